Context: an optimization exercise on an open-source flow, tuned for small area. The choices shown serve that exercise and are no tape-out recipe. In this exercise RTL edits were held to simulation tests only and were not proved equivalent to the original. Runs are listed by start time; runs that overlapped did not see each other's results, and the first one shown may already differ from the original design. The series may have gaps, and a smaller design here may also do less where the tests do not look. Power is estimated from default activity; no workload was simulated.

**flow/config.mk**
```make
export PLATFORM = sky130hd
export DESIGN_NAME = sortAndMerge
export DESIGN_NICKNAME = sortAndMerge
export VERILOG_FILES = /design/flow/design.v
export SDC_FILE = /design/flow/constraint.sdc
export NUM_CORES = 4
export LEC_CHECK = 0
export CAP_MARGIN = 20
export CORE_MARGIN = 2
export CORE_UTILIZATION = 40
export PLACE_DENSITY = 0.6
export SLEW_MARGIN = 20
```
**flow/constraint.sdc**
```tcl
create_clock -name core_clock -period 10.0 [get_ports {clk}]
set_input_delay 2.0000 -clock core_clock [delete_from_list [all_inputs] [get_ports {clk}]]
set_output_delay 2.0000 -clock core_clock [all_outputs]
set_load 0.01 [all_outputs]
```
**flow/design.v**
```verilog
module ftadder(
	clk0,
	ena,
	ax,
	ay,
	result
);
input clk0;
input ena;
input [31:0] ax, ay;
output reg [31:0] result;
wire [7:0] ea = ax[30:23];
wire [7:0] eb = ay[30:23];
wire [22:0] fa = ax[22:0];
wire [22:0] fb = ay[22:0];
wire nan_a = (ea == 8'hFF) && (fa != 0);
wire nan_b = (eb == 8'hFF) && (fb != 0);
wire inf_a = (ea == 8'hFF) && (fa == 0);
wire inf_b = (eb == 8'hFF) && (fb == 0);
wire a_big = (ax[30:0] >= ay[30:0]);
wire        s_big   = a_big ? ax[31] : ay[31];
wire        s_small = a_big ? ay[31] : ax[31];
wire [7:0]  e_bigr  = a_big ? ea : eb;
wire [7:0]  e_smlr  = a_big ? eb : ea;
wire [22:0] f_big   = a_big ? fa : fb;
wire [22:0] f_sml   = a_big ? fb : fa;
wire [7:0]  e_big  = (e_bigr == 0) ? 8'd1 : e_bigr;
wire [7:0]  e_sml  = (e_smlr == 0) ? 8'd1 : e_smlr;
wire [26:0] m_big  = {(e_bigr != 0), f_big, 3'b000};
wire [26:0] m_sml  = {(e_smlr != 0), f_sml, 3'b000};
wire [7:0]  diff   = e_big - e_sml;
reg [26:0] m_sml_sh;
reg        sticky;
integer k;
always @(*) begin
	if (diff >= 8'd27) begin
		m_sml_sh = 27'd0;
		sticky = (m_sml != 0);
	end
	else begin
		m_sml_sh = m_sml >> diff;
		sticky = 1'b0;
		for (k = 0; k < 27; k = k + 1)
			if (k < diff && m_sml[k])
				sticky = 1'b1;
	end
end
wire        special1 = nan_a | nan_b | inf_a | inf_b;
wire [31:0] spec_val1 = (nan_a | nan_b | (inf_a & inf_b & (ax[31] != ay[31]))) ? 32'h7FC00000 :
                        inf_a ? ax : ay;
reg        r1_special;
reg [31:0] r1_spec_val;
reg        r1_sign;
reg        r1_sub;
reg [7:0]  r1_exp;
reg [26:0] r1_mbig;
reg [26:0] r1_msml;
always @(posedge clk0) begin
	if (ena) begin
		r1_special  <= special1;
		r1_spec_val <= spec_val1;
		r1_sign     <= s_big;
		r1_sub      <= s_big ^ s_small;
		r1_exp      <= e_big;
		r1_mbig     <= m_big;
		r1_msml     <= {m_sml_sh[26:1], m_sml_sh[0] | sticky};
	end
end
wire [27:0] sum2 = r1_sub ? ({1'b0, r1_mbig} - {1'b0, r1_msml}) : ({1'b0, r1_mbig} + {1'b0, r1_msml});
reg [4:0] lz2;
integer j;
always @(*) begin
	lz2 = 5'd27;
	for (j = 0; j < 27; j = j + 1)
		if (sum2[j])
			lz2 = 26 - j;
end
reg        r2_special;
reg [31:0] r2_spec_val;
reg        r2_sign;
reg        r2_sub;
reg [7:0]  r2_exp;
reg [27:0] r2_sum;
reg [4:0]  r2_lz;
always @(posedge clk0) begin
	if (ena) begin
		r2_special  <= r1_special;
		r2_spec_val <= r1_spec_val;
		r2_sign     <= r1_sign;
		r2_sub      <= r1_sub;
		r2_exp      <= r1_exp;
		r2_sum      <= sum2;
		r2_lz       <= lz2;
	end
end
reg [26:0] norm;
reg [9:0]  eout;
always @(*) begin
	if (r2_sum[27]) begin
		norm = {r2_sum[27:2], r2_sum[1] | r2_sum[0]};
		eout = {2'b00, r2_exp} + 10'd1;
	end
	else if ({5'd0, r2_lz} < {2'b00, r2_exp}) begin
		norm = r2_sum[26:0] << r2_lz;
		eout = {2'b00, r2_exp} - {5'd0, r2_lz};
	end
	else begin
		norm = r2_sum[26:0] << (r2_exp - 8'd1);
		eout = 10'd0;
	end
end
wire        rnd_up  = norm[2] & (norm[1] | norm[0] | norm[3]);
wire [30:0] pk  = {eout[7:0], norm[25:3]} + {30'd0, rnd_up};
wire        ovf     = (eout >= 10'd255) || (pk[30:23] == 8'hFF);
wire        zero    = (r2_sum == 28'd0);
wire [31:0] res3 = r2_special ? r2_spec_val :
                   zero       ? {r2_sign & ~r2_sub, 31'd0} :
                   ovf        ? {r2_sign, 8'hFF, 23'd0} :
                                {r2_sign, pk};
always @(posedge clk0) begin
	if (ena)
		result <= res3;
end
endmodule
module CAS(
	clk,
	ena,
	valid1,
	valid2,
	index1,
	index2,
	value1,
	value2,
	outindex1,
	outindex2,
	outvalue1,
	outvalue2,
	outvalid1,
	outvalid2
);
parameter PIPEDEPTH = 5;
parameter ADDRW = 16;
parameter WL = 32;
input clk;
input ena;
input valid1, valid2;
input [ADDRW - 1: 0] index1, index2;
input [WL - 1: 0] value1, value2;
wire [WL - 1: 0]  ftoutput;
output reg outvalid1, outvalid2;
output wire [ADDRW - 1: 0] outindex1, outindex2;
output reg [WL - 1: 0] outvalue1, outvalue2;
reg [WL - 1: 0] tmpvalue1[PIPEDEPTH - 1:0], tmpvalue2[PIPEDEPTH - 1:0];
reg [ADDRW - 1: 0] tmpindex1[PIPEDEPTH - 1:0], tmpindex2[PIPEDEPTH - 1:0];
reg tmpvalid1[PIPEDEPTH - 1:0], tmpvalid2[PIPEDEPTH - 1:0];
ftadder u0 (
        .clk0   (clk),    
        .ena    (ena),     
        .result (ftoutput),  
        .ax     (tmpvalue1[1]),      
        .ay     (tmpvalue2[1])       
);
always @ (posedge clk)
begin
	if (ena) begin
		case ({valid1, valid2})
		2'b11: begin
					if (index1 == index2)
						begin
							tmpindex1[0] <= index1;
							tmpindex2[0] <= index2;
							tmpvalue1[0] <= value1;
							tmpvalue2[0] <= value2;
						end
					else if (index1 < index2)
						begin
							tmpindex1[0] <= index1;
							tmpindex2[0] <= index2;
							tmpvalue1[0] <= value1;
							tmpvalue2[0] <= value2;
						end
					else
						begin
							tmpindex1[0] <= index2;
							tmpindex2[0] <= index1;
							tmpvalue1[0] <= value2;
							tmpvalue2[0] <= value1;
						end
					tmpvalid1[0] <= 1'b1;
				    tmpvalid2[0] <= 1'b1;
			   end
	    2'b10: begin
	     			tmpindex1[0] <= index1;
					tmpindex2[0] <= index2;
	     			tmpvalid1[0] <= 1'b1;
				    tmpvalid2[0] <= 1'b0;
				    tmpvalue1[0] <= value1;
					tmpvalue2[0] <= value2;
	     	   end
	    2'b01: begin
	    			tmpindex1[0] <= index2;
					tmpindex2[0] <= index2;
					tmpvalid1[0] <= 1'b1;
				    tmpvalid2[0] <= 1'b0;
				    tmpvalue1[0] <= value2;
					tmpvalue2[0] <= value2;
	    	   end
	    2'b00: begin
	    			tmpindex1[0] <= index1;
					tmpindex2[0] <= index2;
					tmpvalid1[0] <= 1'b0;
				    tmpvalid2[0] <= 1'b0;
				    tmpvalue1[0] <= value1;
					tmpvalue2[0] <= value2;
	           end
		endcase
	end
	else begin
		tmpindex1[0] <= tmpindex1[0];
		tmpindex2[0] <= tmpindex2[0];
		tmpvalid1[0] <= tmpvalid1[0];
		tmpvalid2[0] <= tmpvalid2[0];
		tmpvalue1[0] <= tmpvalue1[0];
		tmpvalue2[0] <= tmpvalue2[0];
	end
end
genvar i;
generate
for (i = 1; i < PIPEDEPTH; i = i + 1) begin: indexpropogate
	always @(posedge clk) 
		begin
		if (ena)
			begin
					tmpindex1[i] <= tmpindex1[i - 1];
					tmpindex2[i] <= tmpindex2[i - 1];
					tmpvalue1[i] <= tmpvalue1[i - 1];
					tmpvalue2[i] <= tmpvalue2[i - 1];
					tmpvalid1[i] <= tmpvalid1[i - 1];
					tmpvalid2[i] <= tmpvalid2[i - 1];
			end
		else begin
					tmpindex1[i] <= tmpindex1[i];
					tmpindex2[i] <= tmpindex2[i];
					tmpvalue1[i] <= tmpvalue1[i];
					tmpvalue2[i] <= tmpvalue2[i];
					tmpvalid1[i] <= tmpvalid1[i];
					tmpvalid2[i] <= tmpvalid2[i];
		end
	end
end
endgenerate
assign outindex1 = tmpindex1[PIPEDEPTH - 1];
assign outindex2 = tmpindex2[PIPEDEPTH - 1];
always @ (*) begin
	case ({tmpvalid1[PIPEDEPTH - 1], tmpvalid2[PIPEDEPTH - 1]})
	2'b11:begin
		if (tmpindex1[PIPEDEPTH - 1] == tmpindex2[PIPEDEPTH - 1]) begin
			outvalid1 = 1'b1;
			outvalid2 = 1'b0;
			outvalue1 = ftoutput;
			outvalue2 = ftoutput;
		end
		else begin
			outvalid1 = 1'b1;
			outvalid2 = 1'b1;
			outvalue1 = tmpvalue1[PIPEDEPTH - 1];
			outvalue2 = tmpvalue2[PIPEDEPTH - 1];			
		end
	end
	2'b10:begin
		outvalid1 = 1'b1;
		outvalid2 = 1'b0;
		outvalue1 = tmpvalue1[PIPEDEPTH - 1];
		outvalue2 = tmpvalue2[PIPEDEPTH - 1];
	end
	default: begin
		outvalid1 = 1'b0;
		outvalid2 = 1'b0;
		outvalue1 = 32'd0;
		outvalue2 = 32'd0;
    end	
	endcase
end
endmodule 
module sortAndMerge(
	clk,
	ena,
	valid1,
	valid2,
	valid3,
	valid4,
	index1,
	index2,
	index3,
	index4,
	value1,
	value2,
	value3,
	value4,
	outindex1,
	outindex2,
	outindex3,
	outindex4,
	outvalue1,
	outvalue2,
	outvalue3,
	outvalue4,
	outvalid1,
	outvalid2,
	outvalid3,
	outvalid4
);
parameter PIPEDEPTH = 5;
parameter ADDRW = 16;
parameter WL = 32;
input clk;
input ena;
input valid1, valid2, valid3, valid4;
input [ADDRW - 1 : 0] index1, index2, index3, index4;
input [WL - 1 : 0] value1, value2, value3, value4;
output wire outvalid1, outvalid2, outvalid3, outvalid4;
output wire [ADDRW - 1 : 0] outindex1, outindex2, outindex3, outindex4;
output wire [WL - 1 : 0] outvalue1, outvalue2, outvalue3, outvalue4;
wire F2Svalid1, F2Svalid2, F2Svalid3, F2Svalid4;
wire [ADDRW - 1 : 0] F2Sindex1, F2Sindex2, F2Sindex3, F2Sindex4;
wire [WL - 1 : 0] F2Svalue1, F2Svalue2, F2Svalue3, F2Svalue4;
wire S2Tvalid1, S2Tvalid2, S2Tvalid3, S2Tvalid4;
wire [ADDRW - 1 : 0] S2Tindex1, S2Tindex2, S2Tindex3, S2Tindex4;
wire [WL - 1 : 0] S2Tvalue1, S2Tvalue2, S2Tvalue3, S2Tvalue4;
CAS insfirstlayer1(
	.clk(clk),
	.ena(ena),
	.valid1(valid1),
	.valid2(valid2),
	.index1(index1),
	.index2(index2),
	.value1(value1),
	.value2(value2),
	.outindex1(F2Sindex1),
	.outindex2(F2Sindex2),
	.outvalue1(F2Svalue1),
	.outvalue2(F2Svalue2),
	.outvalid1(F2Svalid1),
	.outvalid2(F2Svalid2)
);
CAS insfirstlayerw(
	.clk(clk),
	.ena(ena),
	.valid1(valid3),
	.valid2(valid4),
	.index1(index3),
	.index2(index4),
	.value1(value3),
	.value2(value4),
	.outindex1(F2Sindex3),
	.outindex2(F2Sindex4),
	.outvalue1(F2Svalue3),
	.outvalue2(F2Svalue4),
	.outvalid1(F2Svalid3),
	.outvalid2(F2Svalid4)
);
CAS inssecondlayer1(
	.clk(clk),
	.ena(ena),
	.valid1(F2Svalid1),
	.valid2(F2Svalid3),
	.index1(F2Sindex1),
	.index2(F2Sindex3),
	.value1(F2Svalue1),
	.value2(F2Svalue3),
	.outindex1(S2Tindex1),
	.outindex2(S2Tindex3),
	.outvalue1(S2Tvalue1),
	.outvalue2(S2Tvalue3),
	.outvalid1(S2Tvalid1),
	.outvalid2(S2Tvalid3)
);
CAS inssecondlayerw(
	.clk(clk),
	.ena(ena),
	.valid1(F2Svalid2),
	.valid2(F2Svalid4),
	.index1(F2Sindex2),
	.index2(F2Sindex4),
	.value1(F2Svalue2),
	.value2(F2Svalue4),
	.outindex1(S2Tindex2),
	.outindex2(S2Tindex4),
	.outvalue1(S2Tvalue2),
	.outvalue2(S2Tvalue4),
	.outvalid1(S2Tvalid2),
	.outvalid2(S2Tvalid4)
);
CAS insthirdlayer1(
	.clk(clk),
	.ena(ena),
	.valid1(S2Tvalid1),
	.valid2(S2Tvalid2),
	.index1(S2Tindex1),
	.index2(S2Tindex2),
	.value1(S2Tvalue1),
	.value2(S2Tvalue2),
	.outindex1(outindex1),
	.outindex2(outindex2),
	.outvalue1(outvalue1),
	.outvalue2(outvalue2),
	.outvalid1(outvalid1),
	.outvalid2(outvalid2)
);
CAS insthirdlayerw(
	.clk(clk),
	.ena(ena),
	.valid1(S2Tvalid3),
	.valid2(S2Tvalid4),
	.index1(S2Tindex3),
	.index2(S2Tindex4),
	.value1(S2Tvalue3),
	.value2(S2Tvalue4),
	.outindex1(outindex3),
	.outindex2(outindex4),
	.outvalue1(outvalue3),
	.outvalue2(outvalue4),
	.outvalid1(outvalid3),
	.outvalid2(outvalid4)
);
endmodule
```
**flow/run.sh**
```bash
#!/bin/bash
# synth_recipe.tcl (not shown) runs the flow's synth.tcl, then flattens the netlist and writes it again
# the make line also repeats each setting of config.mk as NAME=value (left out here)
make -C /OpenROAD-flow-scripts/flow DESIGN_CONFIG=/design/flow/config.mk WORK_HOME=/design/flow/orfs CLKGATE_MAP_FILE= SYNTH_SCRIPT=/design/flow/synth_recipe.tcl finish
```
==> results of run 1 <==
## stage by stage
| stage | area, µm² | util, % |
|---|---|---|
| after floorplan | 201500 | - |
| after global placement | 213100 | 42.49 |
| after detailed placement | 213100 | 42.49 |
| after CTS | 227100 | 45.27 |
| after global routing | 227100 | 45.28 |
| final | 227200 | 45.29 |
## logic make-up (layout without fill, tap and decap cells)
group                    Yosys count  in the layout  synth area share (%)
adder cells (fa/ha/maj)          685            685                 4.320
AO/OA/AOI/OAI                   4084           4084                 13.56
multiplexers                     911            911                 5.130
buffers and inverters           1535           2168                 2.953
other                              0             13                     0
XOR/XNOR                         490            490                 2.130
flip-flops                      4152           4152                 61.88
AND/OR/NAND/NOR                 4247           4247                 10.02
## layout make-up
class	count	area (µm²)
Tap cell	6681	8359
Fill cell	45300	274500
Sequential cell	4152	124700
Clock buffer	490	10730
Inverter	767	2879
Clock inverter	279	3218
Multi-Input combinational cell	10420	71240
Timing Repair Buffer	632	6036
Antenna cell	13	32.53
## synth_stat cells, types with 110 or more instances
cell type,number
xor2_1,241
a22oi_1,187
a22o_1,298
ha_1,666
edfxtp_1,4152
a31oi_1,139
nand4_1,183
and2_1,134
a211oi_1,160
nand2b_1,123
o31ai_1,121
nor3_1,402
nor2b_1,110
clkbuf_1,605
o22ai_1,147
nor4_1,203
o21ai_0,958
mux2i_1,499
mux2_2,348
nand3_1,286
inv_1,756
nand2_1,1449
a21o_1,172
a21oi_1,793
nor2_1,964
xnor2_1,249
## worst reg2reg max path: cells and delay by family, from the launching register on
family	cells	cell delay (ns)
AO/OA/AOI/OAI	20	5.20
adder cells (fa/ha/maj)	3	0.98
buffers and inverters	3	0.44
flip-flops	1	0.48
multiplexers	1	0.12
AND/OR/NAND/NOR	7	1.69
## metal layers
layer	vias to the layer above	share of wire [%]	track usage (%)
met1	65910	44	32.28
li1	62390	-	-
met4	12	3.6	7.198
met2	5200	47	36.62
met3	957	6.1	2.716
met5	-	0.015	0
## state kept, by name (all words and copies together) (netlist names), 160 cells and up
register                   flops
insfirstlayerw.tmpvalue2     160
inssecondlayerw.tmpvalue1    160
inssecondlayerw.tmpvalue2    160
insthirdlayerw.tmpvalue1     160
insthirdlayer1.tmpvalue2     160
insfirstlayer1.tmpvalue2     160
inssecondlayer1.tmpvalue2    160
insthirdlayer1.tmpvalue1     160
inssecondlayer1.tmpvalue1    160
insfirstlayer1.tmpvalue1     160
insthirdlayerw.tmpvalue2     160
insfirstlayerw.tmpvalue1     160
## final timing paths
kind	endpoint
worst max-delay path	insthirdlayerw.u0.r1_msml[0]
worst min-delay path	insfirstlayerw.u0.r2_spec_val[9]
worst max register to register	insthirdlayerw.u0.r1_msml[0]
worst min register to register	insfirstlayerw.u0.r2_spec_val[9]
## power by group through the flow
| stage | logic (mW) | clock network [mW] | registers, mW |
|---|---|---|---|
| 2_1_floorplan | 7.76 | 0 | 21.8 |
| 3_3_place_gp | 11.7 | 0 | 22.6 |
| 3_5_place_dp | 11.5 | 0 | 22.6 |
| 4_1_cts | 11.6 | 16.1 | 22.3 |
| 5_1_grt | 12.7 | 16.8 | 22.4 |
| 6_report | 11.8 | 15.8 | 22.3 |
==> metrics.md, run 1 <==
| Metric | Value |
|---|---|
| Max-Cap Viols | 0 |
| Crit end category | flop |
| Count of state elements after synthesis | 4152 |
| Vias | ~130k |
| DRT Wirelength | 599900 µm |
| Total power draw | 49.81 mW |
| F_max | 109.3 MHz |
| Avg WL per Cell | 25.60 µm |
| Initial Util | 40.16% |
| Lkg Pwr | 81.42 nW |
| Commonest non-fill, non-tap cell in the layout | edfxtp_1 |
| Sequential area share after synthesis | 61.88% |
| P_sw | 15.88 mW |
| Synth Instances | around 16000 |
| EDFF count, synth | 4152 |
| Post-CTS Hold Fix Bufs | 0 |
| Post-CTS sizing | 0 |
| Vias in the first global route | 126400 |
| Commonest cells after routing, fill and taps aside | edfxtp_1 (4152), nand2_1 (1444), nor2_1 (958), o21ai_0 (958), a21oi_1 (787) |
| CP Class | reg2reg |
| TritonCTS clock tree | yes |
| Synth cell types | 118 |
| Critical Path Max Stage Delay | 0.65 ns |
| Levels on crit path | 34 |
| PnR worst setup slack | 0.8467 ns |
| Peak VDD IR | around 0.17 mV |
| Antenna Nets Post-Route | 0 |
| Non-filler cells, final | around 23000 |
| Fin. Hold Viols | 0 |
| Biggest area consumer among synthesized cells | edfxtp_1 |
| Height of the die | between 700 and 800 µm |
| Clock Pin Slew Worst Setup and Hold Paths | 0.06 ns |
| Top-area cell type share of the netlist area | 61.88% |
| Nets | ~17000 |
| Final setup fails | 0 |
| Setup TNS | 0 ns |
| Ys async rst share | 0% |
| Worst reg-to-reg path cell count | 34 |
| First-pass GRT wire length | 873500 µm |
| Routability congestion estimate | 0.9254 |
| Number of buffers added on ports | 393 |
| Final worst path period share | 91.53% |
| Sw frac | around a third |
| Total gr overflow | 0 |
| HP Class | reg2reg |
| Synth-to-Final Area Change | 12.75% |
| Critical path arrival | 9.91 ns |
| Worst hold start | insfirstlayerw.u0.r1_spec_val[9] |
| Core footprint | 501600 µm² |
| Seq pwr share | between 40 and 50% |
| 1st-pass router iterations | 7 |
| Syn nets | roughly 17000 |
| H-tree levels | 5 |
| Vias/cell | 5.739 |
| Cell repeated most along the worst path | o21ai_0 |
| Cell Pwr Density | 219.2 nW/µm² |
| Slowest-stage cell, CP | o21ai_0 |
| WP buf/inv | 3 |
| Placed instance count | roughly 23000 |
| Hold_ws | 0.3358 ns |
| Num CTS Buffers | 417 |
| Worst Path Required | between 10 and 15 ns |
| Status | no timing/DRC/antenna violations |
| Unrepaired setup endpoints after global routing | no |
| Avg Inst Size Synth | around 13 µm² |
| Worst Path Max Fanout | 27 |
| Ratio of cells with drive above 1 in the final layout | 8.926% |
| Clock latency (worst-skew pair) | 1.03 ns |
| CP Launch Type | flop |
| Cell family with most CP delay | compound AO/OA/AOI/OAI gates |
| Critical Path Start | insthirdlayerw.tmpvalue2[1][12] |
| Pin count of the biggest net entering global routing | ~200 |
| Top FF cell, synth | edfxtp_1 |
| # IOs | between 300 and 400 |
| Tmin final | about 9.2 ns |
| Max-slew headroom | 17.88% |
| YS warnings | 14 |
| Cell Int Power | approximately 34 mW |
| Top area cells in the synthesized netlist | edfxtp_1 (62%), ha_1 (4.1%), nand2_1 (2.7%) |
| Worst-case clock buffer depth | 4 |
| Reg2reg setup slack | roughly 0.85 ns |
| Clock root buffer master | clkbuf_16 |
| Die Width | 713.7 µm |
| Worst slew pin tran | ~1.2 ns |
| Initial DRC count | 16520 |
| Clock power frac | 31.6% |
| Clock skew | about 0.10 ns |
| Reg2reg start | insthirdlayerw.tmpvalue2[1][12] |
| Total die area | between 500000 and 600000 µm² |
| Site Rows | 260 |
| Initial antenna violation count | 41 |
| WHS Path Cells | 0 |
| DRC viols | 0 |
| Setup Buffers After CTS | 0 |
| Pins Over Slew Limit | 0 |
| Num Clock Sinks | 4152 |
| Total Routing Usage GR | 22.77% |
| HPWL Detailed | 445100 µm |
| Pre-CTS WS | 1.081 ns |
| Logic gate share of total power | a little under a quarter |
| Mapped Area | between 200000 and 250000 µm² |
==> run 2, diff against run 1 <==
==> flow/design.v (replaced) <==
module ftadder(
	a,
	b,
	add,
	bsel,
	result
);
input [31:0] a, b;
input add;
input bsel;
output [31:0] result;
wire nan_a = (a[30:23] == 8'hFF) && (a[22:0] != 0);
wire nan_b = (b[30:23] == 8'hFF) && (b[22:0] != 0);
wire inf_a = (a[30:23] == 8'hFF) && (a[22:0] == 0);
wire inf_b = (b[30:23] == 8'hFF) && (b[22:0] == 0);
wire sub = a[31] ^ b[31];
wire a_big = add ? (a[30:0] >= b[30:0]) : ~bsel;
wire [30:0] big = a_big ? a[30:0] : b[30:0];
wire [30:0] sml = a_big ? b[30:0] : a[30:0];
wire        sb  = a_big ? a[31] : b[31];
wire        hb = |big[30:23];
wire        hs = |sml[30:23];
wire [7:0]  eb = {big[30:24], big[23] | ~hb};
wire [7:0]  es = {sml[30:24], sml[23] | ~hs};
wire [7:0]  d  = eb - es;
wire [4:0]  dd = (d[7:5] != 3'd0) ? 5'd31 : d[4:0];
reg [25:0] x;
reg        st;
integer k;
always @(*) begin
	x = {hs, sml[22:0], 2'b00};
	st = 1'b0;
	if (dd[0]) begin st = st | x[0];       x = {1'd0,  x[25:1]};  end
	if (dd[1]) begin st = st | (|x[1:0]);  x = {2'd0,  x[25:2]};  end
	if (dd[2]) begin st = st | (|x[3:0]);  x = {4'd0,  x[25:4]};  end
	if (dd[3]) begin st = st | (|x[7:0]);  x = {8'd0,  x[25:8]};  end
	if (dd[4]) begin st = st | (|x[15:0]); x = {16'd0, x[25:16]}; end
end
wire [27:0] mb = {1'b0, hb, big[22:0], 3'b000};
wire [27:0] ms = {1'b0, x, st};
wire [27:0] sum = sub ? (mb - ms) : (mb + ms);
reg [4:0] lz;
integer j;
always @(*) begin
	lz = 5'd28;
	for (j = 0; j < 28; j = j + 1)
		if (sum[j])
			lz = 27 - j;
end
wire [4:0] sh = ({3'b000, lz} > eb) ? eb[4:0] : lz;
wire [27:0] norm = sum << sh;
wire [8:0]  ex = {1'b0, eb} + 9'd1 - {4'd0, sh};
wire [7:0]  ef = norm[27] ? ex[7:0] : 8'd0;
wire        rnd = norm[3] & (norm[4] | norm[2] | norm[1] | norm[0]);
wire [30:0] pk  = {ef, norm[26:4]} + {30'd0, rnd};
wire        ovf = norm[27] & (ex[7:0] == 8'hFF);
wire        zero = (sum == 28'd0);
wire special = ~add | nan_a | nan_b | inf_a | inf_b;
wire qnan = add & (nan_a | nan_b | (inf_a & inf_b & sub));
assign result = qnan    ? 32'h7FC00000 :
                special ? {sb, big} :
                zero    ? {sb & ~sub, 31'd0} :
                ovf     ? {sb, 8'hFF, 23'd0} :
                          {sb, pk};
endmodule
module CAS(
	valid1,
	valid2,
	index1,
	index2,
	outvalid1,
	outvalid2,
	outindex1,
	outindex2,
	swap,
	merge
);
parameter ADDRW = 16;
input valid1, valid2;
input [ADDRW - 1 : 0] index1, index2;
output outvalid1, outvalid2;
output [ADDRW - 1 : 0] outindex1, outindex2;
output swap, merge;
wire eq = (index1 == index2);
assign swap = valid2 & (~valid1 | (index2 < index1));
assign merge = valid1 & valid2 & eq;
assign outvalid1 = valid1 | valid2;
assign outvalid2 = valid1 & valid2 & ~eq;
assign outindex1 = swap ? index2 : index1;
assign outindex2 = swap ? index1 : index2;
endmodule
module sortAndMerge(
	clk,
	ena,
	valid1,
	valid2,
	valid3,
	valid4,
	index1,
	index2,
	index3,
	index4,
	value1,
	value2,
	value3,
	value4,
	outindex1,
	outindex2,
	outindex3,
	outindex4,
	outvalue1,
	outvalue2,
	outvalue3,
	outvalue4,
	outvalid1,
	outvalid2,
	outvalid3,
	outvalid4
);
parameter ADDRW = 16;
parameter WL = 32;
parameter DELAY = 12;	 
input clk;
input ena;
input valid1, valid2, valid3, valid4;
input [ADDRW - 1 : 0] index1, index2, index3, index4;
input [WL - 1 : 0] value1, value2, value3, value4;
output wire outvalid1, outvalid2, outvalid3, outvalid4;
output wire [ADDRW - 1 : 0] outindex1, outindex2, outindex3, outindex4;
output wire [WL - 1 : 0] outvalue1, outvalue2, outvalue3, outvalue4;
wire fv1, fv2, fv3, fv4;
wire [ADDRW - 1 : 0] fi1, fi2, fi3, fi4;
wire s12, m12, s34, m34;
CAS c12(.valid1(valid1), .valid2(valid2), .index1(index1), .index2(index2),
	.outvalid1(fv1), .outvalid2(fv2), .outindex1(fi1), .outindex2(fi2), .swap(s12), .merge(m12));
CAS c34(.valid1(valid3), .valid2(valid4), .index1(index3), .index2(index4),
	.outvalid1(fv3), .outvalid2(fv4), .outindex1(fi3), .outindex2(fi4), .swap(s34), .merge(m34));
wire sv1, sv2, sv3, sv4;
wire [ADDRW - 1 : 0] si1, si2, si3, si4;
wire s13, m13, s24, m24;
CAS c13(.valid1(fv1), .valid2(fv3), .index1(fi1), .index2(fi3),
	.outvalid1(sv1), .outvalid2(sv3), .outindex1(si1), .outindex2(si3), .swap(s13), .merge(m13));
CAS c24(.valid1(fv2), .valid2(fv4), .index1(fi2), .index2(fi4),
	.outvalid1(sv2), .outvalid2(sv4), .outindex1(si2), .outindex2(si4), .swap(s24), .merge(m24));
reg [WL - 1 : 0] r1v1, r1v2, r1v3, r1v4;
reg [ADDRW - 1 : 0] r1i1, r1i2, r1i3, r1i4;
reg [3:0] r1vld;
reg r1s12, r1m12, r1s34, r1m34, r1dm, r1s13, r1m13, r1s24, r1o3;
always @(posedge clk) begin
	if (ena) begin
		r1v1 <= value1;
		r1v2 <= value2;
		r1v3 <= value3;
		r1v4 <= value4;
		r1i1 <= si1;
		r1i2 <= si2;
		r1i3 <= sv3 ? si3 : si4;
		r1i4 <= si4;
		r1vld <= {sv3 & sv4, sv3 | sv4, sv2, sv1};
		r1s12 <= s12;
		r1m12 <= m12;
		r1s34 <= s34;
		r1m34 <= m34;
		r1dm <= m24;
		r1s13 <= s13;
		r1m13 <= m13;
		r1s24 <= s24 & ~m24;
		r1o3 <= sv3;
	end
end
wire [WL - 1 : 0] max34 = r1s34 ? r1v3 : r1v4;
wire [WL - 1 : 0] xa = (r1dm & ~r1s12) ? r1v2 : r1v1;
wire [WL - 1 : 0] xb = r1dm ? max34 : r1v2;
wire [WL - 1 : 0] xr, yr;
ftadder ux(.a(xa), .b(xb), .add(r1m12 | r1dm), .bsel(r1s12), .result(xr));
ftadder uy(.a(r1v3), .b(r1v4), .add(r1m34), .bsel(r1s34), .result(yr));
reg [WL - 1 : 0] r2w1, r2w2, r2w3, r2w4;
reg [ADDRW - 1 : 0] r2i1, r2i2, r2i3, r2i4;
reg [3:0] r2vld;
reg r2dm, r2s13, r2m13, r2s24, r2o3;
always @(posedge clk) begin
	if (ena) begin
		r2w1 <= xr;			 
		r2w2 <= (r1dm ^ r1s12) ? r1v1 : r1v2;	 
		r2w3 <= yr;			 
		r2w4 <= max34;			 
		r2i1 <= r1i1;
		r2i2 <= r1i2;
		r2i3 <= r1i3;
		r2i4 <= r1i4;
		r2vld <= r1vld;
		r2dm <= r1dm;
		r2s13 <= r1s13;
		r2m13 <= r1m13;
		r2s24 <= r1s24;
		r2o3 <= r1o3;
	end
end
wire [WL - 1 : 0] f1 = r2dm ? r2w2 : r2w1;
wire [WL - 1 : 0] f2 = r2dm ? r2w1 : r2w2;
wire [WL - 1 : 0] zr;
ftadder uz(.a(f1), .b(r2w3), .add(r2m13), .bsel(r2s13), .result(zr));
wire [WL - 1 : 0] s3 = r2s13 ? f1 : r2w3;
wire [WL - 1 : 0] s2 = r2s24 ? r2w4 : f2;
wire [WL - 1 : 0] s4 = r2s24 ? f2 : r2w4;
localparam W = 4 * (WL + ADDRW) + 4;
wire [W - 1 : 0] pin = {r2vld, r2i4, r2i3, r2i2, r2i1, s4, (r2o3 ? s3 : s4), s2, zr};
reg [W * (DELAY + 1) - 1 : 0] pipe;
always @(posedge clk)
	if (ena)
		pipe <= {pipe[W * DELAY - 1 : 0], pin};
assign {outvalid4, outvalid3, outvalid2, outvalid1,
	outindex4, outindex3, outindex2, outindex1,
	outvalue4, outvalue3, outvalue2, outvalue1} = pipe[W * (DELAY + 1) - 1 : W * DELAY];
endmodule
--- a/flow/config.mk
+++ b/flow/config.mk
@@ -5,6 +5,7 @@
 export SDC_FILE = /design/flow/constraint.sdc
 export NUM_CORES = 4
 export LEC_CHECK = 0
+export ABC_AREA = 1
 export CAP_MARGIN = 20
 export CORE_MARGIN = 2
 export CORE_UTILIZATION = 40
==> run 2 against run 1 <==
Highest routed layer unchanged. Global-route usage shrank 1.6 points. Largest cell class unchanged. Count of clock-buffer cells in the layout decreased by 138. Hold slack improved by 0.047 ns. Via count down 36%. Now fails the layout checks on negative setup slack. Core utilization rose by 7.0 points.
==> metrics.md, run 2 <==
| Metric | Value |
|---|---|
| Mapped Area | 128300 µm² |
| Failing Checks | negative setup slack |
| Worst Path Required | 10.59 ns |
| Sequential area share after synthesis | between 60% and 70% |
| Biggest area consumer among synthesized cells | edfxtp_1 |
| Vias | 86470 |
| Syn nets | 11140 |
| Unrepaired setup endpoints after global routing | yes |
| Avg Inst Size Synth | between 10 and 15 µm² |
| Crit end category | flop |
| Most frequent cell after synthesis | edfxtp_1 |
| Clock Pin Slew Worst Setup and Hold Paths | 0.06 ns |
| Ys async rst share | 0% |
| Initial antenna violation count | 13 |
| Number of buffers added on ports | ~390 |
| Seq pwr share | roughly a third |
| Clock power frac | a little under a quarter |
| TritonCTS clock tree | yes |
| Worst hold start | r2i4[15] |
| Capturing point of the worst reg2reg path | pipe[5] |
| H-tree levels | 5 |
| Sw frac | 35.68% |
| Num CTS Buffers | 300 |
| Worst slew pin tran | 1.223 ns |
| EDFF count, synth | 2954 |
| Worst Path Max Fanout | 7 |
| Peak VDD IR | 0.1621 mV |
| Critical path arrival | 13.26 ns |
| Clock skew | 0.1000 ns |
| Cell Pwr Density | 286.7 nW/µm² |
| Site Rows | ~210 |
| HP Class | reg2reg |
| Nets | 13600 |
| Status | failed layout checks |
| Cell Int Power | 30.72 mW |
| Top FF cell, synth | edfxtp_1 |
| F_max | about 80 MHz |
| PnR worst setup slack | -2.675 ns |
| Vias in the first global route | about 84000 |
| WHS Path Cells | 0 |
| Worst-case clock buffer depth | 4 |
| YS warnings | 2 |
| Top area cells in the synthesized netlist | edfxtp_1 (69%), nand2_1 (6.4%), nand3_1 (4.7%) |
| Height of the die | 570.5 µm |
| Logic gate share of total power | 44.8% |
| Reg2reg start | r2dm |
| P_sw | 17.04 mW |
| Commonest non-fill, non-tap cell in the layout | edfxtp_1 |
| Total die area | 325400 µm² |
| Synth cell types | 85 |
| Ratio of cells with drive above 1 in the final layout | about 28% |
| Fin. Hold Viols | 0 |
| Clock latency (worst-skew pair) | 0.89 ns |
| Initial DRC count | 7790 |
| Total Routing Usage GR | around a fifth |
| Synth-to-Final Area Change | 29.79% |
| Clock root buffer master | clkbuf_16 |
| Setup TNS | -223.14 ns |
| Core footprint | 318600 µm² |
| Synth cell count leaders | edfxtp_1 (2954), nand2_1 (2190), nand3_1 (1209), inv_1 (854), o21ai_0 (653) |
| Tmin final | 12.67 ns |
| 1st-pass router iterations | 6 |
| First-pass GRT wire length | ~520000 µm |
| Register with the most flip-flops | pipe |
| Num Clock Sinks | 2954 |
| Avg WL per Cell | between 20 and 25 µm |
| DRC viols | 0 |
| Commonest cells after routing, fill and taps aside | edfxtp_1 (2954), buf_4 (2153), nand2_1 (2059), nand3_1 (992), inv_1 (800) |
| Critical Path Max Stage Delay | between 0.4 and 0.5 ns |
| Finished Core Util | 52.29% |
| Routability congestion estimate | 0.9468 |
| DRT Wirelength | about 360000 µm |
| Max-Cap Viols | 0 |
| # IOs | 394 |
| Cell repeated most along the worst path | buf_4 |
| Fill cells | 27420 |
| CP Launch Type | flop |
| CP Class | reg2reg |
| Initial Util | ~40% |
| Total gr overflow | 0 |
| Reg2reg setup slack | -2.67 ns |
| Pin count of the biggest net entering global routing | 188 |
| Vias/cell | 4.953 |
| Max-slew headroom | around 18% |
| Max reg flops | 2548 |
| Post-CTS Hold Fix Bufs | 0 |
| Final setup fails | 93 |
| Antenna Nets Post-Route | 0 |
| Synth Instances | 10570 |
| HPWL Detailed | roughly 270000 µm |
| Hold EP | pipe[191] |
| Die Width | ~570 µm |
| Lkg Pwr | around 67 nW |
| Pins Over Slew Limit | 0 |
| Top-area cell type share of the netlist area | 69.11% |
| Final worst path period share | 126.7% |
| Worst reg-to-reg path cell count | 93 |
| Slowest-stage cell, CP | edfxtp_1 |
| Count of state elements after synthesis | 2954 |
[run 2: metrics by stage]
stage | power [mW] | instances | setup WS [ns] | hold WS, ns | area, µm²
2_1_floorplan | 24.95 | 10570 | -1.962 | 0.4003 | 129600
3_3_place_gp | 34.77 | 16700 | -3.643 | 0.4002 | 151100
3_5_place_dp | 34.81 | 16700 | -3.909 | 0.4045 | 151100
4_1_cts | 46.43 | 17340 | -2.666 | 0.3680 | 162500
5_1_grt | 50.67 | 17460 | -3.314 | 0.3590 | 166600
6_report | 47.75 | 17460 | -2.675 | 0.3831 | 166600
[run 2: worst max path at each step]
stage                         from        to  slack, ns
after floorplan               r1dm   r2w1[3]      -1.96
after global placement        r2dm  pipe[11]      -3.64
after detailed placement      r2dm  pipe[11]      -3.91
after CTS                     r2dm  pipe[30]      -2.67
after global routing      r1v4[26]   r2w3[8]      -3.31
final                         r2dm   pipe[5]      -2.67
[run 2: area by class of cell]
type,count,area [µm²],share of cell area [%]
Clock inverter,192,2034,1.221
Timing Repair inverter,1,16.27,0.009764
Inverter,910,3515,2.110
Timing Repair Buffer,2685,22470,13.49
Antenna cell,3,7.507,0.004507
Sequential cell,2954,88710,53.25
Clock buffer,352,7745,4.649
Multi-Input combinational cell,6182,36850,22.12
Tap cell,4180,5230,3.140
[run 2: layer usage]
layer  vias to the layer above  share of wire, %  GRT usage, %
met5                         -            0.0062             0
met3                       511               5.1         2.532
met1                     41390                45         29.62
met2                      2325                47         34.62
met4                         4               3.2         6.587
li1                      42240                 -             -
[run 2: what timing repair did]
action,in CTS,in global routing
pin swaps,66,243
endpoints found under the setup margin,96,96
gates resized for setup,188,662
setup buffers,88,114
gates cloned,7,19
[run 2: cells by family (layout without fill, tap and decap cells)]
group,Yosys count,in the layout,share of synthesized area (%)
other,0,3,0
AO/OA/AOI/OAI,1260,1260,5.372
flip-flops,2954,2954,69.11
buffers and inverters,1442,4140,5.489
XOR/XNOR,79,79,0.5625
multiplexers,15,15,0.1170
adder cells (fa/ha/maj),372,372,3.662
AND/OR/NAND/NOR,4450,4456,15.68
[run 2: power by group through the flow]
stage / combinational [mW] / sequential [mW] / clock (mW)
6_report: 21.4 / 15.4 / 11.0
4_1_cts: 19.7 / 15.4 / 11.3
2_1_floorplan: 9.57 / 15.4 / 0
5_1_grt: 23.4 / 15.5 / 11.8
3_3_place_gp: 19.1 / 15.6 / 0
3_5_place_dp: 19.1 / 15.7 / 0
[run 2: worst max-delay path: cells and delay by family, from the launching register on]
| kind | cells | cell delay, ns |
|---|---|---|
| buffers and inverters | 53 | 6.30 |
| and+or+nand+nor | 24 | 2.98 |
| adders and majority gates | 7 | 1.64 |
| AOI/OAI and AO/OA | 8 | 0.85 |
| DFF | 1 | 0.42 |
| xor gates and xnor gates | 1 | 0.14 |
==> run 3, diff against run 2 <==
==> flow/design.v (replaced) <==
module ftadder(
	clk,
	ena,
	a,
	b,
	add,
	bsel,
	r,
	q,
	added
);
input clk;
input ena;
input [31:0] a, b;
input add;
input bsel;
output [31:0] r;
output [31:0] q;
output added;
genvar i;
wire [31:0] ge;
assign ge[0] = 1'b1;
generate for (i = 0; i < 31; i = i + 1) begin: gcmp
	assign ge[i + 1] = (a[i] ^ b[i]) ? a[i] : ge[i];
end endgenerate
wire a_big = add ? ge[31] : ~bsel;
wire [30:0] big = a_big ? a[30:0] : b[30:0];
wire [30:0] sml = a_big ? b[30:0] : a[30:0];
wire        sb  = a_big ? a[31] : b[31];
wire        ss  = a_big ? b[31] : a[31];
wire        hs = |sml[30:23];
wire [7:0]  eb = {big[30:24], big[23] | ~(|big[30:23])};
wire [7:0]  es = {sml[30:24], sml[23] | ~hs};
wire [8:0] dc;
wire [7:0] d;
assign dc[0] = 1'b1;
generate for (i = 0; i < 8; i = i + 1) begin: gd
	assign d[i] = eb[i] ^ ~es[i] ^ dc[i];
	assign dc[i + 1] = (eb[i] & ~es[i]) | (dc[i] & (eb[i] ^ ~es[i]));
end endgenerate
wire [4:0] dd = ~add ? 5'd0 : (d[7:5] != 3'd0) ? 5'd31 : d[4:0];
reg [25:0] x;
reg        st;
always @(*) begin
	x = {hs, sml[22:0], 2'b00};
	st = 1'b0;
	if (dd[0]) begin st = st | x[0];       x = {1'd0,  x[25:1]};  end
	if (dd[1]) begin st = st | (|x[1:0]);  x = {2'd0,  x[25:2]};  end
	if (dd[2]) begin st = st | (|x[3:0]);  x = {4'd0,  x[25:4]};  end
	if (dd[3]) begin st = st | (|x[7:0]);  x = {8'd0,  x[25:8]};  end
	if (dd[4]) begin st = st | (|x[15:0]); x = {16'd0, x[25:16]}; end
end
wire qnan1 = add & (&big[30:23]) & ((|big[22:0]) | ((&sml[30:23]) & (sb ^ ss)));
reg [30:0] r1_big;
reg        r1_sb, r1_ss, r1_add, r1_qnan;
reg [25:0] r1_x;
reg        r1_st;
reg [7:0]  r1_qexp;
always @(posedge clk) begin
	if (ena) begin
		r1_big  <= big;
		r1_sb   <= sb;
		r1_ss   <= ss;
		r1_add  <= add;
		r1_qnan <= qnan1;
		r1_x    <= x;
		r1_st   <= st;
		r1_qexp <= sml[30:23];
	end
end
wire        hb2  = |r1_big[30:23];
wire        kill = ~r1_add | (&r1_big[30:23]);
wire        sub  = r1_add & (r1_sb ^ r1_ss);
wire [27:0] mb   = {1'b0, hb2, r1_big[22:0], 3'b000};
wire [27:0] ms   = kill ? 28'd0 : {1'b0, r1_x, r1_st};
wire [27:0] mo   = ms ^ {28{sub}};
wire [27:0] ap = mb ^ mo, ag = mb & mo;
wire [14:0] sc;
wire [27:0] sum;
wire [8:0] lc;
assign lc[0] = sub;
generate for (i = 0; i < 8; i = i + 1) begin: gs
	assign sum[i] = ap[i] ^ lc[i];
	assign lc[i + 1] = (mb[i] & mo[i]) | (lc[i] & ap[i]);
end endgenerate
assign sc[4] = lc[8];
generate for (i = 4; i < 14; i = i + 1) begin: gs2
	wire c1 = ag[2 * i] | (ap[2 * i] & sc[i]);
	assign sum[2 * i] = ap[2 * i] ^ sc[i];
	assign sum[2 * i + 1] = ap[2 * i + 1] ^ c1;
	assign sc[i + 1] = ag[2 * i + 1] | (ap[2 * i + 1] & ag[2 * i]) | (ap[2 * i + 1] & ap[2 * i] & sc[i]);
end endgenerate
reg [27:0] r2_sum;
reg [7:0]  r2_eb;
reg        r2_sb, r2_sub, r2_add, r2_qnan;
reg [31:0] r2_q;
always @(posedge clk) begin
	if (ena) begin
		r2_sum  <= sum;
		r2_eb   <= {r1_big[30:24], r1_big[23] | ~hb2};
		r2_sb   <= r1_sb;
		r2_sub  <= sub;
		r2_add  <= r1_add;
		r2_qnan <= r1_qnan;
		r2_q    <= {r1_ss, r1_qexp, r1_x[24:2]};
	end
end
reg [27:0] stop;
integer j;
always @(*) begin
	stop = 28'd0;
	for (j = 0; j < 28; j = j + 1)
		if (r2_eb == 27 - j)
			stop[j] = 1'b1;
end
wire [27:0] lzin = r2_sum | stop;
reg [4:0] lz;
always @(*) begin
	lz = 5'd0;
	for (j = 0; j < 28; j = j + 1)
		if (lzin[j])
			lz = 27 - j;
end
wire [27:0] norm = r2_sum << lz;
wire [7:0] en;
wire [8:0] ec;
wire [7:0] nlz = ~{3'b000, lz};
assign ec[0] = 1'b1;
generate for (i = 0; i < 8; i = i + 1) begin: ge3
	assign en[i] = r2_eb[i] ^ nlz[i] ^ ec[i];
	assign ec[i + 1] = (r2_eb[i] & nlz[i]) | (ec[i] & (r2_eb[i] ^ nlz[i]));
end endgenerate
wire [30:0] inc = {7'd0, norm[27], 22'd0, norm[3] & (norm[4] | norm[2] | norm[1] | norm[0])};
wire [30:0] base = {en, norm[26:4]};
wire rnd = inc[0];
wire [6:0] blk;
wire [23:0] pc;
assign blk[0] = rnd;
generate for (i = 0; i < 6; i = i + 1) begin: gb
	assign blk[i + 1] = blk[i] & (&base[4 * i + 3 : 4 * i]);
end endgenerate
generate for (i = 0; i < 24; i = i + 1) begin: gp
	if (i % 4 == 0)
		assign pc[i] = blk[i / 4];
	else
		assign pc[i] = blk[i / 4] & (&base[i - 1 : (i / 4) * 4]);
end endgenerate
wire [30:0] pk;
assign pk[22:0] = base[22:0] ^ pc[22:0];
assign pk[30:23] = base[30:23] + {7'd0, norm[27]} + {7'd0, pc[23]};
wire ovf  = r2_add & norm[27] & (en == 8'hFE);
wire zero = (r2_sum == 28'd0);
assign r = r2_qnan ? 32'h7FC00000 :
           zero    ? {r2_sb & ~r2_sub, 31'd0} :
           ovf     ? {r2_sb, 8'hFF, 23'd0} :
                     {r2_sb, pk};
assign q = r2_q;
assign added = r2_add;
endmodule
module CAS(
	valid1,
	valid2,
	index1,
	index2,
	outvalid1,
	outvalid2,
	outindex1,
	outindex2,
	swap,
	merge
);
parameter ADDRW = 16;
input valid1, valid2;
input [ADDRW - 1 : 0] index1, index2;
output outvalid1, outvalid2;
output [ADDRW - 1 : 0] outindex1, outindex2;
output swap, merge;
wire eq = (index1 == index2);
assign swap = valid2 & (~valid1 | (index2 < index1));
assign merge = valid1 & valid2 & eq;
assign outvalid1 = valid1 | valid2;
assign outvalid2 = valid1 & valid2 & ~eq;
assign outindex1 = swap ? index2 : index1;
assign outindex2 = swap ? index1 : index2;
endmodule
module sortAndMerge(
	clk,
	ena,
	valid1,
	valid2,
	valid3,
	valid4,
	index1,
	index2,
	index3,
	index4,
	value1,
	value2,
	value3,
	value4,
	outindex1,
	outindex2,
	outindex3,
	outindex4,
	outvalue1,
	outvalue2,
	outvalue3,
	outvalue4,
	outvalid1,
	outvalid2,
	outvalid3,
	outvalid4
);
parameter ADDRW = 16;
parameter WL = 32;
input clk;
input ena;
input valid1, valid2, valid3, valid4;
input [ADDRW - 1 : 0] index1, index2, index3, index4;
input [WL - 1 : 0] value1, value2, value3, value4;
output wire outvalid1, outvalid2, outvalid3, outvalid4;
output wire [ADDRW - 1 : 0] outindex1, outindex2, outindex3, outindex4;
output wire [WL - 1 : 0] outvalue1, outvalue2, outvalue3, outvalue4;
wire fv1, fv2, fv3, fv4;
wire [ADDRW - 1 : 0] fi1, fi2, fi3, fi4;
wire s12, m12, s34, m34;
CAS c12(.valid1(valid1), .valid2(valid2), .index1(index1), .index2(index2),
	.outvalid1(fv1), .outvalid2(fv2), .outindex1(fi1), .outindex2(fi2), .swap(s12), .merge(m12));
CAS c34(.valid1(valid3), .valid2(valid4), .index1(index3), .index2(index4),
	.outvalid1(fv3), .outvalid2(fv4), .outindex1(fi3), .outindex2(fi4), .swap(s34), .merge(m34));
wire sv1, sv2, sv3, sv4;
wire [ADDRW - 1 : 0] si1, si2, si3, si4;
wire s13, m13, s24, m24;
CAS c13(.valid1(fv1), .valid2(fv3), .index1(fi1), .index2(fi3),
	.outvalid1(sv1), .outvalid2(sv3), .outindex1(si1), .outindex2(si3), .swap(s13), .merge(m13));
CAS c24(.valid1(fv2), .valid2(fv4), .index1(fi2), .index2(fi4),
	.outvalid1(sv2), .outvalid2(sv4), .outindex1(si2), .outindex2(si4), .swap(s24), .merge(m24));
reg [WL - 1 : 0] r1v1, r1v2, r1v3, r1v4;
reg [4 * ADDRW + 3 : 0] r1ix;
reg r1s12, r1m12, r1s34, r1m34, r1dm, r1s13, r1m13, r1s24;
always @(posedge clk) begin
	if (ena) begin
		r1v1 <= value1;
		r1v2 <= value2;
		r1v3 <= value3;
		r1v4 <= value4;
		r1ix <= {sv3 & sv4, sv3 | sv4, sv2, sv1, si4, (sv3 ? si3 : si4), si2, si1};
		r1s12 <= s12;
		r1m12 <= m12;
		r1s34 <= s34;
		r1m34 <= m34;
		r1dm <= m24;
		r1s13 <= s13;
		r1m13 <= m13;
		r1s24 <= s24;
	end
end
wire [WL - 1 : 0] xa = (r1dm & r1s12) ? r1v2 : r1v1;
wire [WL - 1 : 0] xb = r1dm ? (r1s34 ? r1v4 : r1v3) : r1v2;
wire [WL - 1 : 0] ya = r1dm ? (r1s12 ? r1v1 : r1v2) : r1v3;
wire [WL - 1 : 0] yb = (r1dm & r1s34) ? r1v3 : r1v4;
wire [WL - 1 : 0] xp, xq, yp, yq, zp, zq;
wire xadd, yadd, zadd;
ftadder ux(.clk(clk), .ena(ena), .a(xa), .b(xb),
	.add(r1dm ? r1m13 : r1m12), .bsel(r1dm ? r1s13 : r1s12), .r(xp), .q(xq), .added(xadd));
ftadder uy(.clk(clk), .ena(ena), .a(ya), .b(yb),
	.add(r1dm | r1m34), .bsel(r1s34), .r(yp), .q(yq), .added(yadd));
reg [4 * ADDRW + 3 : 0] r2ix, r3ix, r4ix;
reg r2dm, r2s13, r2m13, r2s24;
reg r3dm, r3s13, r3m13, r3s24;
reg r4dm, r4s13, r4m13, r4s24;
reg [WL - 1 : 0] r4xp, r4xq, r4yp, r4yq;
always @(posedge clk) begin
	if (ena) begin
		r2ix <= r1ix;
		r2dm <= r1dm;
		r2s13 <= r1s13;
		r2m13 <= r1m13;
		r2s24 <= r1s24;
		r3ix <= r2ix;
		r3dm <= r2dm;
		r3s13 <= r2s13;
		r3m13 <= r2m13;
		r3s24 <= r2s24;
		r4ix <= r3ix;
		r4dm <= r3dm;
		r4s13 <= r3s13;
		r4m13 <= r3m13;
		r4s24 <= r3s24;
		r4xp <= xp;	 
		r4xq <= xq;	 
		r4yp <= yp;	 
		r4yq <= yq;	 
	end
end
ftadder uz(.clk(clk), .ena(ena), .a(r4xp), .b(r4dm ? r4xq : r4yp),
	.add(~r4dm & r4m13), .bsel(~r4dm & r4s13), .r(zp), .q(zq), .added(zadd));
reg [4 * ADDRW + 3 : 0] r5ix, r6ix;
reg [WL - 1 : 0] r5s2, r5s4, r6s2, r6s4;
always @(posedge clk) begin
	if (ena) begin
		r5ix <= r4ix;
		r5s2 <= r4dm ? r4yp : (r4s24 ? r4yq : r4xq);
		r5s4 <= r4s24 ? r4xq : r4yq;
		r6ix <= r5ix;
		r6s2 <= r5s2;
		r6s4 <= r5s4;
	end
end
localparam W = 4 * (WL + ADDRW) + 4;
localparam DELAY = 8;
wire [W - 1 : 0] pin = {r6ix, r6s4, (zadd ? r6s4 : zq), r6s2, zp};
reg [W * (DELAY + 1) - 1 : 0] pipe;
always @(posedge clk)
	if (ena)
		pipe <= {pipe[W * DELAY - 1 : 0], pin};
assign {outvalid4, outvalid3, outvalid2, outvalid1,
	outindex4, outindex3, outindex2, outindex1,
	outvalue4, outvalue3, outvalue2, outvalue1} = pipe[W * (DELAY + 1) - 1 : W * DELAY];
endmodule
--- a/flow/config.mk
+++ b/flow/config.mk
@@ -8,6 +8,9 @@
 export ABC_AREA = 1
 export CAP_MARGIN = 20
 export CORE_MARGIN = 2
-export CORE_UTILIZATION = 40
+export CORE_UTILIZATION = 45
+export CTS_BUF_LIST = sky130_fd_sc_hd__clkbuf_16
+export CTS_CLUSTER_DIAMETER = 80
+export CTS_CLUSTER_SIZE = 24
 export PLACE_DENSITY = 0.6
 export SLEW_MARGIN = 20
==> run 3 against run 2 <==
Largest power group is now registers. Non-clock buffer count is 2179 lower. Clock skew is 0.035 ns lower. Core utilization is 2.7 points lower. Wire length is 22% lower. Die area is 16% lower. The run now finishes clean. Worst setup slack better by 3.6 ns. Synthesized cell count is 14% lower. Global-route usage is 1.4 points lower. Fmax is 40% higher. Register-to-register slack better by 3.6 ns. Hold slack worse by 0.013 ns. Critical path type unchanged. Flip-flop and latch count is 48 higher.
==> metrics.md, run 3 <==
| Metric | Value |
|---|---|
| Count of state elements after synthesis | between 3000 and 4000 |
| Core footprint | 267900 µm² |
| WP buf/inv | 9 |
| Site Rows | 190 |
| CP Class | reg2reg |
| Cell repeated most along the worst path | nand2_1 |
| First-pass GRT wire length | approximately 410000 µm |
| Register with the most flip-flops | pipe |
| Status | no timing/DRC/antenna violations |
| Number of buffers added on ports | 393 |
| Max reg flops | 1764 |
| Initial antenna violation count | 10 |
| DRT Wirelength | between 200000 and 300000 µm |
| F_max | 110.4 MHz |
| Num CTS Buffers | 168 |
| YS warnings | 2 |
| Setup crit end | ux.r1_st |
| Clock root buffer master | clkbuf_16 |
| Lkg Pwr | 49.74 nW |
| Clock latency (worst-skew pair) | 0.87 ns |
| 1st-pass router iterations | 7 |
| Vias/cell | about 5.1 |
| Fill cells | 22920 |
| Initial DRC count | 5789 |
| Reg2reg start | r1dm |
| H-tree levels | 4 |
| Nets | 9704 |
| Routability congestion estimate | ~0.97 |
| CP Launch Type | flop |
| Commonest cells after routing, fill and taps aside | edfxtp_1 (3002), nand2_1 (1715), inv_1 (915), o21ai_0 (694), nand3_1 (482) |
| DRC viols | 0 |
| Vias in the first global route | 62740 |
| Clock skew | 0.06550 ns |
| Die Width | 523.0 µm |
| Placed instance count | 12650 |
| Final setup fails | 0 |
| Ys async rst share | 0% |
| Critical path arrival | between 9 and 10 ns |
| Ratio of cells with drive above 1 in the final layout | about 5.6% |
| Tmin final | 9.058 ns |
| Synth cell count leaders | edfxtp_1 (3002), nand2_1 (1717), inv_1 (913), o21ai_0 (702), nand3_1 (482) |
| Avg WL per Cell | 21.39 µm |
| Setup TNS | 0 ns |
| Top-area cell type share of the netlist area | 74.36% |
| Critical Path Max Stage Delay | 0.53 ns |
| Biggest area consumer among synthesized cells | edfxtp_1 |
| Num Clock Sinks | 3002 |
| Commonest non-fill, non-tap cell in the layout | edfxtp_1 |
| Antenna Nets Post-Route | 0 |
| Vias | around 65000 |
| PnR worst setup slack | 0.9420 ns |
| HP Class | reg2reg |
| Pin count of the biggest net entering global routing | roughly 200 |
| Initial Util | 45.25% |
| Crit end category | flop |
| Total gr overflow | 0 |
| Worst-case clock buffer depth | 4 |
| Syn nets | 9505 |
| EDFF count, synth | 3002 |
| Worst Path Required | about 11 ns |
| Top FF cell, synth | edfxtp_1 |
| Worst reg-to-reg path cell count | 66 |
| Worst Path Max Fanout | 36 |
| # IOs | between 300 and 400 |
| Cell family with most CP delay | simple AND/OR/NAND/NOR gates |
| Clock Pin Slew Worst Setup and Hold Paths | 0.09 ns |
| Post-CTS Hold Fix Bufs | 0 |
| Slowest-stage cell, CP | edfxtp_1 |
| Max-slew headroom | 17.40% |
| Max-Cap Viols | 0 |
| Cell Pwr Density | 229.4 nW/µm² |
| Total die area | 273600 µm² |
| Pins Over Slew Limit | 0 |
| Mapped Area | 121200 µm² |
| Worst slew pin tran | 1.226 ns |
| Fin. Hold Viols | 0 |
| Reg2reg setup slack | roughly 0.94 ns |
| Synth Instances | 9072 |
| Total power draw | 30.49 mW |
| Unrepaired setup endpoints after global routing | no |
| Avg Inst Size Synth | 13.36 µm² |
| Sequential area share after synthesis | ~74% |
| Pre-CTS WS | approximately 0.84 ns |
| HPWL Detailed | roughly 200000 µm |
| Hold_ws | 0.3705 ns |
| Total Routing Usage GR | 19.84% |
| Final worst path period share | 90.58% |
| Non-filler cells, final | 12880 |
| Levels on crit path | 66 |
| Synth-to-Final Area Change | 9.645% |
| Critical Path Start | r1dm |
| Height of the die | 523.0 µm |
| TritonCTS clock tree | yes |
| Synth cell types | 70 |
| Top area cells in the synthesized netlist | edfxtp_1 (74%), nand2_1 (5.3%), o21ai_0 (2.9%) |
| Capturing point of the worst reg2reg path | ux.r1_st |
| Peak VDD IR | 0.1380 mV |
| Most frequent cell after synthesis | edfxtp_1 |
run 3: changes by cell type after synthesis, sizes merged, moves of 97 or more:
cell	change
a21oi	-97
nor2	-158
o21ai	+129
nand4	-109
nand3	-781
nand2	-546
ha	-191
run 3: worst min-delay path by stage:
stage,end,from,slack (ns),depth (start not counted)
floorplan,pipe[1000],pipe[804],0.40,0
global route,r6s2[26],r5s2[26],0.38,0
detailed placement,pipe[1005],pipe[809],0.40,0
finish,r5ix[3],r4ix[3],0.37,0
global placement,pipe[150],r6ix[22],0.40,0
CTS,uz.r2_q[25],uz.r1_qexp[2],0.36,0
run 3: cells by family after synthesis:
logic type / synth area share (%)
XOR/XNOR: 1.134
flip-flops: 74.36
multiplexers: 0.1352
AO/OA/AOI/OAI: 6.335
buffers and inverters: 5.283
adder cells (fa/ha/maj): 2.797
AND/OR/NAND/NOR: 9.955
run 3: repair_timing:
item / 4_1_cts / 5_1_grt
resized for setup: 0 / 2
endpoints found under the setup margin: 0 / 3
buffers inserted: 0 / 0
hold endpoints to repair: 0 / 0
run 3: final cells by class:
class | instances | area (µm²) | share of cell area [%]
Clock buffer | 170 | 4254 | 3.200
Sequential cell | 3002 | 90150 | 67.82
Timing Repair Buffer | 506 | 5000 | 3.761
Inverter | 966 | 3628 | 2.730
Multi-Input combinational cell | 4627 | 24740 | 18.61
Clock inverter | 50 | 693.2 | 0.5215
Tap cell | 3552 | 4444 | 3.344
Antenna cell | 7 | 17.52 | 0.01318
run 3: worst reg2reg max path: cells and delay by family (launching register included):
| family | cells | cell delay [ns] |
|---|---|---|
| simple gates | 38 | 2.91 |
| buf+inv | 9 | 2.17 |
| fa+ha+maj | 7 | 1.39 |
| compound gates | 12 | 1.94 |
| flops | 1 | 0.53 |
run 3: power breakdown:
part | internal (mW) | total, mW | switching (mW)
Sequential | 15.5 | 16.3 | 0.803
Clock | 3.23 | 7.11 | 3.88
Combinational | 2.19 | 7.09 | 4.91
Total | 20.9 | 30.5 | 9.59
run 3: stage by stage:
stage                     instance area (µm²)  utilization, %
final                                  132900           49.61
after detailed placement               128000           47.76
after global routing                   132900           49.61
after CTS                              132900           49.60
after floorplan                        121200               -
after global placement                 127900           47.76
run 3: layer usage:
metal  track usage, %  vias up  part of all wire, %
li1                 -    32000                    -
met1            28.64    31540                   47
met2            32.13     1502                   47
met3            2.065      331                  3.9
met4            5.484        2                  2.8
met5                0        -               0.0047
==> run 4, diff against run 3 <==
--- a/flow/design.v
+++ b/flow/design.v
@@ -29,15 +29,19 @@
 wire        sb  = a_big ? a[31] : b[31];
 wire        ss  = a_big ? b[31] : a[31];
 wire        hs = |sml[30:23];
-wire [7:0]  eb = {big[30:24], big[23] | ~(|big[30:23])};
-wire [7:0]  es = {sml[30:24], sml[23] | ~hs};
-wire [8:0] dc;
-wire [7:0] d;
-assign dc[0] = 1'b1;
+wire [7:0] ea = {a[30:24], a[23] | ~(|a[30:23])};
+wire [7:0] eb0 = {b[30:24], b[23] | ~(|b[30:23])};
+wire [8:0] c1, c2;
+wire [7:0] dab, dba;
+assign c1[0] = 1'b1;
+assign c2[0] = 1'b1;
 generate for (i = 0; i < 8; i = i + 1) begin: gd
-	assign d[i] = eb[i] ^ ~es[i] ^ dc[i];
-	assign dc[i + 1] = (eb[i] & ~es[i]) | (dc[i] & (eb[i] ^ ~es[i]));
+	assign dab[i] = ea[i] ^ ~eb0[i] ^ c1[i];
+	assign c1[i + 1] = (ea[i] & ~eb0[i]) | (c1[i] & (ea[i] ^ ~eb0[i]));
+	assign dba[i] = eb0[i] ^ ~ea[i] ^ c2[i];
+	assign c2[i + 1] = (eb0[i] & ~ea[i]) | (c2[i] & (eb0[i] ^ ~ea[i]));
 end endgenerate
+wire [7:0] d = a_big ? dab : dba;
 wire [4:0] dd = ~add ? 5'd0 : (d[7:5] != 3'd0) ? 5'd31 : d[4:0];
 reg [25:0] x;
 reg        st;
@@ -55,21 +59,23 @@
 reg        r1_sb, r1_ss, r1_add, r1_qnan;
 reg [25:0] r1_x;
 reg        r1_st;
-reg [7:0]  r1_qexp;
+reg [2:0]  r1_qe;
 always @(posedge clk) begin
 	if (ena) begin
 		r1_big  <= big;
 		r1_sb   <= sb;
 		r1_ss   <= ss;
 		r1_add  <= add;
-		r1_qnan <= qnan1;
-		r1_x    <= x;
-		r1_st   <= st;
-		r1_qexp <= sml[30:23];
+		r1_qnan <= add ? qnan1 : sml[23];
+		r1_x    <= {add ? x[25] : sml[24], x[24:2], add ? x[1:0] : sml[26:25]};
+		r1_st   <= add ? st : sml[27];
+		r1_qe   <= sml[30:28];
 	end
 end
+wire [7:0] qexp1 = {r1_qe, r1_st, r1_x[1:0], r1_x[25], r1_qnan};
 wire        hb2  = |r1_big[30:23];
 wire        kill = ~r1_add | (&r1_big[30:23]);
+wire        qnan2 = r1_add & r1_qnan;
 wire        sub  = r1_add & (r1_sb ^ r1_ss);
 wire [27:0] mb   = {1'b0, hb2, r1_big[22:0], 3'b000};
 wire [27:0] ms   = kill ? 28'd0 : {1'b0, r1_x, r1_st};
@@ -93,18 +99,21 @@
 reg [27:0] r2_sum;
 reg [7:0]  r2_eb;
 reg        r2_sb, r2_sub, r2_add, r2_qnan;
-reg [31:0] r2_q;
+reg [25:0] r2_q;
 always @(posedge clk) begin
 	if (ena) begin
-		r2_sum  <= sum;
+		r2_sum  <= r1_add ? sum : {r1_ss, sum[26:3], qexp1[7:5]};
 		r2_eb   <= {r1_big[30:24], r1_big[23] | ~hb2};
 		r2_sb   <= r1_sb;
-		r2_sub  <= sub;
+		r2_sub  <= r1_add ? sub : qexp1[4];
 		r2_add  <= r1_add;
-		r2_qnan <= r1_qnan;
-		r2_q    <= {r1_ss, r1_qexp, r1_x[24:2]};
+		r2_qnan <= r1_add ? qnan2 : qexp1[3];
+		r2_q    <= {qexp1[2:0], r1_x[24:2]};
 	end
 end
+wire [27:0] sum3 = {r2_add & r2_sum[27], r2_sum[26:3], r2_add ? r2_sum[2:0] : 3'b000};
+wire        sub3 = r2_add & r2_sub;
+wire        qnan3 = r2_add & r2_qnan;
 reg [27:0] stop;
 integer j;
 always @(*) begin
@@ -113,7 +122,7 @@
 		if (r2_eb == 27 - j)
 			stop[j] = 1'b1;
 end
-wire [27:0] lzin = r2_sum | stop;
+wire [27:0] lzin = sum3 | stop;
 reg [4:0] lz;
 always @(*) begin
 	lz = 5'd0;
@@ -121,7 +130,7 @@
 		if (lzin[j])
 			lz = 27 - j;
 end
-wire [27:0] norm = r2_sum << lz;
+wire [27:0] norm = sum3 << lz;
 wire [7:0] en;
 wire [8:0] ec;
 wire [7:0] nlz = ~{3'b000, lz};
@@ -149,12 +158,12 @@
 assign pk[22:0] = base[22:0] ^ pc[22:0];
 assign pk[30:23] = base[30:23] + {7'd0, norm[27]} + {7'd0, pc[23]};
 wire ovf  = r2_add & norm[27] & (en == 8'hFE);
-wire zero = (r2_sum == 28'd0);
-assign r = r2_qnan ? 32'h7FC00000 :
-           zero    ? {r2_sb & ~r2_sub, 31'd0} :
+wire zero = (sum3 == 28'd0);
+assign r = qnan3 ? 32'h7FC00000 :
+           zero    ? {r2_sb & ~sub3, 31'd0} :
            ovf     ? {r2_sb, 8'hFF, 23'd0} :
                      {r2_sb, pk};
-assign q = r2_q;
+assign q = {r2_sum[27], r2_sum[2:0], r2_sub, r2_qnan, r2_q};
 assign added = r2_add;
 endmodule
 module CAS(
@@ -235,8 +244,9 @@
 	.outvalid1(sv1), .outvalid2(sv3), .outindex1(si1), .outindex2(si3), .swap(s13), .merge(m13));
 CAS c24(.valid1(fv2), .valid2(fv4), .index1(fi2), .index2(fi4),
 	.outvalid1(sv2), .outvalid2(sv4), .outindex1(si2), .outindex2(si4), .swap(s24), .merge(m24));
+wire [2:0] vcode = {(sv3 & sv4) | (sv1 & ~sv2 & ~sv3 & ~sv4), sv3 | sv4, sv2};
 reg [WL - 1 : 0] r1v1, r1v2, r1v3, r1v4;
-reg [4 * ADDRW + 3 : 0] r1ix;
+reg [4 * ADDRW + 2 : 0] r1ix;
 reg r1s12, r1m12, r1s34, r1m34, r1dm, r1s13, r1m13, r1s24;
 always @(posedge clk) begin
 	if (ena) begin
@@ -244,7 +254,7 @@
 		r1v2 <= value2;
 		r1v3 <= value3;
 		r1v4 <= value4;
-		r1ix <= {sv3 & sv4, sv3 | sv4, sv2, sv1, si4, (sv3 ? si3 : si4), si2, si1};
+		r1ix <= {vcode, si4, (sv3 ? si3 : si4), si2, si1};
 		r1s12 <= s12;
 		r1m12 <= m12;
 		r1s34 <= s34;
@@ -265,7 +275,7 @@
 	.add(r1dm ? r1m13 : r1m12), .bsel(r1dm ? r1s13 : r1s12), .r(xp), .q(xq), .added(xadd));
 ftadder uy(.clk(clk), .ena(ena), .a(ya), .b(yb),
 	.add(r1dm | r1m34), .bsel(r1s34), .r(yp), .q(yq), .added(yadd));
-reg [4 * ADDRW + 3 : 0] r2ix, r3ix, r4ix;
+reg [4 * ADDRW + 2 : 0] r2ix, r3ix, r4ix;
 reg r2dm, r2s13, r2m13, r2s24;
 reg r3dm, r3s13, r3m13, r3s24;
 reg r4dm, r4s13, r4m13, r4s24;
@@ -295,7 +305,7 @@
 end
 ftadder uz(.clk(clk), .ena(ena), .a(r4xp), .b(r4dm ? r4xq : r4yp),
 	.add(~r4dm & r4m13), .bsel(~r4dm & r4s13), .r(zp), .q(zq), .added(zadd));
-reg [4 * ADDRW + 3 : 0] r5ix, r6ix;
+reg [4 * ADDRW + 2 : 0] r5ix, r6ix;
 reg [WL - 1 : 0] r5s2, r5s4, r6s2, r6s4;
 always @(posedge clk) begin
 	if (ena) begin
@@ -307,14 +317,19 @@
 		r6s4 <= r5s4;
 	end
 end
-localparam W = 4 * (WL + ADDRW) + 4;
+localparam W = 4 * (WL + ADDRW) + 3;
 localparam DELAY = 8;
 wire [W - 1 : 0] pin = {r6ix, r6s4, (zadd ? r6s4 : zq), r6s2, zp};
 reg [W * (DELAY + 1) - 1 : 0] pipe;
 always @(posedge clk)
 	if (ena)
 		pipe <= {pipe[W * DELAY - 1 : 0], pin};
-assign {outvalid4, outvalid3, outvalid2, outvalid1,
+wire [2:0] ovc;
+assign {ovc,
 	outindex4, outindex3, outindex2, outindex1,
 	outvalue4, outvalue3, outvalue2, outvalue1} = pipe[W * (DELAY + 1) - 1 : W * DELAY];
+assign outvalid1 = |ovc;
+assign outvalid2 = ovc[0];
+assign outvalid3 = ovc[1];
+assign outvalid4 = &ovc;
 endmodule
==> flow/flow/run.sh (new file) <==
#!/bin/bash
# Layout: the standard ORFS flow (standard.sh), with
#  - synthesis mapped by ABC with an area-recovery script (flow/synth.tcl, flow/area.abc);
#  - every port buffered with buf_1 instead of the flow's default buffer;
#  - clock tree from clkbuf_16 in clusters of up to 24 sinks, without dummy loads.
# The make output goes to flow_make.log; ORFS keeps each step's log under orfs/logs.
set -euo pipefail
export FLOW_WORK="$PWD"
export FLOW_ABC_SCRIPT="$PWD/flow/area.abc"
bash standard.sh \
  "SYNTH_SCRIPT=$PWD/flow/synth.tcl" \
  "BUFFER_PORTS_ARGS=-buffer_cell sky130_fd_sc_hd__buf_1" \
  "CTS_ARGS=-sink_clustering_enable -repair_clock_nets -dont_use_dummy_load -buf_list sky130_fd_sc_hd__clkbuf_16 -sink_clustering_size 24 -sink_clustering_max_diameter 80" \
  finish > flow_make.log 2>&1
==> flow/flow/area.abc (new file) <==
strash
dch
map -a
mfs2
strash
dch -f
map -a
topo
stime -c
buffer -c
upsize -c
dnsize -c
==> flow/flow/synth.tcl (new file) <==
# The standard flow's synthesis script (synth_recipe.tcl in the work folder), with ABC's
# technology mapping run on an area-recovery script (area.abc) in place of
# ORFS's abc_area.script. Registers are untouched: abc maps only the logic
# between them.
proc abc {args} {
  set i [lsearch -exact $args -script]
  if { $i >= 0 } { lset args [expr {$i + 1}] $::env(FLOW_ABC_SCRIPT) }
  yosys abc {*}$args
}
source $::env(FLOW_WORK)/synth_recipe.tcl
==> flow/standard.sh (new file) <==
#!/bin/bash
# synth_recipe.tcl (not shown) runs the flow's synth.tcl, then flattens the netlist and writes it again
# the make line also repeats each setting of config.mk as NAME=value (left out here)
make -C /OpenROAD-flow-scripts/flow DESIGN_CONFIG=/design/flow/config.mk WORK_HOME=/design/flow/orfs CLKGATE_MAP_FILE= SYNTH_SCRIPT=/design/flow/synth_recipe.tcl "${@:-finish}"
==> flow/config.mk (replaced) <==
export PLATFORM = sky130hd
export DESIGN_NAME = sortAndMerge
export DESIGN_NICKNAME = sortAndMerge
export VERILOG_FILES = /design/flow/design.v
export SDC_FILE = /design/flow/constraint.sdc
export NUM_CORES = 4
export LEC_CHECK = 0
export ABC_AREA = 1
export CAP_MARGIN = 20
export CORE_MARGIN = 2
export CORE_UTILIZATION = 50
export PLACE_DENSITY = 0.62
export SLEW_MARGIN = 20
removed: flow/run.sh
==> run 4 against run 3 <==
Combinational power increased by 2%. Design area decreased by 4.9%. Via count decreased by 2.8%. Count of clock-buffer cells in the layout decreased by 13. Critical endpoint is now uy.r1_st.
==> metrics.md, run 4 <==
| Metric | Value |
|---|---|
| Status | no timing/DRC/antenna violations |
| Cell repeated most along the worst path | fa_1 |
| Critical Path Max Stage Delay | around 0.77 ns |
| Cell family with most CP delay | adder cells |
| Clock Pin Slew Worst Setup and Hold Paths | 0.09 ns |
| Worst Path Required | roughly 11 ns |
| H-tree levels | 4 |
| Height of the die | roughly 490 µm |
| F_max | 111.2 MHz |
| Initial DRC count | 5923 |
| Max-Cap Viols | 0 |
| Pins Over Slew Limit | 0 |
| Vias | 63510 |
| Total gr overflow | 0 |
| Cell Area, Placed | roughly 120000 µm² |
| Pre-CTS WS | 0.8815 ns |
| Mapped Area | approximately 120000 µm² |
| CP Class | reg2reg |
| Peak VDD IR | approximately 0.16 mV |
| CP Launch Type | flop |
| Placed instance count | around 12000 |
| Worst hold start | pipe[537] |
| HPWL Detailed | 192400 µm |
| Tmin final | 8.991 ns |
| Pin count of the biggest net entering global routing | 233 |
| Count of state elements after synthesis | 2954 |
| Post-CTS Hold Fix Bufs | 0 |
| PnR worst setup slack | about 1 ns |
| Register with the most flip-flops | pipe |
| Reg2reg setup slack | around 1 ns |
| Hold EP | pipe[732] |
| Synth-to-Final Area Change | 6.710% |
| Hold_ws | 0.3495 ns |
| Initial Util | 50.32% |
| First-pass GRT wire length | 384900 µm |
| Unrepaired setup endpoints after global routing | no |
| Worst reg-to-reg path cell count | 34 |
| Commonest non-fill, non-tap cell in the layout | edfxtp_1 |
| Total Routing Usage GR | 21.24% |
| Slowest-stage cell, CP | o21ai_0 |
| Die Width | 490.7 µm |
| DRC viols | 0 |
| EDFF count, synth | 2954 |
| Nets | 9320 |
| Final worst path period share | 89.91% |
| Capturing point of the worst reg2reg path | uy.r1_st |
| Critical path arrival | 9.52 ns |
| Top FF cell, synth | edfxtp_1 |
| Levels on crit path | 34 |
| Cell Pwr Density | 233.9 nW/µm² |
| Biggest area consumer among synthesized cells | edfxtp_1 |
| Top-area cell type share of the netlist area | 74.89% |
| Crit end category | flop |
| Core footprint | 235400 µm² |
| WP buf/inv | 8 |
| Worst Path Max Fanout | 51 |
| Worst slew pin tran | 1.227 ns |
| Initial antenna violation count | 15 |
| Max-slew headroom | 18.21% |
| Top area cells in the synthesized netlist | edfxtp_1 (75%), nand2_1 (4.2%), o21ai_0 (3.4%) |
| Routability congestion estimate | 0.9584 |
| Avg Inst Size Synth | 13.70 µm² |
| Synth Instances | 8646 |
| Final setup fails | 0 |
| Total die area | 240800 µm² |
| Setup TNS | 0 ns |
| DRT Wirelength | 258500 µm |
| Most frequent cell after synthesis | edfxtp_1 |
| Ys async rst share | 0% |
| Fin. Hold Viols | 0 |
| YS warnings | 2 |
| Clock skew | between 0.1 and 0.15 ns |
| TritonCTS clock tree | yes |
| Critical Path Start | r1s34 |
| Ratio of cells with drive above 1 in the final layout | 4.034% |
| Syn nets | 9115 |
| Max reg flops | 1755 |
| Antenna Nets Post-Route | 0 |
| Sequential area share after synthesis | 74.89% |
| WHS Path Cells | 0 |
| HP Class | reg2reg |
| Commonest cells after routing, fill and taps aside | edfxtp_1 (2954), nand2_1 (1329), inv_1 (807), o21ai_0 (793), nor2_1 (644) |
| Site Rows | between 150 and 200 |
| Avg WL per Cell | roughly 22 µm |
| Number of buffers added on ports | 393 |
| Num Clock Sinks | 2954 |
| Num CTS Buffers | 157 |
| Clock root buffer master | clkbuf_16 |
| Fin area | 126400 µm² |
| Synth cell count leaders | edfxtp_1 (2954), nand2_1 (1330), inv_1 (807), o21ai_0 (794), nor2_1 (647) |
| 1st-pass router iterations | 7 |
| Synth cell types | between 70 and 80 |
| Reg2reg start | r1s34 |
| Lkg Pwr | roughly 46 nW |
| Vias/cell | 5.291 |
| Clock latency (worst-skew pair) | 0.83 ns |
| Vias in the first global route | 60500 |
| Worst-case clock buffer depth | 3 |
| # IOs | 394 |
| Non-filler cells, final | approximately 12000 |
-- run 4: cell count changes in the layout (fill, tap and decap cells not counted), sizes merged, moves of 36 or more --
cell           change
xor2              -50
nand3            -373
edfxtp            -48
fa                +36
nor2             +241
clkdlybuf4s50    -392
inv              -160
o21ai             +53
buf              +396
nand2            -415
a21oi            +164
-- run 4: cell families after synthesis --
kind of cell / count (synthesis) / share of synthesized area (%)
DFF: 2954 / 74.89
and+or+nand+nor: 2303 / 7.807
AOI/OAI and AO/OA: 1672 / 7.893
buffers and inverters: 1299 / 4.811
adders and majority gates: 272 / 3.481
xor gates and xnor gates: 110 / 0.8134
muxes: 36 / 0.3063
-- run 4: per-layer routing --
metal,GRT usage (%),vias to the layer above,wire (µm)
li1,-,30790,-
met1,32.74,30620,124000
met2,31.96,1752,114600
met3,2.531,345,12640
met4,6.067,12,7246
met5,0,-,76
-- run 4: cell type report --
cell class | count | area (µm²)
inverter | 834 | 3131
fill | 19620 | 109000
clock buffer | 157 | 3929
antenna | 5 | 12.51
timing repair buffer | 511 | 2560
tap | 3150 | 3941
sequential | 2954 | 88710
multi-input combinational | 4393 | 24120
-- run 4: stage by stage --
stage	power (mW)	utilization, %
after global placement	23.61	52.00
after global routing	31.23	53.69
after detailed placement	23.60	52.00
after CTS	29.82	53.67
final	29.57	53.69
after floorplan	20.67	-
-- run 4: what timing repair did --
item                                    CTS  global route
gates resized for setup                   0             1
hold endpoints to repair                  0             0
endpoints found under the setup margin    0             2
setup buffers                             0             1
-- run 4: worst max-delay path by stage --
stage / slack, ns / end
2_1_floorplan: 1.15 / ux.r1_st
3_3_place_gp: 0.87 / uy.r1_st
3_5_place_dp: 0.88 / uy.r1_st
4_1_cts: 0.91 / uy.r1_st
5_1_grt: 0.05 / r4yp[30]
6_report: 1.01 / uy.r1_st
-- run 4: worst reg2reg max path: cells and delay by family (launching register included) --
family	cells	cell delay, ns
flip-flops	1	0.41
adder cells (fa/ha/maj)	7	2.74
buffers and inverters	8	1.61
AO/OA/AOI/OAI	9	2.09
AND/OR/NAND/NOR	10	1.92
-- run 4: report_power, final --
part           switching, mW  total (mW)  internal (mW)
clock                   3.41        6.20           2.79
sequential             0.776        16.2           15.4
combinational           5.04        7.20           2.16
==> run 5, diff against run 4 <==
--- a/flow/design.v
+++ b/flow/design.v
@@ -244,9 +244,11 @@
 	.outvalid1(sv1), .outvalid2(sv3), .outindex1(si1), .outindex2(si3), .swap(s13), .merge(m13));
 CAS c24(.valid1(fv2), .valid2(fv4), .index1(fi2), .index2(fi4),
 	.outvalid1(sv2), .outvalid2(sv4), .outindex1(si2), .outindex2(si4), .swap(s24), .merge(m24));
-wire [2:0] vcode = {(sv3 & sv4) | (sv1 & ~sv2 & ~sv3 & ~sv4), sv3 | sv4, sv2};
+wire [1:0] vcode = {sv3 | sv4, sv2};
+wire [ADDRW - 1 : 0] oi2 = {si2[ADDRW - 1 : 1], sv2 ? si2[0] : sv1};
+wire [ADDRW - 1 : 0] oi4 = sv4 ? si4 : {ADDRW{1'b0}};
 reg [WL - 1 : 0] r1v1, r1v2, r1v3, r1v4;
-reg [4 * ADDRW + 2 : 0] r1ix;
+reg [4 * ADDRW + 1 : 0] r1ix;
 reg r1s12, r1m12, r1s34, r1m34, r1dm, r1s13, r1m13, r1s24;
 always @(posedge clk) begin
 	if (ena) begin
@@ -254,7 +256,7 @@
 		r1v2 <= value2;
 		r1v3 <= value3;
 		r1v4 <= value4;
-		r1ix <= {vcode, si4, (sv3 ? si3 : si4), si2, si1};
+		r1ix <= {vcode, oi4, (sv3 ? si3 : si4), oi2, si1};
 		r1s12 <= s12;
 		r1m12 <= m12;
 		r1s34 <= s34;
@@ -275,7 +277,7 @@
 	.add(r1dm ? r1m13 : r1m12), .bsel(r1dm ? r1s13 : r1s12), .r(xp), .q(xq), .added(xadd));
 ftadder uy(.clk(clk), .ena(ena), .a(ya), .b(yb),
 	.add(r1dm | r1m34), .bsel(r1s34), .r(yp), .q(yq), .added(yadd));
-reg [4 * ADDRW + 2 : 0] r2ix, r3ix, r4ix;
+reg [4 * ADDRW + 1 : 0] r2ix, r3ix, r4ix;
 reg r2dm, r2s13, r2m13, r2s24;
 reg r3dm, r3s13, r3m13, r3s24;
 reg r4dm, r4s13, r4m13, r4s24;
@@ -305,7 +307,7 @@
 end
 ftadder uz(.clk(clk), .ena(ena), .a(r4xp), .b(r4dm ? r4xq : r4yp),
 	.add(~r4dm & r4m13), .bsel(~r4dm & r4s13), .r(zp), .q(zq), .added(zadd));
-reg [4 * ADDRW + 2 : 0] r5ix, r6ix;
+reg [4 * ADDRW + 1 : 0] r5ix, r6ix;
 reg [WL - 1 : 0] r5s2, r5s4, r6s2, r6s4;
 always @(posedge clk) begin
 	if (ena) begin
@@ -317,19 +319,19 @@
 		r6s4 <= r5s4;
 	end
 end
-localparam W = 4 * (WL + ADDRW) + 3;
+localparam W = 4 * (WL + ADDRW) + 2;
 localparam DELAY = 8;
 wire [W - 1 : 0] pin = {r6ix, r6s4, (zadd ? r6s4 : zq), r6s2, zp};
 reg [W * (DELAY + 1) - 1 : 0] pipe;
 always @(posedge clk)
 	if (ena)
 		pipe <= {pipe[W * DELAY - 1 : 0], pin};
-wire [2:0] ovc;
+wire [1:0] ovc;
 assign {ovc,
 	outindex4, outindex3, outindex2, outindex1,
 	outvalue4, outvalue3, outvalue2, outvalue1} = pipe[W * (DELAY + 1) - 1 : W * DELAY];
-assign outvalid1 = |ovc;
+assign outvalid1 = ovc[0] | ovc[1] | outindex2[0];
 assign outvalid2 = ovc[0];
 assign outvalid3 = ovc[1];
-assign outvalid4 = &ovc;
+assign outvalid4 = ovc[0] & ovc[1] & (outindex4 > outindex3);
 endmodule
==> flow/flow/run.sh (replaced) <==
#!/bin/bash
# Layout: the standard ORFS flow (standard.sh), with
#  - synthesis mapped by ABC with an area-recovery script (flow/synth.tcl, flow/area.abc);
#  - every port buffered with buf_1 instead of the flow's default buffer;
#  - clock tree from clkbuf_16 in clusters of up to 30 sinks, without dummy loads.
# The make output goes to flow_make.log; ORFS keeps each step's log under orfs/logs.
set -euo pipefail
export FLOW_WORK="$PWD"
export FLOW_ABC_SCRIPT="$PWD/flow/area.abc"
bash standard.sh \
  "SYNTH_SCRIPT=$PWD/flow/synth.tcl" \
  "BUFFER_PORTS_ARGS=-buffer_cell sky130_fd_sc_hd__buf_1" \
  "CTS_ARGS=-sink_clustering_enable -repair_clock_nets -dont_use_dummy_load -buf_list sky130_fd_sc_hd__clkbuf_16 -sink_clustering_size 30 -sink_clustering_max_diameter 100" \
  finish > flow_make.log 2>&1
==> run 5 against run 4 <==
Clock skew increased by 0.027 ns. Area after synthesis decreased by 0.19%. Via count decreased by 0.38%. Critical path depth increased by 6. Core utilization decreased by 0.37 points. Worst setup slack got worse by 0.098 ns. Largest cell class unchanged.
==> metrics.md, run 5 <==
| Metric | Value |
|---|---|
| Synth Instances | 8700 |
| Pin count of the biggest net entering global routing | approximately 210 |
| H-tree levels | 3 |
| Tmin final | 9.089 ns |
| Avg WL per Cell | roughly 21 µm |
| Top FF cell, synth | edfxtp_1 |
| Worst reg-to-reg path cell count | 40 |
| CP Launch Type | flop |
| Avg Inst Size Synth | 13.59 µm² |
| Final setup fails | 0 |
| Clock Pin Slew Worst Setup and Hold Paths | 0.11 ns |
| Antenna Nets Post-Route | 0 |
| 1st-pass router iterations | 9 |
| Max-Cap Viols | 0 |
| Ratio of cells with drive above 1 in the final layout | 3.583% |
| Mapped Area | between 100000 and 150000 µm² |
| Final worst path period share | 90.89% |
| Vias/cell | 5.257 |
| Finished Core Util | 53.32% |
| Top area cells in the synthesized netlist | edfxtp_1 (75%), nand2_1 (4.3%), o21ai_0 (3.7%) |
| Cell repeated most along the worst path | a21oi_1 |
| Most frequent cell after synthesis | edfxtp_1 |
| Post-CTS Hold Fix Bufs | 0 |
| TritonCTS clock tree | yes |
| Critical Path Start | r1s12 |
| Levels on crit path | 40 |
| Number of buffers added on ports | 393 |
| Worst Path Max Fanout | 97 |
| Critical Path Max Stage Delay | between 0.7 and 0.8 ns |
| Cell family with most CP delay | compound AO/OA/AOI/OAI gates |
| Total gr overflow | 0 |
| WP buf/inv | 5 |
| DRT Wirelength | 256200 µm |
| Synth cell count leaders | edfxtp_1 (2939), nand2_1 (1357), o21ai_0 (876), inv_1 (810), nor2_1 (678) |
| Ys async rst share | 0% |
| Routability congestion estimate | around 0.95 |
| Total die area | between 200000 and 250000 µm² |
| DRC viols | 0 |
| HPWL Detailed | around 190000 µm |
| Peak VDD IR | 0.1982 mV |
| First-pass GRT wire length | 381900 µm |
| Initial DRC count | 6257 |
| Num Clock Sinks | 2939 |
| Synth cell types | 66 |
| Post-CTS sizing | 0 |
| Worst slew pin tran | 1.204 ns |
| Core footprint | 235200 µm² |
| Vias in the first global route | 60050 |
| HP Class | reg2reg |
| Setup Buffers After CTS | 0 |
| Fin area | 125400 µm² |
| Nets | 9363 |
| Total Routing Usage GR | between 20% and 30% |
| Max-slew headroom | 19.73% |
| Biggest area consumer among synthesized cells | edfxtp_1 |
| Worst Path Required | 10.51 ns |
| Height of the die | 490.3 µm |
| Syn nets | between 9000 and 10000 |
| Count of state elements after synthesis | 2939 |
| Hold_ws | ~0.33 ns |
| Worst-case clock buffer depth | 3 |
| EDFF count, synth | 2939 |
| Commonest non-fill, non-tap cell in the layout | edfxtp_1 |
| Site Rows | 178 |
| Cell Area, Placed | roughly 120000 µm² |
| Top-area cell type share of the netlist area | 74.65% |
| Fin. Hold Viols | 0 |
| Register with the most flip-flops | pipe |
| Reg2reg start | r1s12 |
| Pins Over Slew Limit | 0 |
| Critical path arrival | about 9.6 ns |
| Vias | 63270 |
| Clock skew | roughly 0.14 ns |
| WHS Path Cells | 0 |
| Status | no timing/DRC/antenna violations |
| F_max | 110.0 MHz |
| # IOs | a little under 400 |
| Sequential area share after synthesis | 74.65% |
| Clock root buffer master | clkbuf_16 |
| Commonest cells after routing, fill and taps aside | edfxtp_1 (2939), nand2_1 (1354), o21ai_0 (872), inv_1 (810), nor2_1 (674) |
| Cell Pwr Density | roughly 230 nW/µm² |
| Setup TNS | 0 ns |
| Num CTS Buffers | 118 |
| Clock latency (worst-skew pair) | roughly 0.81 ns |
| Slowest-stage cell, CP | buf_4 |
| Initial antenna violation count | 20 |
| Die Width | 490.3 µm |
| Crit end category | flop |
| YS warnings | 2 |
| Lkg Pwr | 45.77 nW |
| CP Class | reg2reg |
| Max reg flops | ~1700 |
| Synth-to-Final Area Change | 6.071% |
| Initial Util | between 50 and 60% |
| Worst hold start | pipe[1487] |
## run 5: worst register-to-register path, delay by kind of cell, from the launching register on
family	cells	cell delay, ns
DFF	1	0.42
AOI/OAI and AO/OA	27	5.00
buffers and inverters	5	2.16
and+or+nand+nor	8	1.24
## run 5: logic make-up (layout without fill, tap and decap cells)
kind of cell / Yosys count / after routing / synth area share (%)
compound gates: 1698 / 1699 / 7.913
flops: 2939 / 2939 / 74.65
buf+inv: 1310 / 1484 / 4.831
xor+xnor: 98 / 98 / 0.7260
fa+ha+maj: 296 / 296 / 3.733
simple gates: 2323 / 2323 / 7.839
other cells: 0 / 10 / 0
mux: 36 / 36 / 0.3048
## run 5: layer usage
metal  track usage (%)  wire (µm)
met3             2.018      10630
met5                 0         31
met4             6.755       8705
met1             32.21     122900
met2             31.95     113900
## run 5: report_power, final
group          switching, mW  total, mW  internal [mW]
clock                   3.26       5.36           2.10
combinational           4.89       7.02           2.14
sequential             0.775       16.1           15.3
## run 5: area by class of cell
type	instances	area [µm²]
Fill cell	19690	109800
Sequential cell	2939	88250
Multi-Input combinational cell	4452	24350
Tap cell	3150	3941
Inverter	833	3127
Clock buffer	118	2953
Timing Repair Buffer	533	2746
Antenna cell	10	25.02
## run 5: through the flow
step / total power [mW] / worst slack (ns) / instances
2_1_floorplan: 20.37 / 0.6235 / 8700
3_3_place_gp: 23.33 / 0.7988 / 11910
3_5_place_dp: 23.33 / 0.8069 / 11910
4_1_cts: 28.68 / 0.7441 / 12020
5_1_grt: 30.10 / -0.005748 / 12030
6_report: 28.44 / 0.9110 / 12040
## run 5: final timing paths
| kind | end | slack, ns |
|---|---|---|
| max | uy.r1_st | 0.91 |
| min | pipe[1681] | 0.33 |
| max reg2reg | uy.r1_st | 0.91 |
| min reg2reg | pipe[1681] | 0.33 |
==> run 6, diff against run 5 <==
==> flow/flow/area.abc (replaced) <==
strash
dch
map -a
mfs2
strash
dch -f
map -a
topo
==> run 6 against run 5 <==
Power grew 2.2%. Design area grew 0.76%. Combinational power grew 3.4%. Still clean. Clock skew shrank 0.033 ns. Critical endpoint unchanged. Final cell count grew 0.44%. Via count grew 0.92%. Area after synthesis shrank 1.0%.
==> metrics.md, run 6 <==
| Metric | Value |
|---|---|
| Status | no timing/DRC/antenna violations |
| Routability congestion estimate | 0.9321 |
| Vias in the first global route | 60790 |
| First-pass GRT wire length | between 300000 and 400000 µm |
| Reg2reg setup slack | 0.69 ns |
| 1st-pass router iterations | 7 |
| Slowest-stage cell, CP | o21ai_0 |
| Ys async rst share | 0% |
| Seq pwr share | 55.3% |
| Commonest non-fill, non-tap cell in the layout | edfxtp_1 |
| # IOs | 394 |
| Commonest cells after routing, fill and taps aside | edfxtp_1 (2939), nand2_1 (1352), o21ai_0 (889), clkinv_1 (823), nor2_1 (672) |
| Count of state elements after synthesis | 2939 |
| Sw frac | 31.36% |
| Non-filler cells, final | 12090 |
| Worst reg-to-reg path cell count | 30 |
| Synth cell count leaders | edfxtp_1 (2939), nand2_1 (1359), o21ai_0 (937), clkinv_1 (833), nor2_1 (678) |
| TritonCTS clock tree | yes |
| Max-slew headroom | a little over a fifth |
| P_sw | between 9 and 10 mW |
| Most frequent cell after synthesis | edfxtp_1 |
| Syn nets | 8901 |
| Logic gate share of total power | 25.0% |
| Synth-to-Final Area Change | 7.973% |
| Clock root buffer master | clkbuf_16 |
| Nets | 9440 |
| H-tree levels | 4 |
| DRC viols | 0 |
| Worst Path Required | around 10 ns |
| Total die area | 237900 µm² |
| HPWL Detailed | 193100 µm |
| Sequential area share after synthesis | between 70% and 80% |
| Tmin final | 9.309 ns |
| Num CTS Buffers | between 100 and 150 |
| Biggest area consumer among synthesized cells | edfxtp_1 |
| Total gr overflow | 0 |
| Peak VDD IR | 0.1899 mV |
| Capturing point of the worst reg2reg path | uy.r1_st |
| Cell Int Power | 19.94 mW |
| Final setup fails | 0 |
| YS warnings | 2 |
| Max-Cap Viols | 0 |
| Total power draw | ~29 mW |
| Top area cells in the synthesized netlist | edfxtp_1 (75%), nand2_1 (4.4%), o21ai_0 (4.0%) |
| Initial DRC count | 5754 |
| Initial antenna violation count | 11 |
| CP Class | reg2reg |
| Ratio of cells with drive above 1 in the final layout | 4.815% |
| Initial Util | 50.28% |
| Core footprint | approximately 230000 µm² |
| Fin. Hold Viols | 0 |
| Pin count of the biggest net entering global routing | 204 |
| Clock Pin Slew Worst Setup and Hold Paths | 0.11 ns |
| F_max | around 110 MHz |
| Pins Over Slew Limit | 0 |
| Clock latency (worst-skew pair) | 0.79 ns |
| Avg Inst Size Synth | between 10 and 15 µm² |
| Max reg flops | 1746 |
| Placed instance count | around 12000 |
| Avg WL per Cell | between 20 and 25 µm |
| Synth cell types | 50 |
| Clock skew | 0.1049 ns |
| Cell repeated most along the worst path | fa_1 |
| CP Launch Type | flop |
| Worst slew pin tran | between 1 and 1.5 ns |
| Antenna Nets Post-Route | 0 |
| Number of buffers added on ports | between 300 and 400 |
| Critical Path Max Stage Delay | roughly 0.89 ns |
| Site Rows | around 180 |
| EDFF count, synth | 2939 |
| Clock power frac | about a fifth |
| Crit end category | flop |
| Hold_ws | 0.3271 ns |
| Vias/cell | 5.283 |
| Worst-case clock buffer depth | 3 |
| Lkg Pwr | 43.22 nW |
| Num Clock Sinks | 2939 |
| Top FF cell, synth | edfxtp_1 |
| Setup crit end | uy.r1_st |
| Mapped Area | ~120000 µm² |
| Register with the most flip-flops | pipe |
| Unrepaired setup endpoints after global routing | no |
| Reg2reg start | r1dm |
| DRT Wirelength | 256400 µm |
| Die Width | 487.8 µm |
| Critical path arrival | 9.77 ns |
| Total Routing Usage GR | between 20% and 30% |
| Critical Path Start | r1dm |
| Cell Pwr Density | between 200 and 250 nW/µm² |
| Vias | 63860 |
| Synth Instances | 8415 |
| Finished Core Util | roughly 54% |
| HP Class | reg2reg |
| Final worst path period share | approximately 93% |
| Top-area cell type share of the netlist area | 75.42% |
| Worst Path Max Fanout | 63 |
| Height of the die | between 400 and 500 µm |
==> run 6: worst min path at each step <==
stage                     cells after the start  slack [ns]         end  startpoint
after floorplan                               0        0.40  pipe[1000]   pipe[806]
after CTS                                     0        0.32   pipe[442]   pipe[248]
after global placement                        0        0.40   pipe[716]   pipe[522]
final                                         0        0.33   pipe[442]   pipe[248]
after detailed placement                      0        0.40  pipe[1002]   pipe[808]
after global routing                          0        0.33   pipe[442]   pipe[248]
==> run 6: worst max-delay path, delay by kind of cell (launching register included) <==
family / cells / cell delay (ns)
adder cells (fa/ha/maj): 7 / 2.90
flip-flops: 1 / 0.41
AO/OA/AOI/OAI: 9 / 3.22
AND/OR/NAND/NOR: 7 / 0.87
buffers and inverters: 7 / 1.51
==> run 6: per-layer routing <==
layer	up-vias	part of all wire (%)	GRT usage, %	routed length (µm)
met5	-	0.012	0	30
met4	4	2.5	5.171	6483
met3	288	3.6	2.201	9197
met2	1358	47	34.49	120100
met1	31070	47	31.71	120600
li1	31140	-	-	-
==> run 6: layout make-up <==
cell class                      instances  area, µm²
Tap cell                             3132       3919
Fill cell                           19210     106400
Antenna cell                            4      10.01
Clock buffer                          133       3328
Sequential cell                      2939      88250
Timing Repair Buffer                  595       3199
Inverter                              833       3151
Multi-Input combinational cell       4452      24490
==> run 6: metrics by stage <==
| stage | worst slack, ns | setup TNS, ns | area (µm²) |
|---|---|---|---|
| final | 0.6914 | 0 | 126400 |
| after global routing | 0.003133 | 0 | 126300 |
| after CTS | 0.3633 | 0 | 126300 |
| after detailed placement | 0.4357 | 0 | 123000 |
| after global placement | 0.1730 | 0 | 123000 |
| after floorplan | -1.602 | -25.47 | 117300 |
==> run 6: logic make-up after synthesis <==
| kind of cell | synth area share (%) |
|---|---|
| and+or+nand+nor | 7.915 |
| adders and majority gates | 3.764 |
| DFF | 75.42 |
| AOI/OAI and AO/OA | 7.959 |
| buffers and inverters | 3.904 |
| muxes | 0.3079 |
| xor gates and xnor gates | 0.7335 |
==> run 6: power by group through the flow <==
| stage | clock [mW] | combinational (mW) | sequential, mW |
|---|---|---|---|
| finish | 5.73 | 7.26 | 16.1 |
| global route | 6.36 | 8.13 | 16.2 |
| CTS | 5.98 | 7.27 | 16.1 |
| detailed placement | 0 | 7.23 | 16.4 |
| global placement | 0 | 7.24 | 16.3 |
| floorplan | 0 | 4.52 | 15.9 |
==> run 6: repair_timing <==
action                                  4_1_cts  5_1_grt
gates resized for setup                       0        9
hold buffers                                  0        0
buffers inserted                              0        2
endpoints found under the setup margin        0        8
==> run 7, diff against run 6 <==
==> flow/flow/area.abc (replaced) <==
strash
dch
map -a
mfs2
strash
dch -f
map -a
topo
stime -c
buffer -c
upsize -c
dnsize -c
--- a/flow/config.mk
+++ b/flow/config.mk
@@ -9,5 +9,6 @@
 export CAP_MARGIN = 20
 export CORE_MARGIN = 2
 export CORE_UTILIZATION = 50
+export GPL_TIMING_DRIVEN = 0
 export PLACE_DENSITY = 0.62
 export SLEW_MARGIN = 20
==> run 7 against run 6 <==
Via count increased by 2.4%. Wire length increased by 4.0%. Fmax decreased by 1.5%. Power decreased by 1.5%. Largest power group unchanged.
==> metrics.md, run 7 <==
| Metric | Value |
|---|---|
| Count of state elements after synthesis | 2939 |
| Slowest-stage cell, CP | fa_1 |
| DRC viols | 0 |
| Total Routing Usage GR | about 22% |
| Core footprint | 235200 µm² |
| Max-slew headroom | 14.38% |
| Commonest cells after routing, fill and taps aside | edfxtp_1 (2939), nand2_1 (1356), o21ai_0 (836), inv_1 (810), nor2_1 (678) |
| Pins Over Slew Limit | 0 |
| # IOs | between 300 and 400 |
| Initial antenna violation count | 13 |
| Num CTS Buffers | 121 |
| Avg Inst Size Synth | 13.59 µm² |
| Synth Instances | 8700 |
| Placed instance count | about 12000 |
| Syn nets | 9186 |
| Finished Core Util | between 50% and 60% |
| Pin count of the biggest net entering global routing | 40 |
| Lkg Pwr | about 48 nW |
| Hold_ws | 0.3295 ns |
| Site Rows | 178 |
| Initial DRC count | 5199 |
| Avg WL per Cell | 21.41 µm |
| Number of buffers added on ports | between 300 and 400 |
| Final setup fails | 0 |
| Clock Pin Slew Worst Setup and Hold Paths | 0.10 ns |
| Worst Path Required | 10.46 ns |
| Max-Cap Viols | 0 |
| Commonest non-fill, non-tap cell in the layout | edfxtp_1 |
| Cell repeated most along the worst path | fa_1 |
| Post-CTS Hold Fix Bufs | 0 |
| Status | no timing/DRC/antenna violations |
| Non-filler cells, final | ~12000 |
| TritonCTS clock tree | yes |
| Reg2reg setup slack | 0.55 ns |
| Final worst path period share | 94.50% |
| Synth cell count leaders | edfxtp_1 (2939), nand2_1 (1357), o21ai_0 (876), inv_1 (810), nor2_1 (678) |
| Register with the most flip-flops | pipe |
| Synth cell types | 66 |
| Max reg flops | 1746 |
| YS warnings | 2 |
| Tmin final | 9.450 ns |
| F_max | about 110 MHz |
| Clock latency (worst-skew pair) | 0.80 ns |
| M2 GR Usage | 34.05% |
| Biggest area consumer among synthesized cells | edfxtp_1 |
| Most frequent cell after synthesis | edfxtp_1 |
| Critical path arrival | around 9.9 ns |
| EDFF count, synth | approximately 2900 |
| HPWL Detailed | between 200000 and 250000 µm |
| Global routing's busiest layer | met2 |
| Num Clock Sinks | 2939 |
| Fin. Hold Viols | 0 |
| Critical Path Max Stage Delay | approximately 0.49 ns |
| Nets | a little under 10000 |
| Ys async rst share | 0% |
| Synth-to-Final Area Change | 9.254% |
| Worst Path Max Fanout | 10 |
| Clock skew | between 0.09 and 0.1 ns |
| Vias/cell | 5.250 |
| Ratio of cells with drive above 1 in the final layout | under 10% |
| Global Route met1 Usage | 33.15% |
| Pre-CTS WS | -2.607 ns |
| 1st-pass router iterations | 6 |
| Worst-case clock buffer depth | 3 |
| DRT Wirelength | 266700 µm |
| Vias in the first global route | about 63000 |
| H-tree levels | 3 |
| Clock root buffer master | clkbuf_16 |
| Vias | around 65000 |
| Antenna Nets Post-Route | 0 |
| CP Class | reg2reg |
| Unrepaired setup endpoints after global routing | no |
| Peak VDD IR | 0.1849 mV |
| PnR worst setup slack | 0.5504 ns |
| First-pass GRT wire length | 398200 µm |
| Top FF cell, synth | edfxtp_1 |
| Cell Pwr Density | 221.6 nW/µm² |
| Total gr overflow | 0 |
| Crit end category | flop |
| Routability congestion estimate | about 0.95 |
| Total power draw | 28.63 mW |
| Top area cells in the synthesized netlist | edfxtp_1 (75%), nand2_1 (4.3%), o21ai_0 (3.7%) |
| Initial Util | between 50% and 60% |
| Sequential area share after synthesis | 74.65% |
| Top-area cell type share of the netlist area | between 70% and 80% |
| Total die area | approximately 240000 µm² |
| Height of the die | 490.3 µm |
| CP Launch Type | flop |
| Die Width | ~490 µm |
| Mapped Area | 118200 µm² |
| Met3 usage | 2.302% |
| Worst slew pin tran | ~1.3 ns |
| HP Class | reg2reg |
run 7: power breakdown:
group	internal, mW	total (mW)	leakage [nW]	switching (mW)
combinational	2.22	7.23	17.2	5.00
sequential	15.3	16.0	28.9	0.744
clock	2.15	5.39	1.49	3.24
run 7: critical path: cells and delay by family, from the launching register on:
family | cells | cell delay (ns)
AO/OA/AOI/OAI | 9 | 2.24
adder cells (fa/ha/maj) | 7 | 2.68
buffers and inverters | 12 | 2.27
flip-flops | 1 | 0.46
multiplexers | 1 | 0.29
AND/OR/NAND/NOR | 9 | 1.12
run 7: cell type report:
type	instances	area (µm²)
Clock buffer	121	3028
Tap cell	3150	3941
Multi-Input combinational cell	4451	24530
Inverter	833	3131
Antenna cell	3	7.507
Fill cell	19310	106000
Buffer	466	2621
Sequential cell	2939	88250
Timing Repair Buffer	495	3651
run 7: path summary, 6_finish.rpt:
kind / from / to / cells after the start
max: r1dm / uy.r1_st / 38
min: r6s2[26] / pipe[58] / 0
max reg2reg: r1dm / uy.r1_st / 38
min reg2reg: r6s2[26] / pipe[58] / 0
run 7: kinds of logic after synthesis:
| family | after synthesis | share of synthesized area (%) |
|---|---|---|
| DFF | 2939 | 74.65 |
| xor gates and xnor gates | 98 | 0.7260 |
| and+or+nand+nor | 2323 | 7.839 |
| AOI/OAI and AO/OA | 1698 | 7.913 |
| buffers and inverters | 1310 | 4.831 |
| muxes | 36 | 0.3048 |
| adders and majority gates | 296 | 3.733 |
run 7: layer usage:
layer | routed length, µm | part of all wire, % | vias to the layer above
li1 | - | - | 31810
met1 | 127600 | 48 | 31700
met2 | 119600 | 45 | 1618
met3 | 11780 | 4.4 | 279
met4 | 7777 | 2.9 | 0
met5 | 0 | 0 | -
run 7: repair_timing:
item                       CTS  global route
setup buffers                0             1
setup endpoints to repair   70            44
pin swaps                    0             1
gates resized for setup     57            87
run 7: through the flow:
step | area, µm² | setup TNS [ns]
3_5_place_dp | 125800 | -84.58
3_3_place_gp | 123600 | -
6_report | 129200 | 0
5_1_grt | 129200 | 0
4_1_cts | 129000 | 0
2_1_floorplan | 118200 | 0
==> run 8, diff against run 7 <==
--- a/flow/design.v
+++ b/flow/design.v
@@ -184,8 +184,15 @@
 output outvalid1, outvalid2;
 output [ADDRW - 1 : 0] outindex1, outindex2;
 output swap, merge;
-wire eq = (index1 == index2);
-assign swap = valid2 & (~valid1 | (index2 < index1));
+wire [ADDRW - 1 : 0] df = index1 ^ index2;
+wire [ADDRW : 0] lt;
+assign lt[0] = 1'b0;
+genvar i;
+generate for (i = 0; i < ADDRW; i = i + 1) begin: glt
+	assign lt[i + 1] = df[i] ? index1[i] : lt[i];
+end endgenerate
+wire eq = ~(|df);
+assign swap = valid2 & (~valid1 | lt[ADDRW]);
 assign merge = valid1 & valid2 & eq;
 assign outvalid1 = valid1 | valid2;
 assign outvalid2 = valid1 & valid2 & ~eq;
@@ -333,5 +340,12 @@
 assign outvalid1 = ovc[0] | ovc[1] | outindex2[0];
 assign outvalid2 = ovc[0];
 assign outvalid3 = ovc[1];
-assign outvalid4 = ovc[0] & ovc[1] & (outindex4 > outindex3);
+wire [ADDRW - 1 : 0] od = outindex4 ^ outindex3;
+wire [ADDRW : 0] ogt;
+assign ogt[0] = 1'b0;
+genvar i;
+generate for (i = 0; i < ADDRW; i = i + 1) begin: gogt
+	assign ogt[i + 1] = od[i] ? outindex4[i] : ogt[i];
+end endgenerate
+assign outvalid4 = ovc[0] & ovc[1] & ogt[ADDRW];
 endmodule
--- a/flow/config.mk
+++ b/flow/config.mk
@@ -9,6 +9,5 @@
 export CAP_MARGIN = 20
 export CORE_MARGIN = 2
 export CORE_UTILIZATION = 50
-export GPL_TIMING_DRIVEN = 0
 export PLACE_DENSITY = 0.62
 export SLEW_MARGIN = 20
==> run 8 against run 7 <==
Register-to-register slack improved by 0.29 ns. Power about the same. Highest routed layer is now met5. Still clean on timing, DRC and antenna. Critical path type unchanged. Flip-flop and latch count did not move.
==> metrics.md, run 8 <==
| Metric | Value |
|---|---|
| Max reg flops | 1746 |
| Pin count of the biggest net entering global routing | approximately 220 |
| Ratio of cells with drive above 1 in the final layout | 3.460% |
| Top FF cell, synth | edfxtp_1 |
| Logic gate share of total power | 24.7% |
| Most frequent cell after synthesis | edfxtp_1 |
| Seq pwr share | a little under three fifths |
| Worst Path Required | 10.47 ns |
| Site Rows | 178 |
| Die Width | roughly 490 µm |
| CP Class | reg2reg |
| Post-CTS sizing | 0 |
| P_sw | 9.054 mW |
| Max-slew headroom | 14.77% |
| H-tree levels | 3 |
| Max-Cap Viols | 0 |
| Top area cells in the synthesized netlist | edfxtp_1 (75%), nand2_1 (4.3%), o21ai_0 (3.9%) |
| Height of the die | slightly below 500 µm |
| EDFF count, synth | 2939 |
| Nets | around 9300 |
| Initial DRC count | about 5700 |
| Clock root buffer master | clkbuf_16 |
| Peak VDD IR | 0.1674 mV |
| Cell Int Power | 19.58 mW |
| Num Clock Sinks | 2939 |
| Final worst path period share | 91.60% |
| Commonest non-fill, non-tap cell in the layout | edfxtp_1 |
| HP Class | reg2reg |
| Synth-to-Final Area Change | 6.068% |
| Count of state elements after synthesis | 2939 |
| Pins Over Slew Limit | 0 |
| HPWL Detailed | 195700 µm |
| First-pass GRT wire length | 385100 µm |
| Total die area | ~240000 µm² |
| PnR worst setup slack | ~0.84 ns |
| Setup TNS | 0 ns |
| Top-area cell type share of the netlist area | 74.96% |
| Status | no timing/DRC/antenna violations |
| Antenna Nets Post-Route | 0 |
| Clock power frac | 19.0% |
| Biggest area consumer among synthesized cells | edfxtp_1 |
| Worst slew pin tran | 1.265 ns |
| Vias in the first global route | slightly below 60000 |
| Synth Instances | 8709 |
| Core footprint | 234700 µm² |
| Lkg Pwr | 45.37 nW |
| Crit end category | flop |
| Critical Path Max Stage Delay | approximately 0.8 ns |
| Post-CTS Hold Fix Bufs | 0 |
| Critical path arrival | 9.63 ns |
| Routability congestion estimate | 0.9191 |
| CP Launch Type | flop |
| Ys async rst share | 0% |
| F_max | 109.2 MHz |
| Fin. Hold Viols | 0 |
| Avg WL per Cell | 21.70 µm |
| Initial Util | 50.16% |
| Cell Area, Placed | 121800 µm² |
| Unrepaired setup endpoints after global routing | no |
| Total gr overflow | 0 |
| 1st-pass router iterations | 6 |
| YS warnings | 2 |
| TritonCTS clock tree | yes |
| Syn nets | 9118 |
| Sequential area share after synthesis | 74.96% |
| Tmin final | 9.160 ns |
| Final setup fails | 0 |
| Slowest-stage cell, CP | o21ai_0 |
| DRT Wirelength | 261000 µm |
| Non-filler cells, final | between 10000 and 15000 |
| Worst-case clock buffer depth | 3 |
| Clock latency (worst-skew pair) | 0.81 ns |
| Vias | 63330 |
| Register with the most flip-flops | pipe |
| Setup Buffers After CTS | 0 |
| Fin area | 124900 µm² |
| Num CTS Buffers | 121 |
| Commonest cells after routing, fill and taps aside | edfxtp_1 (2939), nand2_1 (1341), o21ai_0 (905), inv_1 (863), nor2_1 (658) |
| Pre-CTS WS | between 0.9 and 1 ns |
| Avg Inst Size Synth | around 14 µm² |
| Placed instance count | approximately 12000 |
| Vias/cell | 5.265 |
| Number of buffers added on ports | 393 |
| Total Routing Usage GR | between 20% and 30% |
| Synth cell types | 71 |
| DRC viols | 0 |
| Initial antenna violation count | 9 |
| Synth cell count leaders | edfxtp_1 (2939), nand2_1 (1342), o21ai_0 (907), inv_1 (863), nor2_1 (661) |
| Sw frac | 31.62% |
| Cell Pwr Density | approximately 230 nW/µm² |
| # IOs | 394 |
| Clock skew | 0.1184 ns |
| Fill cells | just under 20000 |
| Mapped Area | between 100000 and 150000 µm² |
| Clock Pin Slew Worst Setup and Hold Paths | 0.11 ns |
| Worst Path Max Fanout | 38 |
| Cell repeated most along the worst path | fa_1 |
[run 8: changes by cell type after synthesis, sizes merged, moves of 14 or more]
cell   delta
a22oi    +22
ha       -77
inv      +56
nand2    -15
nor2     -17
nor4     +14
o21ai    +26
o22ai    +34
[run 8: power groups by stage]
stage               logic, mW  clock network [mW]  registers [mW]
global route             7.95                6.05            16.2
floorplan                4.58                   0            15.9
detailed placement       7.03                   0            16.4
CTS                      7.05                5.68            16.1
global placement         7.02                   0            16.4
finish                   7.09                5.44            16.1
[run 8: cell families after synthesis]
kind of cell	Yosys count	share of synthesized area (%)
muxes	28	0.2434
DFF	2939	74.96
buffers and inverters	1361	5.001
xor gates and xnor gates	97	0.7216
AOI/OAI and AO/OA	1769	8.375
and+or+nand+nor	2303	7.837
adders and majority gates	212	2.864
[run 8: final timing paths]
path	start	endpoint	slack, ns	depth (start not counted)
min	r3ix[9]	r4ix[9]	0.35	0
max	r1dm	ux.r1_st	0.84	31
max reg2reg	r1dm	ux.r1_st	0.84	31
min reg2reg	r3ix[9]	r4ix[9]	0.35	0
[run 8: layout make-up]
class / count / area, µm² / share of cell area, %
diodes: 6 / 15.01 / 0.01202
clock buffers: 121 / 3028 / 2.425
inverters: 884 / 3318 / 2.657
multi-input cells: 4410 / 23670 / 18.95
flip-flops and latches: 2939 / 88250 / 70.67
well taps: 3150 / 3941 / 3.156
repair buffers: 519 / 2661 / 2.131
[run 8: stage by stage]
step                      utilization [%]  hold slack, ns  power (mW)
after floorplan                         -          0.4003       20.46
after global placement              51.88          0.4003       23.41
after detailed placement            51.88          0.4045       23.43
after CTS                           53.17          0.3408       28.86
after global routing                53.20          0.3617       30.23
final                               53.20          0.3525       28.63
[run 8: critical path: cells and delay by family (launching register included)]
| kind | cells | cell delay (ns) |
|---|---|---|
| adders and majority gates | 7 | 2.75 |
| AOI/OAI and AO/OA | 8 | 2.70 |
| buffers and inverters | 7 | 0.91 |
| and+or+nand+nor | 9 | 1.72 |
| DFF | 1 | 0.70 |
[run 8: routing by layer]
layer	wire [µm]	up-vias	global-route usage (%)
met3	11910	282	2.244
met1	123600	30600	32.53
met2	118500	1524	33.61
met4	6937	2	5.734
li1	-	30930	-
met5	13	-	0
==> run 9, diff against run 8 <==
--- a/flow/config.mk
+++ b/flow/config.mk
@@ -6,8 +6,8 @@
 export NUM_CORES = 4
 export LEC_CHECK = 0
 export ABC_AREA = 1
-export CAP_MARGIN = 20
+export CAP_MARGIN = 5
 export CORE_MARGIN = 2
 export CORE_UTILIZATION = 50
 export PLACE_DENSITY = 0.62
-export SLEW_MARGIN = 20
+export SLEW_MARGIN = 5
==> run 9 against run 8 <==
Highest routed layer unchanged. Combinational power barely moved. Still clean. Fmax fell by 0.45%. Final cell count barely moved. Global-route usage barely moved. Largest power group unchanged. Critical path type unchanged. Sequential power barely moved.
==> metrics.md, run 9 <==
| Metric | Value |
|---|---|
| Seq pwr share | 56.3% |
| Antenna Nets Post-Route | 0 |
| Slowest-stage cell, CP | edfxtp_1 |
| Cell family with most CP delay | compound AO/OA/AOI/OAI gates |
| Register with the most flip-flops | pipe |
| Finished Core Util | 53.18% |
| Max-Cap Viols | 0 |
| Cell Int Power | 19.56 mW |
| Tmin final | 9.202 ns |
| First-pass GRT wire length | 385200 µm |
| Clock root buffer master | clkbuf_16 |
| Met3 WL | 11700 µm |
| Routability congestion estimate | 0.9191 |
| Nets | 9283 |
| Hold EP | pipe[1486] |
| Worst-case clock buffer depth | 3 |
| WP buf/inv | 4 |
| CP Class | reg2reg |
| Logic gate share of total power | 24.8% |
| Synth-to-Final Area Change | 6.020% |
| Worst hold start | pipe[1292] |
| Sequential area share after synthesis | 74.96% |
| Clock latency (worst-skew pair) | about 0.8 ns |
| Synth Instances | approximately 8700 |
| Cell Pwr Density | 229.3 nW/µm² |
| Syn nets | 9118 |
| Total Routing Usage GR | about 22% |
| Ys async rst share | 0% |
| Most frequent cell after synthesis | edfxtp_1 |
| Die Width | 489.3 µm |
| Worst reg-to-reg path cell count | 47 |
| Max reg flops | about 1700 |
| DRC viols | 0 |
| Core footprint | 234700 µm² |
| WL met2 | 117900 µm |
| Critical path arrival | 9.68 ns |
| Final setup fails | 0 |
| CP Launch Type | flop |
| TritonCTS clock tree | yes |
| Status | no timing/DRC/antenna violations |
| Avg Inst Size Synth | 13.52 µm² |
| Avg WL per Cell | 21.72 µm |
| Site Rows | 178 |
| Post-Route M1 WL | 123800 µm |
| YS warnings | 2 |
| Clock Pin Slew Worst Setup and Hold Paths | 0.11 ns |
| Setup Buffers After CTS | 0 |
| P_sw | 9.065 mW |
| Top-area cell type share of the netlist area | 74.96% |
| Initial DRC count | 5701 |
| HPWL Detailed | 195700 µm |
| Num CTS Buffers | 120 |
| H-tree levels | 3 |
| Total gr overflow | 0 |
| Sw frac | 31.66% |
| Final worst path period share | 92.02% |
| DRT Wirelength | 261100 µm |
| Clock power frac | between 10% and 20% |
| Initial Util | between 50% and 60% |
| Biggest area consumer among synthesized cells | edfxtp_1 |
| Reg2reg start | r1dm |
| HP Class | reg2reg |
| Mapped Area | 117700 µm² |
| # IOs | 394 |
| Top area cells in the synthesized netlist | edfxtp_1 (75%), nand2_1 (4.3%), o21ai_0 (3.9%) |
| WHS Path Cells | 0 |
| Cell repeated most along the worst path | o21ai_0 |
| Vias/cell | 5.275 |
| Vias in the first global route | 59770 |
| Vias | roughly 63000 |
| Commonest non-fill, non-tap cell in the layout | edfxtp_1 |
| DR top layer | met5 |
| Setup TNS | 0 ns |
| Initial antenna violation count | 11 |
| Post-CTS Hold Fix Bufs | 0 |
| Count of state elements after synthesis | 2939 |
| EDFF count, synth | 2939 |
| Synth cell types | 71 |
| Crit end category | flop |
| Worst slew pin tran | between 1 and 1.5 ns |
| Synth cell count leaders | edfxtp_1 (2939), nand2_1 (1342), o21ai_0 (907), inv_1 (863), nor2_1 (661) |
| Pins Over Slew Limit | 0 |
| Peak VDD IR | 0.1695 mV |
| F_max | roughly 110 MHz |
| Lkg Pwr | 45.34 nW |
| Height of the die | 489.3 µm |
| Commonest cells after routing, fill and taps aside | edfxtp_1 (2939), nand2_1 (1341), o21ai_0 (906), inv_1 (863), nor2_1 (658) |
| Total die area | 239400 µm² |
| Capturing point of the worst reg2reg path | ux.r1_st |
| Fin. Hold Viols | 0 |
| Hold_ws | 0.3566 ns |
| Unrepaired setup endpoints after global routing | no |
| Reg2reg setup slack | about 0.8 ns |
| Critical Path Max Stage Delay | 0.69 ns |
| Top FF cell, synth | edfxtp_1 |
| Max-slew headroom | 15.84% |
| Ratio of cells with drive above 1 in the final layout | 3.449% |
| Clock skew | 0.1250 ns |
| Num Clock Sinks | 2939 |
| 1st-pass router iterations | 6 |
| Number of buffers added on ports | approximately 390 |
| Worst Path Max Fanout | 37 |
| Worst Path Required | 10.48 ns |
| Pin count of the biggest net entering global routing | 215 |
run 9: logic make-up after synthesis:
group           synth area share, %
mux                          0.2434
fa+ha+maj                     2.864
buf+inv                       5.001
simple gates                  7.837
compound gates                8.375
flops                         74.96
xor+xnor                     0.7216
run 9: layout make-up:
type,count,area (µm²)
flip-flops and latches,2939,88250
multi-input cells,4411,23670
diodes,3,7.507
well taps,3150,3941
inverters,884,3318
fillers,19580,109900
repair buffers,518,2630
clock buffers,120,3003
run 9: repair_timing:
action / CTS / global route
endpoints found under the setup margin: 0 / 3
endpoints found under the hold margin: 0 / 0
gates resized for setup: 0 / 2
run 9: worst reg2reg max path: cells and delay by family, from the launching register on:
| family | cells | cell delay [ns] |
|---|---|---|
| AO/OA/AOI/OAI | 32 | 5.54 |
| AND/OR/NAND/NOR | 10 | 1.52 |
| buffers and inverters | 4 | 0.99 |
| flip-flops | 1 | 0.69 |
| multiplexers | 1 | 0.16 |
run 9: per-stage QoR:
| step | cell area [µm²] | cells | worst slack (ns) | power (mW) |
|---|---|---|---|---|
| detailed placement | 121800 | 11900 | 0.8451 | 23.43 |
| CTS | 124800 | 12020 | 0.7256 | 28.84 |
| global route | 124800 | 12020 | 0.02776 | 30.21 |
| finish | 124800 | 12030 | 0.7982 | 28.63 |
| global placement | 121800 | 11900 | 0.7640 | 23.41 |
| floorplan | 117700 | 8709 | 1.212 | 20.46 |
run 9: power groups by stage:
stage	Combinational [mW]	Sequential, mW	Clock [mW]
after floorplan	4.58	15.9	0
after global placement	7.02	16.4	0
after detailed placement	7.03	16.4	0
after CTS	7.06	16.1	5.66
after global routing	7.96	16.2	6.02
final	7.10	16.1	5.43
run 9: worst max-delay path by stage:
stage | from | to | slack (ns) | cells past startpoint
6_report | r1dm | ux.r1_st | 0.80 | 47
5_1_grt | uy.r2_eb[7] | r4yp[30] | 0.03 | 56
4_1_cts | r1dm | ux.r1_st | 0.73 | 31
3_5_place_dp | r1dm | ux.r1_st | 0.85 | 31
3_3_place_gp | r1dm | ux.r1_st | 0.76 | 31
2_1_floorplan | r1dm | ux.r1_st | 1.21 | 41
run 9: per-layer routing:
layer  track usage, %  vias to the layer above
met5                0                        -
met4            6.334                        2
met3            2.203                      292
met2            33.35                     1567
met1            32.55                    30660
li1                 -                    30910
==> run 10, diff against run 9 <==
--- a/flow/design.v
+++ b/flow/design.v
@@ -81,16 +81,16 @@
 wire [27:0] ms   = kill ? 28'd0 : {1'b0, r1_x, r1_st};
 wire [27:0] mo   = ms ^ {28{sub}};
 wire [27:0] ap = mb ^ mo, ag = mb & mo;
-wire [14:0] sc;
+wire [14:5] sc;
 wire [27:0] sum;
-wire [8:0] lc;
+wire [10:0] lc;
 assign lc[0] = sub;
-generate for (i = 0; i < 8; i = i + 1) begin: gs
+generate for (i = 0; i < 10; i = i + 1) begin: gs
 	assign sum[i] = ap[i] ^ lc[i];
 	assign lc[i + 1] = (mb[i] & mo[i]) | (lc[i] & ap[i]);
 end endgenerate
-assign sc[4] = lc[8];
-generate for (i = 4; i < 14; i = i + 1) begin: gs2
+assign sc[5] = lc[10];
+generate for (i = 5; i < 14; i = i + 1) begin: gs2
 	wire c1 = ag[2 * i] | (ap[2 * i] & sc[i]);
 	assign sum[2 * i] = ap[2 * i] ^ sc[i];
 	assign sum[2 * i + 1] = ap[2 * i + 1] ^ c1;
==> run 10 against run 9 <==
Clock power about the same. Power down 1.1%. Sequential share of layout area about the same. Highest routed layer unchanged.
==> metrics.md, run 10 <==
| Metric | Value |
|---|---|
| Top-area cell type share of the netlist area | 75.03% |
| Fin area | 124900 µm² |
| Top area cells in the synthesized netlist | edfxtp_1 (75%), nand2_1 (4.4%), o21ai_0 (3.7%) |
| Commonest cells after routing, fill and taps aside | edfxtp_1 (2939), nand2_1 (1360), o21ai_0 (865), inv_1 (852), nor2_1 (637) |
| Pins Over Slew Limit | 0 |
| Reg2reg setup slack | 0.80 ns |
| Site Rows | between 150 and 200 |
| Ratio of cells with drive above 1 in the final layout | 3.707% |
| Ys async rst share | 0% |
| Routability congestion estimate | roughly 0.99 |
| Crit end category | flop |
| Total Routing Usage GR | 21.49% |
| Hold_ws | 0.3601 ns |
| Count of state elements after synthesis | about 2900 |
| Number of buffers added on ports | 393 |
| Sequential area share after synthesis | around 75% |
| Max-slew headroom | 22.84% |
| TritonCTS clock tree | yes |
| Total die area | 239100 µm² |
| Total gr overflow | 0 |
| Core footprint | about 230000 µm² |
| Height of the die | roughly 490 µm |
| Vias/cell | 5.272 |
| Mapped Area | 117600 µm² |
| Synth-to-Final Area Change | 6.170% |
| Clock skew | about 0.11 ns |
| Setup TNS | 0 ns |
| Initial DRC count | between 6000 and 7000 |
| DRC viols | 0 |
| Worst slew pin tran | between 1 and 1.5 ns |
| Status | no timing/DRC/antenna violations |
| YS warnings | 2 |
| Vias in the first global route | 59540 |
| CP Class | reg2reg |
| Post-CTS Hold Fix Bufs | 0 |
| DRT Wirelength | 259300 µm |
| Placed instance count | 11900 |
| First-pass GRT wire length | 384100 µm |
| Peak VDD IR | 0.1847 mV |
| Top FF cell, synth | edfxtp_1 |
| Cell Pwr Density | roughly 230 nW/µm² |
| Slowest-stage cell, CP | edfxtp_1 |
| Num CTS Buffers | about 120 |
| Worst-case clock buffer depth | 3 |
| Initial antenna violation count | 13 |
| Antenna Nets Post-Route | 0 |
| Vias | 63400 |
| Max-Cap Viols | 0 |
| Syn nets | slightly above 9000 |
| Critical Path Max Stage Delay | 0.54 ns |
| HP Class | reg2reg |
| Tmin final | 9.204 ns |
| Synth cell types | 67 |
| Final setup fails | 0 |
| Nets | 9283 |
| Synth cell count leaders | edfxtp_1 (2939), nand2_1 (1364), o21ai_0 (867), inv_1 (852), nor2_1 (638) |
| 1st-pass router iterations | 7 |
| Clock latency (worst-skew pair) | 0.78 ns |
| Fin. Hold Viols | 0 |
| Lkg Pwr | between 40 and 50 nW |
| Cell repeated most along the worst path | o21ai_0 |
| Clock root buffer master | clkbuf_16 |
| Num Clock Sinks | 2939 |
| Pin count of the biggest net entering global routing | 208 |
| Biggest area consumer among synthesized cells | edfxtp_1 |
| Die Width | 489.0 µm |
| Worst Path Max Fanout | 37 |
| Synth Instances | about 8700 |
| Avg Inst Size Synth | 13.53 µm² |
| Worst Path Required | approximately 11 ns |
| Non-filler cells, final | 12030 |
| Critical path arrival | 9.72 ns |
| Register with the most flip-flops | pipe |
| EDFF count, synth | 2939 |
| Final worst path period share | 92.04% |
| HPWL Detailed | 193700 µm |
| Cell Area, Placed | between 100000 and 150000 µm² |
| H-tree levels | 3 |
| Avg WL per Cell | about 22 µm |
| Clock Pin Slew Worst Setup and Hold Paths | 0.11 ns |
| # IOs | 394 |
| Unrepaired setup endpoints after global routing | no |
| Commonest non-fill, non-tap cell in the layout | edfxtp_1 |
| F_max | 108.6 MHz |
| Most frequent cell after synthesis | edfxtp_1 |
| Max reg flops | 1746 |
| CP Launch Type | flop |
| Initial Util | around half |
-- run 10: cell count changes in the layout (fill, tap and decap cells not counted), moves of 9 or more --
cell / delta
or2_2: +14
o21ai_0: -41
nand4_1: +12
a21oi_1: +25
nand2_1: +19
nand3_1: +16
o22ai_1: +9
nor2_1: -21
a211oi_1: -12
buf_4: +19
a22oi_1: -14
inv_1: -11
o21ai_1: -10
-- run 10: path summary, 6_finish.rpt --
check	startpoint	depth (start not counted)	end
min reg2reg	r2m13	0	r3m13
max	r1dm	46	ux.r1_st
max reg2reg	r1dm	46	ux.r1_st
min	r2m13	0	r3m13
-- run 10: through the flow --
step	util (%)	power, mW	setup WS, ns
3_5_place_dp	51.94	23.10	0.7490
2_1_floorplan	-	20.26	0.6131
4_1_cts	53.23	28.55	0.7452
3_3_place_gp	51.94	23.09	0.7586
6_report	53.25	28.31	0.7958
5_1_grt	53.25	29.89	0.01448
-- run 10: final cells by class --
class / instances / area, µm²
inverters: 872 / 3273
fillers: 19550 / 109600
repair buffers: 537 / 2764
flip-flops and latches: 2939 / 88250
multi-input cells: 4406 / 23620
diodes: 2 / 5.005
well taps: 3150 / 3941
clock buffers: 121 / 3028
-- run 10: logic make-up (layout without fill, tap and decap cells) --
family	after synthesis	in the layout	share of synthesized area, %
flip-flops	2939	2939	75.03
multiplexers	36	36	0.3149
adder cells (fa/ha/maj)	213	213	2.891
AO/OA/AOI/OAI	1723	1723	8.091
XOR/XNOR	94	94	0.6999
other	0	2	0
buffers and inverters	1346	1530	4.945
AND/OR/NAND/NOR	2340	2340	8.027
-- run 10: worst max-delay path, delay by kind of cell (launching register included) --
family | cells | cell delay [ns]
AOI/OAI and AO/OA | 26 | 4.76
xor gates and xnor gates | 1 | 0.16
buffers and inverters | 3 | 0.77
DFF | 1 | 0.54
muxes | 2 | 0.49
and+or+nand+nor | 14 | 2.22
-- run 10: timing repair --
action	4_1_cts	5_1_grt
setup endpoints to repair	0	5
setup buffers	0	3
resized for setup	0	4
endpoints found under the hold margin	0	0
-- run 10: layer usage --
metal / global-route usage [%] / wire, µm / up-vias
met4: 4.828 / 6120 / 2
met2: 33.77 / 118600 / 1559
met5: 0 / 13 / -
met1: 32.57 / 123700 / 30680
li1: - / - / 30880
met3: 2.268 / 10910 / 278
-- run 10: power by group --
group	total, mW	switching (mW)	internal, mW
Clock	5.46	3.31	2.15
Combinational	6.82	4.75	2.07
Sequential	16.0	0.765	15.3

-- separate check: timing with driven ports --
No port has a modelled driver above. Below, the same layouts with a new extraction and two added sets of constraints. Step 1, drivers: a clkbuf_16 drives clk and a buf_2 each remaining input, both assumed. Step 2 moves the port delays by t, midway between the first and last clock arrival at a register: inputs arrive t later, outputs are due t later. That takes back most of the time a late clock gives input paths. Slacks: ideal ports / drivers / drivers and shift; pairs: ideal ports / drivers.
| run | t (ns) | setup slack, ns | hold slack, ns | worst slew at a driven data input, ns | cell pins on the clock port's net |
|---|---|---|---|---|---|
| run 1 | 1.085 | 0.847 / 0.847 / 0.847 | 0.336 / 0.336 / 0.336 | 0.13 | 1 |
| run 2 | 0.928 | -2.675 / -2.675 / -2.675 | 0.383 / 0.383 / 0.383 | 0.08 | 1 |
| run 3 | 0.943 | 0.942 / 0.942 / 0.942 | 0.371 / 0.371 / 0.371 | 0.09 | 1 |
| run 4 | 0.881 | 1.009 / 1.009 / 1.009 | 0.350 / 0.350 / 0.350 | 0.08 | 1 |
| run 5 | 0.861 | 0.911 / 0.911 / 0.911 | 0.328 / 0.328 / 0.328 | 0.16 | 1 |
| run 6 | 0.859 | 0.691 / 0.691 / 0.691 | 0.327 / 0.327 / 0.327 | 0.11 | 1 |
| run 7 | 0.867 | 0.550 / 0.550 / 0.550 | 0.329 / 0.329 / 0.329 | 0.15 | 1 |
| run 8 | 0.863 | 0.840 / 0.840 / 0.840 | 0.352 / 0.352 / 0.352 | 0.09 | 1 |
| run 9 | 0.861 | 0.798 / 0.798 / 0.798 | 0.357 / 0.357 / 0.357 | 0.08 | 1 |
| run 10 | 0.859 | 0.796 / 0.796 / 0.796 | 0.360 / 0.360 / 0.360 | 0.07 | 1 |
